Context: an optimization exercise on an open-source flow, tuned for small area and a short achievable clock period. The choices shown serve that exercise and are no tape-out recipe.
Where RTL was checked, it was by simulation tests only, not by an equivalence proof against the original.
Runs are listed by start time; runs that overlapped did not see each other's results, and the first one shown may already differ from the original design.
Not every run is shown, and edits may drop behaviour that the tests do not exercise.
Function not checked in run 2: the RTL went through the layout flow alone.
Power figures rest on the tool's default switching activity, not on a simulated workload.

`flow/constraint.sdc`:
```
create_clock -name core_clock -period 12.0 [get_ports {clk}]
set_input_delay 2.4000 -clock core_clock [delete_from_list [all_inputs] [get_ports {clk}]]
set_output_delay 2.4000 -clock core_clock [all_outputs]
set_load 0.01 [all_outputs]
```
`flow/run.sh`:
```
#!/bin/bash
# synth_recipe.tcl (not shown) runs the flow's synth.tcl, then flattens the netlist and writes it again
# the make line also repeats each setting of config.mk as NAME=value (left out here)
make -C /OpenROAD-flow-scripts/flow DESIGN_CONFIG=/design/flow/config.mk WORK_HOME=/design/flow/orfs CLKGATE_MAP_FILE= SYNTH_SCRIPT=/design/flow/synth_recipe.tcl finish
```
`flow/design.v`:
```
module CPU(
    clk,
    rst_n,
    data_read,
    instruction,
    data_wen,
    data_addr,
    inst_addr,
    data_write
);
    input clk;
    input rst_n;
    input [31:0] instruction;
    input [31:0] data_read;
    output reg data_wen;
    output reg [31:0] data_addr;
    output reg [31:0] inst_addr;
    output reg [31:0] data_write;
    reg [31:0] pc;
    reg signed [31:0] reg_file [0:31];
    reg [31:0] cnt;
    reg [31:0] IF_ID_pc;
    reg [31:0] IF_ID_instr;
    reg [31:0] ID_EX_instr;
    reg [31:0] EX_MEM_instr;
    reg [31:0] ID_EX_pc;
    reg [31:0] ID_EX_reg_data2;
    wire [31:0] ID_EX_sign_ext_imm= {{16{ID_EX_instr[15]}}, ID_EX_instr[15:0]};
    wire [5:0] ID_EX_opcode=ID_EX_instr[31:26]; 
    wire [4:0] ID_EX_rs=ID_EX_instr[25:21];
    wire [4:0] ID_EX_rt=ID_EX_instr[20:16];
    wire [4:0] ID_EX_rd=ID_EX_instr[15:11];
    wire [5:0] ID_EX_funct=ID_EX_instr[5:0];
    wire[25:0] ID_EX_address=ID_EX_instr[25:0];
    reg [31:0] EX_MEM_alu_result;
    reg [31:0] EX_MEM_pc;
    reg [31:0] EX_MEM_reg_data2;
    wire [31:0] EX_MEM_sign_ext_imm = {{16{EX_MEM_instr[15]}}, EX_MEM_instr[15:0]};;
    wire [5:0] EX_MEM_opcode=EX_MEM_instr[31:26];
    wire [4:0] EX_MEM_rd=EX_MEM_instr[15:11];
    wire [4:0] EX_MEM_rt=EX_MEM_instr[20:16];
    reg EX_MEM_zero;
    reg forwardbeq;
    reg [4:0] forwardrs;
    integer i;
    always @(*) begin
        if(IF_ID_instr[31:26]=='b000100)begin  
            if ((ID_EX_instr[31:26]=='b000000)&&(ID_EX_instr[5:0]=='b101010)) begin  
                forwardbeq = 1; 
                forwardrs=(reg_file[ID_EX_rs] < reg_file[ID_EX_rt]) ? 1 : 0;
            end else begin 
                forwardbeq = 0; 
                forwardrs=0;
            end
        end else begin 
            forwardbeq = 0; 
            forwardrs=0;
        end
    end
    always @(posedge clk or negedge rst_n) begin
        if(!rst_n)
            pc<=0;
        else begin
            if(instruction[31:26]==6'b000010)
                pc <= {2'b00, pc[31:28],instruction[25:0]};
            else if(IF_ID_instr[31:26]==6'b00100)begin 
                if(forwardbeq==1)
                    pc <= (((forwardrs - reg_file[IF_ID_instr[20:16]]) == 0) ? pc + 1 -1 + {{16{IF_ID_instr[15]}},IF_ID_instr[15:0]} : pc + 1);
                else 
                    pc<=pc+1;
            end else begin
                if(cnt>='d1)begin 
                    pc <= pc + 1;
                end else begin
                    pc<=pc;
                end
            end
        end
    end
    always @(posedge clk or negedge rst_n) begin
        if(!rst_n)
            cnt<=0;
        else begin 
            cnt<=cnt+1;
        end
    end
    always @(*) begin
        inst_addr = pc;
    end
    always @(posedge clk or negedge rst_n) begin
        if (!rst_n) begin
            IF_ID_pc <= 0;
            IF_ID_instr<=0;
        end else begin
            IF_ID_instr <= instruction;
            IF_ID_pc <= pc;
        end
    end
    always @(posedge clk or negedge rst_n) begin
        if (!rst_n) begin
            ID_EX_pc <= 0;
            ID_EX_reg_data2 <= 0;
            ID_EX_instr<=0;
        end else begin
            ID_EX_pc <= IF_ID_pc;
            ID_EX_reg_data2 <= reg_file[IF_ID_instr[20:16]]; 
            ID_EX_instr<=IF_ID_instr;
        end
    end
    always@(posedge clk or negedge rst_n)begin
        if (!rst_n) begin
            EX_MEM_instr<=0;
        end else begin
            EX_MEM_instr<=ID_EX_instr;
        end
    end
    always@(*)begin
        EX_MEM_zero = ((reg_file[ID_EX_rs] - reg_file[ID_EX_rt]) == 0);
    end
    always@(posedge clk or negedge rst_n)begin
        if(!rst_n)begin
            EX_MEM_alu_result<=0;
        end else begin
            case(ID_EX_opcode)
                6'b000000: begin  
                    case (ID_EX_funct)
                        6'b100000: EX_MEM_alu_result <= reg_file[ID_EX_rs] + reg_file[ID_EX_rt];  
                        6'b101010: EX_MEM_alu_result <= (reg_file[ID_EX_rs] < reg_file[ID_EX_rt]) ? 1 : 0;  
                        default: EX_MEM_alu_result <= EX_MEM_alu_result;
                    endcase
                end
                6'b001000: EX_MEM_alu_result <= reg_file[ID_EX_rs] + ID_EX_sign_ext_imm;  
                6'b100011: EX_MEM_alu_result <= reg_file[ID_EX_rs] + ID_EX_sign_ext_imm;  
                6'b101011: EX_MEM_alu_result <= reg_file[ID_EX_rs] + ID_EX_sign_ext_imm;  
                6'b000100: EX_MEM_alu_result <= reg_file[ID_EX_rs] - reg_file[ID_EX_rt];  
                6'b000010: EX_MEM_alu_result <= {2'b00, pc[31:28], ID_EX_address};  
                default: EX_MEM_alu_result <= EX_MEM_alu_result;
            endcase
        end
    end
    always@(*)begin
        data_addr = EX_MEM_alu_result;  
        case (EX_MEM_opcode)
            6'b101011: data_wen = 1;  
            default: data_wen = 0;
        endcase
    end
    always @(posedge clk or negedge rst_n)begin
        if(!rst_n)begin
            data_write <= 0;
        end else begin
            data_write <= ID_EX_reg_data2;  
        end
    end
    always @(posedge clk or negedge rst_n) begin
        if (!rst_n) begin
            for (i = 0; i < 32; i = i + 1) begin
                reg_file[i] <= 0;
            end
        end else begin
            if(EX_MEM_instr!='d0)begin
                case (EX_MEM_opcode)
                    6'b000000: reg_file[EX_MEM_rd] <= EX_MEM_alu_result;  
                    6'b001000: reg_file[EX_MEM_rt] <= EX_MEM_alu_result;  
                    6'b100011: reg_file[EX_MEM_rt] <= data_read;  
                    default:begin
                        for (i = 0; i < 32; i = i + 1) begin
                            reg_file[i] <= reg_file[i] ;
                        end
                    end
                endcase
            end else begin
                for (i = 0; i < 32; i = i + 1) begin
                    reg_file[i] <= reg_file[i] ;
                end
            end
        end
    end
endmodule
```
`flow/config.mk`:
```
export PLATFORM = sky130hd
export DESIGN_NAME = CPU
export DESIGN_NICKNAME = CPU
export VERILOG_FILES = /design/flow/design.v
export SDC_FILE = /design/flow/constraint.sdc
export NUM_CORES = 8
export LEC_CHECK = 0
export CAP_MARGIN = 20
export CORE_MARGIN = 2
export CORE_UTILIZATION = 30
export PLACE_DENSITY = 0.5
export SLEW_MARGIN = 20
```
==> flow_summary_export.csv, run 1 <==
group,metric,value,unit
worst_setup_path,reg2reg_slack,910,ps
placement,dpl.hpwl,326800,um
clocking,cts-root-buf,"clkbuf_16",
routing,via_count,83140,
clocking,htreeDepth,4,
die,num_io_pins,163,
clocking,cts_setup_buffers,0,
final_layout,final_nets,8560,
power_and_ir_drop,irDropWorstVdd,206.7,uV
worst_setup_path,required,12800,ps
synthesis,yosysWarnings,2,
clocking,worstSkewPairLatency,900,ps
routing,drtPass1Iterations,14,
timing,finClkSkew,68.05,ps
placement,pre_cts_slack,1492,ps
synthesis,netlist_area,0.07340,mm2
global_route,grt_remaining_overflow,0,
timing,holdWs,348.0,ps
global_route,grt_pass1_vias,75030,
clocking,cts_tree,"built",
clocking,clkSinkCount,1280,
power_and_ir_drop,p_total,16.24,mW
timing,hold_violations,0,
routing,vias_per_cell,7.092,
global_route,grt_max_degree,156,
final_layout,final_common_cell,"dfrtp_1",
final_layout,nFillCells,24950,
timing,finalCritPeriodShare,0.9241,
clocking,numCtsBuffers,156,
timing,setup_ws,910.5,ps
worst_setup_path,crit_top_cell,"nand4_1",
worst_setup_path,cpPeakStageDelay,1040,ps
power_and_ir_drop,leakage,33.01,nW
die,coreArea,0.2432,mm2
worst_setup_path,critical_path.startpoint_type,"flop",
timing,maxSlewViolCount,0,
routing,ant_nets,0,
routing,routed_wl,501600,um
die,fp-row-count,181,
synthesis,avgSynthCellArea,8.681,um2
routing,initialDrtViolationCount,17360,
clocking,hold_buffers,0,
power_and_ir_drop,power.internal,9.689,mW
placement,dp.cells,11370,
timing,finalCriticalPeriod,11090,ps
global_route,grt_pass1_wl,669300,um
synthesis,syn_nets,8685,
synthesis,async_reset_ff_frac,1.000,
timing,tns,0,ps
worst_setup_path,crit_type,"flop to flop",
worst_setup_path,slowest_stage,"and4_2",
clocking,clockBufferDepth,3,
synthesis,synthFlopType,"dfrtp_1",
worst_setup_path,crit_fanout,36,
final_layout,final_cells,11720,
synthesis,syn_inst,8455,
die,die_h,498.6,um
worst_hold_path,hp-class,"flop to flop",
final_layout,drive_gt1_frac,0.09716,
die,initial_core_util,0.3018,
placement,io_buffers,162,
final_layout,final_util,0.3529,
synthesis,synth_cell_types,92,
synthesis,ys_seq_area_frac,0.4364,
timing,setup_viol,0,
power_and_ir_drop,p_per_area,189.2,mW/mm2
power_and_ir_drop,combPwrFrac,0.281,
global_route,antenna_found_initial,64,
timing,max_freq,90.18,MHz
timing,worst_pin_slew,1377,ps
power_and_ir_drop,p_sw,6.550,mW
worst_setup_path,arrival,11890,ps
die,die_w,498.6,um
timing,slew_headroom,0.07840,
power_and_ir_drop,clockPowerShare,0.327,
worst_setup_path,crit_path_end_kind,"flop",
run_status,status,"complete, no violations",
final_layout,final_cell_mix,"dfrtp_1, a21oi_1, nor2_1, nand3_1, a22oi_1",
synthesis,ys_ff_latch,1280,
routing,routedWlPerCell,42.79,um
die,dieArea,0.2486,mm2
clocking,cts_resized,0,
placement,routabilityCongestion,1.095,
flow_run,drv_cap,0,
synthesis,synth_edf_count,0,
power_and_ir_drop,sw_frac_of_total,0.4034,
routing,drc,0,
power_and_ir_drop,p_seq_frac,0.392,
global_route,grt_usage,0.3878,
clocking,clk_pin_slew,60,ps
final_layout,area_delta_synth_final,16.94,%
placement,placed_cell_area,0.07991,mm2
timing,rsz0062_at_grt,"no",
final_layout,fin_area,0.08583,mm2
layer usage:
metal / share of wire / track usage / vias up
met3: 0.15 / 0.1972 / 2610
li1: - / - / 31510
met1: 0.37 / 0.4759 / 40830
met4: 0.086 / 0.2568 / 54
met5: 0.0024 / 0.01814 / -
met2: 0.39 / 0.5244 / 8141
Yosys cell counts (all sizes together), types with 49 or more instances:
cell type / count / area [um2]
o21ai: 355 / 1777
xor2: 49 / 429.2
a2111oi: 82 / 736.9
clkbuf: 650 / 2440
a221oi: 273 / 2391
nand3: 598 / 2998
nor3: 65 / 335.3
nand2: 399 / 1498
a22oi: 498 / 3739
nand4: 254 / 1589
nor4: 72 / 469.2
xnor2: 76 / 665.6
buf: 117 / 653.1
inv: 174 / 653.1
nor2: 1076 / 4041
and3: 296 / 1857
a22o: 264 / 2312
a21oi: 1026 / 5135
ha: 160 / 2002
dfrtp: 1280 / 32030
critical path, delay by kind of cell (launching register included):
| family | cells | cell delay, ps |
|---|---|---|
| buffers and inverters | 2 | 820 |
| and+or+nand+nor | 11 | 3990 |
| DFF | 1 | 590 |
| AOI/OAI and AO/OA | 14 | 4540 |
| adders and majority gates | 3 | 940 |
state kept, by name, summed over array words and instances (netlist names):
| register | cells |
|---|---|
| cnt | 32 |
| EX_MEM_instr | 32 |
| data_write | 32 |
| EX_MEM_alu_result | 32 |
| reg_file | 1024 |
| ID_EX_instr | 32 |
| IF_ID_instr | 32 |
| ID_EX_reg_data2 | 32 |
| pc | 32 |
power by group through the flow:
stage / sequential (mW) / clock (mW) / combinational (mW)
6_report: 6.36 / 5.32 / 4.56
5_1_grt: 6.33 / 5.53 / 4.84
4_1_cts: 6.23 / 5.35 / 4.38
3_5_place_dp: 6.29 / 0 / 4.36
3_3_place_gp: 6.32 / 0 / 4.33
2_1_floorplan: 5.68 / 0 / 2.55
area by class of cell:
cell class                      instances  area (um2)  share of cell area
Clock buffer                          203        4382             0.05105
Timing Repair Buffer                  484        4262             0.04965
Tap cell                             3202        4006             0.04668
Sequential cell                      1280       32040              0.3733
Clock inverter                         85        1304             0.01519
Multi-Input combinational cell       6234       39030              0.4548
Inverter                              174       653.1            0.007609
Antenna cell                           61       152.6            0.001778
final timing paths:
kind,from,end,cells after the start
min,ID_EX_reg_data2[2]$_DFF_PN0_,data_write[2]$_DFF_PN0_,0
max reg2reg,ID_EX_instr[16]$_DFF_PN0_,pc[0]$_DFFE_PN0P_,30
max in group asynchronous,rst_n,IF_ID_instr[18]$_DFF_PN0_,3
min reg2reg,ID_EX_reg_data2[2]$_DFF_PN0_,data_write[2]$_DFF_PN0_,0
max,ID_EX_instr[16]$_DFF_PN0_,pc[0]$_DFFE_PN0P_,30
min in group asynchronous,rst_n,reg_file[6][27]$_DFFE_PN0P_,1
cells by family (layout without fill, tap and decap cells):
family,count (synthesis),after routing,share of synthesized area
simple gates,3005,3005,0.1981
buf+inv,941,946,0.05104
flops,1280,1280,0.4364
mux,56,56,0.007790
fa+ha+maj,164,164,0.02837
other cells,0,61,0
compound gates,2884,2884,0.2634
xor+xnor,125,125,0.01492
==> inputs of run 2 (changes only) <==
==> flow/design.v (replaced) <==
module CPU(
    clk,
    rst_n,
    data_read,
    instruction,
    data_wen,
    data_addr,
    inst_addr,
    data_write
);
    input clk;
    input rst_n;
    input [31:0] instruction;
    input [31:0] data_read;
    output data_wen;
    output [31:0] data_addr;
    output [31:0] inst_addr;
    output reg [31:0] data_write;
    localparam OP_R    = 6'b000000;
    localparam OP_J    = 6'b000010;
    localparam OP_BEQ  = 6'b000100;
    localparam OP_ADDI = 6'b001000;
    localparam OP_LW   = 6'b100011;
    localparam OP_SW   = 6'b101011;
    localparam FN_ADD  = 6'b100000;
    localparam FN_SLT  = 6'b101010;
    reg [31:0] pc;
    reg        started;    
    reg [31:0] d_ins;      
    reg [31:0] e_a;        
    reg [31:0] e_b;        
    reg [25:0] e_addr;     
    reg        e_add, e_slt, e_imm, e_beq, e_j;
    reg [4:0]  e_dst;
    reg        e_wa, e_lw, e_sw;
    reg [31:0] alu;        
    reg [4:0]  m_dst;
    reg        m_wa, m_lw, m_sw;
    reg [31:0] rf [0:31];
    reg [31:0] rf_ok;
    wire        m_we = m_wa | m_lw;
    wire [31:0] wd   = m_lw ? data_read : alu;
    integer k;
    always @(posedge clk) begin
        for (k = 0; k < 32; k = k + 1)
            if (m_we && m_dst == k) rf[k] <= wd;
    end
    always @(posedge clk or negedge rst_n) begin
        if (!rst_n) rf_ok <= 32'd0;
        else if (m_we) rf_ok[m_dst] <= 1'b1;
    end
    wire [5:0]  d_op = d_ins[31:26];
    wire [5:0]  d_fn = d_ins[5:0];
    wire [4:0]  d_rs = d_ins[25:21];
    wire [4:0]  d_rt = d_ins[20:16];
    wire [4:0]  d_rd = d_ins[15:11];
    wire [31:0] rs_v = rf_ok[d_rs] ? rf[d_rs] : 32'd0;
    wire [31:0] rt_v = rf_ok[d_rt] ? rf[d_rt] : 32'd0;
    wire d_isr   = d_op == OP_R;
    wire d_isbeq = d_op == OP_BEQ;
    wire d_issw  = d_op == OP_SW;
    wire d_nz    = |d_ins;
    always @(posedge clk or negedge rst_n) begin
        if (!rst_n) begin
            e_add <= 1'b0; e_slt <= 1'b0; e_imm <= 1'b0; e_beq <= 1'b0; e_j <= 1'b0;
            e_wa <= 1'b0; e_lw <= 1'b0; e_sw <= 1'b0; e_dst <= 5'd0;
        end else begin
            e_add <= d_isr && d_fn == FN_ADD;
            e_slt <= d_isr && d_fn == FN_SLT;
            e_imm <= d_op == OP_ADDI || d_op == OP_LW || d_issw;
            e_beq <= d_isbeq;
            e_j   <= d_op == OP_J;
            e_wa  <= (d_isr && d_nz) || d_op == OP_ADDI;
            e_lw  <= d_op == OP_LW;
            e_sw  <= d_issw;
            e_dst <= d_isr ? d_rd : d_rt;
        end
    end
    always @(posedge clk) begin
        e_a    <= (m_we && m_dst == d_rs) ? wd : rs_v;
        e_b    <= (m_we && m_dst == d_rt && !d_issw) ? wd : rt_v;
        e_addr <= d_ins[25:0];
    end
    wire [31:0] imm32 = {{16{e_addr[15]}}, e_addr[15:0]};
    wire        e_sub = e_beq | e_slt;
    wire [31:0] opb   = e_imm ? imm32 : (e_sub ? ~e_b : e_b);
    wire [31:0] sum   = e_a + opb + {31'd0, e_sub};
    wire        lt    = $signed(e_a) < $signed(e_b);
    always @(posedge clk or negedge rst_n) begin
        if (!rst_n) begin
            alu <= 32'd0;
            m_dst <= 5'd0; m_wa <= 1'b0; m_lw <= 1'b0; m_sw <= 1'b0;
        end else begin
            if (e_add | e_imm | e_beq) alu <= sum;
            else if (e_slt)            alu <= {31'd0, lt};
            else if (e_j)              alu <= {2'b00, pc[31:28], e_addr};
            m_dst <= e_dst; m_wa <= e_wa; m_lw <= e_lw; m_sw <= e_sw;
        end
    end
    always @(posedge clk) data_write <= e_b;
    assign data_addr = alu;
    assign data_wen  = m_sw;
    assign inst_addr = pc;
    wire take = d_isbeq && e_slt && (rt_v == {31'd0, lt});
    always @(posedge clk or negedge rst_n) begin
        if (!rst_n) begin
            pc <= 32'd0;
            started <= 1'b0;
            d_ins <= 32'd0;
        end else begin
            started <= 1'b1;
            d_ins <= instruction;
            if (instruction[31:26] == OP_J)
                pc <= {2'b00, pc[31:28], instruction[25:0]};
            else if (take)
                pc <= pc + {{16{d_ins[15]}}, d_ins[15:0]};
            else if (started)
                pc <= pc + 32'd1;
        end
    end
endmodule
==> run 2 against run 1 <==
  * Still clean
  * Wire length decreased by 38%
  * Die area shrank 20%
  * Sequential share of layout area grew 16 points
  * Via count decreased by 39%
  * First-iteration DRC count is 38% lower
  * Hold slack got worse by 3.5 ps
==> flow_summary_export.csv, run 2 <==
group,metric,value,unit
final_layout,final_common_cell,"edfxtp_1",
routing,initialDrtViolationCount,10740,
timing,slew_headroom,0.1103,
placement,routabilityCongestion,0.9763,
global_route,grt_remaining_overflow,0,
die,initial_core_util,0.3019,
routing,wl_met2,125900,um
timing,finalCriticalPeriod,9202,ps
synthesis,ys_seq_area_frac,0.6283,
worst_setup_path,crit_fanout,43,
synthesis,yosysWarnings,2,
die,dieArea,0.1996,mm2
clocking,clockBufferDepth,3,
clocking,cts_setup_buffers,0,
global_route,grt_pass1_vias,47380,
routing,via_count,50690,
synthesis,synth_edf_count,1024,
die,num_io_pins,163,
final_layout,final_cells,7508,
synthesis,syn_nets,4770,
worst_setup_path,r2r_cells,28,
worst_setup_path,critical_path.startpoint_type,"flop",
worst_hold_path,whs_path_depth,0,
worst_setup_path,crit_top_cell,"buf_4",
placement,dp.cells,7238,
timing,finalCritPeriodShare,0.7668,
synthesis,avgSynthCellArea,12.77,um2
routing,routed_wl,310500,um
die,die_h,446.7,um
synthesis,synth_cell_types,87,
timing,setup_viol,0,
synthesis,synth_common_cells,"edfxtp_1, nand3_1, a221oi_1",
power_and_ir_drop,p_total,11.59,mW
timing,maxSlewViolCount,0,
placement,placed_cell_area,0.06436,mm2
routing,drc,0,
power_and_ir_drop,p_seq_frac,0.466,
worst_setup_path,crit_type,"flop to flop",
timing,hold_violations,0,
routing,routedWlPerCell,41.36,um
global_route,grt_usage,0.3002,
power_and_ir_drop,power.internal,8.376,mW
synthesis,netlist_area,0.05880,mm2
final_layout,drive_gt1_frac,0.1197,
die,coreArea,0.1948,mm2
global_route,grt_pass1_wl,410300,um
final_layout,final_util,0.3554,
worst_setup_path,required,12650,ps
power_and_ir_drop,sw_frac_of_total,0.2771,
synthesis,syn_inst,4603,
die,die_w,446.7,um
routing,ant_nets,0,
power_and_ir_drop,p_per_area,167.4,mW/mm2
routing,wl_met1,109400,um
worst_setup_path,crit_path_end_kind,"flop",
routing,routed.top_layer,"met5",
synthesis,synth_top_area_frac,0.5229,
worst_setup_path,slowest_stage,"dfrtp_4",
timing,tns,0,ps
power_and_ir_drop,leakage,24.11,nW
synthesis,synth_most_common_cell,"edfxtp_1",
final_layout,area_delta_synth_final,17.72,%
synthesis,ys_ff_latch,1296,
worst_hold_path,hp-class,"flop to flop",
clocking,hold_buffers,0,
final_layout,top_register,"rf",
clocking,worstSkewPairLatency,840,ps
synthesis,synthFlopType,"edfxtp_1",
clocking,clk_pin_slew,60,ps
global_route,antenna_found_initial,21,
power_and_ir_drop,p_sw,3.211,mW
power_and_ir_drop,combPwrFrac,0.140,
clocking,numCtsBuffers,143,
placement,dpl.hpwl,182400,um
routing,drtPass1Iterations,13,
global_route,grt_max_degree,79,
routing,vias_per_cell,6.752,
placement,io_buffers,162,
worst_setup_path,cpPeakStageDelay,760,ps
synthesis,yosys.area.top_type,"edfxtp_1",
power_and_ir_drop,clockPowerShare,0.395,
timing,max_freq,108.7,MHz
synthesis,ys_top_cells_by_area,"edfxtp_1, dfrtp_1, dfxtp_1, a221oi_1, a22o_1",
power_and_ir_drop,irDropWorstVdd,130.1,uV
clocking,cts-root-buf,"clkbuf_16",
timing,finClkSkew,57.59,ps
clocking,clkSinkCount,1296,
timing,worst_pin_slew,1335,ps
placement,pre_cts_slack,3177,ps
synthesis,async_reset_ff_frac,0.1157,
final_layout,fin_area,0.06922,mm2
die,fp-row-count,162,
timing,rsz0062_at_grt,"no",
flow_run,drv_cap,0,
clocking,cts_tree,"built",
clocking,htreeDepth,4,
final_layout,final_cell_mix,"edfxtp_1, nand3_1, a221oi_1, a22o_1, a22oi_1",
clocking,cts_resized,0,
routing,met3_wirelength,51730,um
timing,holdWs,344.5,ps
timing,setup_ws,2798,ps
final_layout,largest_register_ffs,1024,
final_layout,final_nets,4928,
run_status,status,"complete, no violations",
worst_setup_path,arrival,9850,ps
run 2: cell count changes after synthesis, sizes merged, moves of 298 or more:
cell	delta
a21oi	-935
clkbuf	-397
dfrtp	-1130
edfxtp	+1024
nand3	-298
nor2	-844
run 2: final cells by class:
class	instances	area, um2
timing repair buffer	340	3058
tap	2624	3283
multi-input combinational	2882	20760
sequential	1296	36960
clock inverter	79	852.1
inverter	98	367.9
fill	18840	125600
clock buffer	182	3923
antenna	7	17.52
run 2: power groups by stage:
stage	Sequential [mW]	Clock (mW)	Combinational, mW
2_1_floorplan	5.44	0	0.763
6_report	5.40	4.57	1.62
4_1_cts	5.40	4.58	1.53
3_5_place_dp	5.49	0	1.53
3_3_place_gp	5.49	0	1.52
5_1_grt	5.41	4.75	1.68
run 2: kinds of logic (layout without fill, tap and decap cells):
| family | after synthesis | after routing | synth area share |
|---|---|---|---|
| simple gates | 1290 | 1290 | 0.1155 |
| mux | 105 | 105 | 0.02092 |
| other cells | 1 | 8 | 0.00006377 |
| compound gates | 1288 | 1288 | 0.1695 |
| flops | 1296 | 1296 | 0.6283 |
| buf+inv | 425 | 699 | 0.02939 |
| xor+xnor | 97 | 97 | 0.01445 |
| fa+ha+maj | 101 | 101 | 0.02187 |
run 2: critical path, delay by kind of cell, from the launching register on:
kind                     cells  cell delay, ps
AO/OA/AOI/OAI               10            2950
AND/OR/NAND/NOR             10            2710
adder cells (fa/ha/maj)      2             420
buffers and inverters        5            1800
flip-flops                   1             760
multiplexers                 1             240
run 2: worst paths after layout:
| check | from | end | slack [ps] |
|---|---|---|---|
| min reg2reg | e_wa$_DFF_PN0_ | m_wa$_DFF_PN0_ | 340 |
| max in group asynchronous | rst_n | d_ins[16]$_DFF_PN0_ | 8760 |
| max reg2reg | d_ins[16]$_DFF_PN0_ | pc[30]$_DFFE_PN0P_ | 2800 |
| min in group asynchronous | rst_n | alu[1]$_DFFE_PN0P_ | 1460 |
| max | d_ins[16]$_DFF_PN0_ | pc[30]$_DFFE_PN0P_ | 2800 |
| min | e_wa$_DFF_PN0_ | m_wa$_DFF_PN0_ | 340 |
run 2: per-layer routing:
metal  vias up  global-route usage
met4        20              0.1844
met1     25020              0.3700
met3      1422              0.1377
li1      18960                   -
met5         -            0.001221
met2      5277              0.4245
==> inputs of run 3 (changes only) <==
==> flow/design.v (replaced) <==
module CPU(
    clk,
    rst_n,
    data_read,
    instruction,
    data_wen,
    data_addr,
    inst_addr,
    data_write
);
    input clk;
    input rst_n;
    input [31:0] instruction;
    input [31:0] data_read;
    output data_wen;
    output [31:0] data_addr;
    output [31:0] inst_addr;
    output reg [31:0] data_write;
    localparam OP_R    = 6'b000000;
    localparam OP_J    = 6'b000010;
    localparam OP_BEQ  = 6'b000100;
    localparam OP_ADDI = 6'b001000;
    localparam OP_LW   = 6'b100011;
    localparam OP_SW   = 6'b101011;
    localparam FN_ADD  = 6'b100000;
    localparam FN_SLT  = 6'b101010;
    reg [31:0] pc;
    reg        started;    
    reg [31:0] d_ins;      
    reg        d_nz;       
    reg        d_is0;      
    reg        d_is1;      
    reg [31:0] e_a;        
    reg [31:0] e_y;        
    reg [31:0] e_sd;       
    reg        e_sum, e_slt, e_sub, e_j;
    reg [4:0]  e_dst;
    reg        e_wa, e_lw, e_sw;
    reg [31:0] alu;        
    reg [4:0]  m_dst;
    reg        m_wa, m_lw, m_sw;
    reg [31:0] rf [0:31];
    reg [31:0] rf_ok;
    reg [31:0] rf_hz;      
    wire        m_we   = m_wa | m_lw;
    wire [31:0] wd     = m_lw ? data_read : alu;
    wire        wd_hz  = wd[31:1] == 31'd0;
    wire [31:0] row_we = {31'd0, m_we} << m_dst;
    integer k;
    always @(posedge clk) begin
        for (k = 0; k < 32; k = k + 1)
            if (row_we[k]) begin
                rf[k]    <= wd;
                rf_hz[k] <= wd_hz;
            end
    end
    always @(posedge clk or negedge rst_n) begin
        if (!rst_n) rf_ok <= 32'd0;
        else rf_ok <= rf_ok | row_we;
    end
    wire [4:0] i_rt  = instruction[20:16];
    wire       i_fwd = m_we && m_dst == i_rt;
    wire       i_ok  = rf_ok[i_rt];
    wire       i_hz  = i_fwd ? wd_hz : (~i_ok | rf_hz[i_rt]);
    wire       i_b0  = i_fwd ? wd[0] : (i_ok & rf[i_rt][0]);
    wire [5:0]  d_op = d_ins[31:26];
    wire [5:0]  d_fn = d_ins[5:0];
    wire [4:0]  d_rs = d_ins[25:21];
    wire [4:0]  d_rt = d_ins[20:16];
    wire [4:0]  d_rd = d_ins[15:11];
    wire [31:0] rs_v = rf_ok[d_rs] ? rf[d_rs] : 32'd0;
    wire [31:0] rt_v = rf_ok[d_rt] ? rf[d_rt] : 32'd0;
    wire [31:0] rs_f = (m_we && m_dst == d_rs) ? wd : rs_v;
    wire [31:0] rt_f = (m_we && m_dst == d_rt) ? wd : rt_v;
    wire d_isr   = d_op == OP_R;
    wire d_isadd = d_isr && d_fn == FN_ADD;
    wire d_isslt = d_isr && d_fn == FN_SLT;
    wire d_isbeq = d_op == OP_BEQ;
    wire d_isimm = d_op == OP_ADDI || d_op == OP_LW || d_op == OP_SW;
    wire d_isj   = d_op == OP_J;
    always @(posedge clk or negedge rst_n) begin
        if (!rst_n) begin
            e_sum <= 1'b0; e_slt <= 1'b0; e_sub <= 1'b0; e_j <= 1'b0;
            e_wa <= 1'b0; e_lw <= 1'b0; e_sw <= 1'b0; e_dst <= 5'd0;
        end else begin
            e_sum <= d_isadd | d_isimm | d_isbeq;
            e_slt <= d_isslt;
            e_sub <= d_isslt | d_isbeq;
            e_j   <= d_isj;
            e_wa  <= (d_isr && d_nz) || d_op == OP_ADDI;
            e_lw  <= d_op == OP_LW;
            e_sw  <= d_op == OP_SW;
            e_dst <= d_isr ? d_rd : d_rt;
        end
    end
    always @(posedge clk) begin
        e_a    <= rs_f;
        e_y    <= d_isimm ? {{16{d_ins[15]}}, d_ins[15:0]}
                : d_isj   ? {6'd0, d_ins[25:0]}
                          : ((d_isslt | d_isbeq) ? ~rt_f : rt_f);
        e_sd   <= rt_v;
    end
    wire [32:0] sum33 = {e_a[31], e_a} + {e_y[31], e_y} + {32'd0, e_sub};
    wire        lt    = sum33[32];
    always @(posedge clk or negedge rst_n) begin
        if (!rst_n) begin
            alu <= 32'd0;
            m_dst <= 5'd0; m_wa <= 1'b0; m_lw <= 1'b0; m_sw <= 1'b0;
        end else begin
            if (e_sum)      alu <= sum33[31:0];
            else if (e_slt) alu <= {31'd0, lt};
            else if (e_j)   alu <= {2'b00, pc[31:28], e_y[25:0]};
            m_dst <= e_dst; m_wa <= e_wa; m_lw <= e_lw; m_sw <= e_sw;
        end
    end
    always @(posedge clk) data_write <= e_sd;
    assign data_addr = alu;
    assign data_wen  = m_sw;
    assign inst_addr = pc;
    wire take = d_isbeq & e_slt & (lt ? d_is1 : d_is0);
    reg  [31:0] pc_c;
    integer b, s;
    always @(*) begin
        pc_c = pc;
        for (s = 1; s < 32; s = s * 2)
            for (b = 31; b >= s; b = b - 1)
                pc_c[b] = pc_c[b] & pc_c[b-s];
    end
    wire [31:0] pc_inc = pc ^ {pc_c[30:0], 1'b1};
    wire [31:0] pc_br  = pc + {{16{d_ins[15]}}, d_ins[15:0]};
    always @(posedge clk or negedge rst_n) begin
        if (!rst_n) begin
            pc <= 32'd0;
            started <= 1'b0;
            d_ins <= 32'd0;
            d_nz  <= 1'b0;
            d_is0 <= 1'b0;
            d_is1 <= 1'b0;
        end else begin
            started <= 1'b1;
            d_ins <= instruction;
            d_nz  <= |instruction;
            d_is0 <= i_hz & ~i_b0;
            d_is1 <= i_hz & i_b0;
            if (instruction[31:26] == OP_J)
                pc <= {2'b00, pc[31:28], instruction[25:0]};
            else if (take)
                pc <= pc_br;
            else if (started)
                pc <= pc_inc;
        end
    end
endmodule
==> flow/flow/run.sh (new file) <==
#!/bin/bash
set -euo pipefail
bash standard.sh SETUP_SLACK_MARGIN=8.3 finish > standard_flow.log 2>&1
==> flow/standard.sh (new file) <==
#!/bin/bash
# synth_recipe.tcl (not shown) runs the flow's synth.tcl, then flattens the netlist and writes it again
# the make line also repeats each setting of config.mk as NAME=value (left out here)
make -C /OpenROAD-flow-scripts/flow DESIGN_CONFIG=/design/flow/config.mk WORK_HOME=/design/flow/orfs CLKGATE_MAP_FILE= SYNTH_SCRIPT=/design/flow/synth_recipe.tcl "${@:-finish}"
--- a/flow/config.mk
+++ b/flow/config.mk
@@ -9,4 +9,6 @@
 export CORE_MARGIN = 2
-export CORE_UTILIZATION = 30
-export PLACE_DENSITY = 0.5
+export CORE_UTILIZATION = 55
+export CTS_CLUSTER_DIAMETER = 80
+export CTS_CLUSTER_SIZE = 30
+export PLACE_DENSITY = 0.65
 export SLEW_MARGIN = 20
removed: flow/run.sh
==> run 3 against run 2 <==
  * Wire length decreased by 12%
  * Combinational power decreased by 6%
  * Area after synthesis increased by 0.19%
  * Hold slack got worse by 9.2 ps
  * Die area decreased by 45%
  * Final cell count decreased by 20%
  * Synthesized cell count decreased by 6.3%
  * Clock skew decreased by 6.4 ps
==> flow_summary_export.csv, run 3 <==
group,metric,value,unit
routing,vias_per_cell,8.336,
final_layout,fin_area,0.06683,mm2
global_route,antenna_found_initial,19,
synthesis,ys_seq_area_frac,0.6463,
timing,finClkSkew,51.19,ps
worst_setup_path,crit_chain,"nand2b_2, nor2_4, buf_4, a22o_1, a221oi_1, nand4_1, o221ai_4, o21ai_0",
routing,routed_wl,273700,um
timing,maxSlewViolCount,0,
routing,ant_nets,0,
global_route,grt_remaining_overflow,0,
placement,dpl.hpwl,144700,um
clocking,clkSinkCount,1336,
worst_setup_path,cpPeakStageDelay,790,ps
final_layout,drive_gt1_frac,0.1877,
global_route,grt_usage,0.4830,
timing,tns,0,ps
synthesis,avgSynthCellArea,13.67,um2
die,num_io_pins,163,
routing,wl_met1,88080,um
clocking,cts_tree,"built",
final_layout,final_nets,4654,
final_layout,final_cell_mix,"edfxtp_1, a221oi_1, a22o_1, buf_4, nand2_1",
synthesis,synthFlopType,"edfxtp_1",
worst_setup_path,required,12620,ps
routing,wl_met2,106400,um
worst_setup_path,crit_path_end_kind,"flop",
flow_run,drv_cap,0,
die,die_h,331.3,um
synthesis,yosys.area.top_type,"edfxtp_1",
die,dieArea,0.1097,mm2
clocking,hold_buffers,0,
clocking,htreeDepth,2,
global_route,grt_pass1_wl,366900,um
final_layout,final_util,0.6269,
die,die_w,331.3,um
routing,met3_wirelength,54880,um
placement,placed_cell_area,0.06292,mm2
synthesis,netlist_area,0.05891,mm2
clocking,numCtsBuffers,56,
synthesis,syn_nets,4443,
final_layout,area_delta_synth_final,13.43,%
worst_setup_path,arrival,4580,ps
final_layout,top_register,"rf",
clocking,clk_pin_slew,110,ps
placement,io_buffers,162,
synthesis,yosysWarnings,2,
synthesis,synth_most_common_cell,"edfxtp_1",
timing,slew_headroom,0.1172,
worst_setup_path,slowest_stage,"nor2_4",
timing,max_freq,252.9,MHz
die,initial_core_util,0.5526,
routing,drtPass1Iterations,13,
worst_setup_path,crit_type,"flop to flop",
worst_setup_path,crit_family,"simple AND/OR/NAND/NOR gates",
clocking,worstSkewPairLatency,770,ps
placement,routabilityCongestion,0.9747,
clocking,clockBufferDepth,3,
synthesis,synth_common_cells,"edfxtp_1, a221oi_1, a22o_1",
routing,routed.top_layer,"met5",
die,fp-row-count,120,
routing,drc,0,
clocking,cts-root-buf,"clkbuf_16",
final_layout,final_common_cell,"edfxtp_1",
power_and_ir_drop,leakage,22.65,nW
routing,via_count,49820,
final_layout,largest_register_ffs,1024,
synthesis,synth_top_area_frac,0.5383,
global_route,grt_pass1_vias,45370,
timing,setup_viol,0,
run_status,status,"complete, no violations",
power_and_ir_drop,irDropWorstVdd,122.7,uV
synthesis,syn_inst,4311,
timing,finalCriticalPeriod,3955,ps
synthesis,synth_edf_count,1056,
worst_setup_path,crit_buf_inv,1,
routing,initialDrtViolationCount,12810,
timing,finalCritPeriodShare,0.3296,
synthesis,ys_top_cells_by_area,"edfxtp_1, dfrtp_1, a221oi_1, a22o_1, dfxtp_1",
worst_setup_path,crit_fanout,23,
timing,hold_violations,0,
global_route,grt_max_degree,66,
synthesis,synth_cell_types,73,
worst_hold_path,hp-class,"flop to flop",
final_layout,nFillCells,8006,
synthesis,async_reset_ff_frac,0.1138,
timing,worst_pin_slew,1321,ps
timing,holdWs,335.3,ps
synthesis,ys_ff_latch,1336,
timing,rsz0062_at_grt,"yes",
worst_setup_path,critical_path.startpoint_type,"flop",
die,coreArea,0.1066,mm2
power_and_ir_drop,p_per_area,139.9,mW/mm2
routing,routedWlPerCell,45.79,um
run 3: where the power goes:
part	switching (mW)	internal (mW)	leakage [nW]
clock network	1.53	0.972	0.891
logic	0.980	0.548	9.11
registers	0.0891	5.23	12.6
run 3: cell families (layout without fill, tap and decap cells):
family,Yosys count,count (layout),share of synthesized area
simple gates,825,829,0.06866
flops,1336,1336,0.6463
fa+ha+maj,66,66,0.01440
xor+xnor,129,129,0.01918
mux,147,147,0.03415
other cells,1,20,0.00006365
compound gates,1444,1445,0.1915
buf+inv,363,602,0.02576
run 3: worst reg2reg max path, delay by kind of cell, from the launching register on:
family | cells | cell delay, ps
buf+inv | 1 | 730
simple gates | 3 | 1460
flops | 1 | 780
compound gates | 4 | 890
run 3: what timing repair did:
action                     4_1_cts  5_1_grt
pin swaps                       20       14
cloned                           7        1
resized for setup              548      130
buffers inserted               106       33
setup endpoints to repair      392      334
run 3: worst paths after layout:
| path | startpoint | slack, ps | depth (start not counted) | to |
|---|---|---|---|---|
| worst max-delay path | d_ins[25]$_DFF_PN0_ | 8050 | 8 | e_a[4]$_DFF_P_ |
| worst min-delay path | e_sd[22]$_DFF_P_ | 340 | 0 | data_write[22]$_DFF_P_ |
| worst max register to register | d_ins[25]$_DFF_PN0_ | 8050 | 8 | e_a[4]$_DFF_P_ |
| worst min register to register | e_sd[22]$_DFF_P_ | 340 | 0 | data_write[22]$_DFF_P_ |
| max in group asynchronous | rst_n | 8760 | 3 | pc[12]$_DFFE_PN0P_ |
| min in group asynchronous | rst_n | 1640 | 1 | alu[19]$_DFFE_PN0P_ |
run 3: layout make-up:
type	instances	area (um2)	area share
antenna	19	47.55	0.0007115
clock buffer	62	1445	0.02163
clock inverter	29	346.6	0.005186
inverter	62	275.3	0.004119
multi-input combinational	2617	20980	0.3139
sequential	1336	38140	0.5708
tap	1403	1755	0.02627
timing repair buffer	448	3830	0.05731
timing repair inverter	1	5.005	0.00007489
run 3: stage by stage:
step	power [mW]	setup WS [ps]	cells
after detailed placement	6.653	6818	5718
after CTS	9.180	8068	5922
after global routing	9.523	8055	5968
after floorplan	6.088	7598	4311
final	9.350	8045	5977
after global placement	6.641	6818	5716
run 3: routing by layer:
layer	global-route usage	vias to the layer above
met1	0.5993	23920
met3	0.2764	1741
met5	0.03778	-
li1	-	18150
met4	0.2826	34
met2	0.6497	5977
==> inputs of run 4 (changes only) <==
--- a/flow/design.v
+++ b/flow/design.v
@@ -28,6 +28,9 @@
     reg        started;    
-    reg [31:0] d_ins;      
+    reg [5:0]  d_opf;      
+    reg [5:0]  d_fnf;      
+    reg [25:6] d_mid;      
+    wire [31:0] d_ins = {d_opf, d_mid, d_fnf};
     reg        d_nz;       
-    reg        d_is0;      
-    reg        d_is1;      
+    reg [3:0]  d_rs_lo, d_rt_lo;
+    reg [7:0]  d_rs_hi, d_rt_hi;
     reg [31:0] e_a;        
@@ -60,7 +63,2 @@
     end
-    wire [4:0] i_rt  = instruction[20:16];
-    wire       i_fwd = m_we && m_dst == i_rt;
-    wire       i_ok  = rf_ok[i_rt];
-    wire       i_hz  = i_fwd ? wd_hz : (~i_ok | rf_hz[i_rt]);
-    wire       i_b0  = i_fwd ? wd[0] : (i_ok & rf[i_rt][0]);
     wire [5:0]  d_op = d_ins[31:26];
@@ -70,4 +68,15 @@
     wire [4:0]  d_rd = d_ins[15:11];
-    wire [31:0] rs_v = rf_ok[d_rs] ? rf[d_rs] : 32'd0;
-    wire [31:0] rt_v = rf_ok[d_rt] ? rf[d_rt] : 32'd0;
+    reg  [31:0] rs_v, rt_v;
+    reg         rt_nhz;    
+    integer r;
+    always @(*) begin
+        rs_v = 32'd0;
+        rt_v = 32'd0;
+        rt_nhz = 1'b0;
+        for (r = 0; r < 32; r = r + 1) begin
+            rs_v = rs_v | (rf[r] & {32{d_rs_lo[r % 4] & d_rs_hi[r / 4] & rf_ok[r]}});
+            rt_v = rt_v | (rf[r] & {32{d_rt_lo[r % 4] & d_rt_hi[r / 4] & rf_ok[r]}});
+            rt_nhz = rt_nhz | (~rf_hz[r] & d_rt_lo[r % 4] & d_rt_hi[r / 4] & rf_ok[r]);
+        end
+    end
     wire [31:0] rs_f = (m_we && m_dst == d_rs) ? wd : rs_v;
@@ -119,3 +128,10 @@
     assign inst_addr = pc;
-    wire take = d_isbeq & e_slt & (lt ? d_is1 : d_is0);
+    wire take = d_isbeq & e_slt & ~rt_nhz & (rt_v[0] == lt);
+    always @(posedge clk) begin
+        d_mid <= instruction[25:6];
+        d_rs_lo <= 4'd1 << instruction[22:21];
+        d_rs_hi <= 8'd1 << instruction[25:23];
+        d_rt_lo <= 4'd1 << instruction[17:16];
+        d_rt_hi <= 8'd1 << instruction[20:18];
+    end
     reg  [31:0] pc_c;
@@ -134,12 +150,10 @@
             started <= 1'b0;
-            d_ins <= 32'd0;
+            d_opf <= 6'd0;
+            d_fnf <= 6'd0;
             d_nz  <= 1'b0;
-            d_is0 <= 1'b0;
-            d_is1 <= 1'b0;
         end else begin
             started <= 1'b1;
-            d_ins <= instruction;
+            d_opf <= instruction[31:26];
+            d_fnf <= instruction[5:0];
             d_nz  <= |instruction;
-            d_is0 <= i_hz & ~i_b0;
-            d_is1 <= i_hz & i_b0;
             if (instruction[31:26] == OP_J)
==> flow/flow/run.sh (replaced) <==
#!/bin/bash
set -euo pipefail
bash standard.sh SETUP_SLACK_MARGIN=8.3 \
  "CTS_ARGS=-sink_clustering_enable -repair_clock_nets -sink_clustering_size 25 -sink_clustering_max_diameter 60 -dont_use_dummy_load" \
  finish > standard_flow.log 2>&1
--- a/flow/config.mk
+++ b/flow/config.mk
@@ -9,6 +9,6 @@
 export CORE_MARGIN = 2
-export CORE_UTILIZATION = 55
-export CTS_CLUSTER_DIAMETER = 80
-export CTS_CLUSTER_SIZE = 30
-export PLACE_DENSITY = 0.65
+export CORE_UTILIZATION = 65
+export CTS_CLUSTER_DIAMETER = 60
+export CTS_CLUSTER_SIZE = 25
+export PLACE_DENSITY = 0.75
 export SLEW_MARGIN = 20
==> run 4 against run 3 <==
  * Register-to-register slack improved by 40 ps
  * Power up 2.3%
  * Combinational power down 14%
  * Die area fell by 16%
  * Sequential power is 2% higher
  * Hold slack worse by 14 ps
  * Sequential cell count is 22 higher
  * Maximum frequency rose by 1.1%
  * Still clean on timing, DRC and antenna
  * Critical path type unchanged
  * Final cell count shrank 5.3%
==> flow_summary_export.csv, run 4 <==
group,metric,value,unit
run_status,status,"complete, no violations",
placement,dp.cells,5448,
synthesis,synth_cell_types,78,
placement,placed_cell_area,0.06135,mm2
worst_setup_path,arrival,4420,ps
clocking,cts_tree,"built",
timing,maxSlewViolCount,0,
final_layout,final_cell_mix,"edfxtp_1, a22oi_1, nand4_1, a22o_1, a221oi_1",
clocking,cts-root-buf,"clkbuf_16",
routing,via_count,50470,
worst_setup_path,required,12510,ps
die,num_io_pins,163,
worst_setup_path,crit_fanout,17,
die,dieArea,0.09206,mm2
synthesis,ys_seq_area_frac,0.6591,
synthesis,synth_common_cells,"edfxtp_1, a22oi_1, nand4_1",
synthesis,synth_most_common_cell,"edfxtp_1",
synthesis,synth_top_family_by_area,"compound AO/OA/AOI/OAI gates",
worst_setup_path,cpPeakStageDelay,1070,ps
worst_hold_path,whs_path_depth,0,
final_layout,fin_area,0.06442,mm2
clocking,numCtsBuffers,87,
power_and_ir_drop,clockPowerShare,0.292,
flow_run,drv_cap,0,
worst_hold_path,hp-class,"flop to flop",
worst_setup_path,crit_path_end_kind,"flop",
power_and_ir_drop,p_per_area,148.4,mW/mm2
synthesis,synth_xor_area_frac,0.01698,
timing,tns,0,ps
clocking,clockBufferDepth,3,
die,fp-row-count,109,
routing,drtPass1Iterations,14,
power_and_ir_drop,power.internal,7.078,mW
synthesis,netlist_area,0.05827,mm2
routing,routed_wl,265100,um
clocking,htreeDepth,3,
die,initial_core_util,0.6573,
final_layout,final_nets,4607,
final_layout,top_register,"rf",
timing,hold_violations,0,
worst_setup_path,critical_path.startpoint_type,"flop",
final_layout,largest_register_ffs,1024,
synthesis,synth_compound_area_frac,0.1762,
timing,holdWs,321.0,ps
synthesis,yosysWarnings,2,
worst_hold_path,min_from,"e_dst[1]$_DFF_PN0_",
final_layout,drive_gt1_frac,0.1368,
synthesis,syn_nets,4464,
timing,finalCritPeriodShare,0.3260,
power_and_ir_drop,p_sw,2.485,mW
synthesis,ys_top_cells_by_area,"edfxtp_1, a22oi_1, dfxtp_1, dfrtp_1, a22o_1",
global_route,grt_pass1_vias,45220,
final_layout,final_cells,5661,
power_and_ir_drop,sw_frac_of_total,0.2598,
final_layout,area_delta_synth_final,10.56,%
worst_setup_path,crit_chain,"and3_2, buf_4, a22o_1, a221oi_1, nand4_1, nor3_1, a21oi_1",
die,die_h,303.4,um
routing,drc,0,
die,die_w,303.4,um
clocking,clkSinkCount,1358,
worst_setup_path,slowest_stage,"nor3_1",
routing,ant_nets,0,
timing,finalCriticalPeriod,3912,ps
synthesis,syn_inst,4332,
synthesis,avgSynthCellArea,13.45,um2
final_layout,final_common_cell,"edfxtp_1",
power_and_ir_drop,p_seq_frac,0.570,
worst_setup_path,worstReg2RegStart,"rf_ok[29]$_DFF_PN0_",
global_route,grt_max_degree,69,
power_and_ir_drop,leakage,22.60,nW
clocking,worstSkewPairLatency,730,ps
synthesis,synth_top_area_frac,0.5442,
placement,routabilityCongestion,1.029,
synthesis,synth_edf_count,1056,
timing,max_freq,255.6,MHz
global_route,grt_usage,0.5611,
synthesis,synthMuxAreaShare,0.01963,
placement,io_buffers,162,
synthesis,synth_simple_gate_area_frac,0.08644,
timing,finClkSkew,74.97,ps
placement,dpl.hpwl,140800,um
timing,setup_viol,0,
synthesis,synth_fa_ha_area_frac,0.01456,
synthesis,async_reset_ff_frac,0.09573,
timing,rsz0062_at_grt,"yes",
clocking,clk_pin_slew,90,ps
routing,routedWlPerCell,46.84,um
timing,slew_headroom,0.04866,
power_and_ir_drop,combPwrFrac,0.138,
worst_setup_path,startpoint,"rf_ok[29]$_DFF_PN0_",
synthesis,yosys.area.top_type,"edfxtp_1",
worst_setup_path,crit_type,"flop to flop",
timing,worst_pin_slew,1416,ps
die,coreArea,0.08865,mm2
synthesis,ys_ff_latch,1358,
global_route,antenna_found_initial,23,
synthesis,synthFlopType,"edfxtp_1",
power_and_ir_drop,irDropWorstVdd,155.3,uV
global_route,grt_remaining_overflow,0,
routing,vias_per_cell,8.916,
routing,initialDrtViolationCount,14110,
global_route,grt_pass1_wl,350200,um
worst_setup_path,r2r_cells,7,
## run 4: changes by cell type after synthesis, moves of 29 or more
cell      change
a22o_1      -181
a22oi_1     +406
nand2_1      -95
and3_1       +67
a221oi_1    -220
nand4_1     +120
mux4_2       -41
nor2_1       -64
o221ai_1     -32
dfxtp_1      +44
buf_1        +30
clkbuf_1     +36
o21ai_0      -29
## run 4: logic make-up (layout without fill, tap and decap cells)
| group | after synthesis | in the layout |
|---|---|---|
| flops | 1358 | 1358 |
| compound gates | 1357 | 1357 |
| simple gates | 924 | 928 |
| buf+inv | 404 | 536 |
| xor+xnor | 113 | 113 |
| mux | 109 | 114 |
| fa+ha+maj | 66 | 66 |
| other cells | 1 | 24 |
## run 4: worst paths after layout
kind                                       end  slack (ps)
max                            e_a[11]$_DFF_P_        8090
min                         m_dst[1]$_DFF_PN0_         320
max reg2reg                    e_a[11]$_DFF_P_        8090
min reg2reg                 m_dst[1]$_DFF_PN0_         320
max in group asynchronous   pc[17]$_DFFE_PN0P_        8710
min in group asynchronous  alu[27]$_DFFE_PN0P_        1670
## run 4: repair_timing
action,in CTS,in global routing
setup endpoints to repair,161,104
hold buffers,0,0
buffers inserted,70,23
cloned,2,7
resized for setup,332,76
pin swaps,10,7
## run 4: power groups by stage
stage | sequential [mW] | combinational [mW] | clock [mW]
after detailed placement | 5.59 | 1.08 | 0
after global routing | 5.45 | 1.37 | 2.91
after floorplan | 5.54 | 0.618 | 0
final | 5.45 | 1.32 | 2.79
after CTS | 5.44 | 1.20 | 2.73
after global placement | 5.58 | 1.06 | 0
## run 4: layer usage
| layer | GRT usage | vias up | wire (um) |
|---|---|---|---|
| met4 | 0.4205 | 40 | 30140 |
| met3 | 0.3601 | 2400 | 57320 |
| met1 | 0.6532 | 23390 | 77860 |
| met5 | 0.06263 | - | 1256 |
| li1 | - | 17910 | - |
| met2 | 0.7316 | 6739 | 98570 |
## run 4: final cells by class
type | instances | area (um2)
Sequential cell | 1358 | 38440
Fill cell | 5871 | 24220
Multi-Input combinational cell | 2579 | 19030
Timing Repair Buffer | 371 | 2972
Clock buffer | 87 | 2177
Tap cell | 1165 | 1458
Inverter | 78 | 292.8
Antenna cell | 23 | 57.56
## run 4: per-stage QoR
stage / power [mW] / utilization / setup WS (ps)
detailed placement: 6.662 / 0.6921 / 7000
finish: 9.563 / 0.7267 / 8088
CTS: 9.370 / 0.7221 / 8300
global route: 9.724 / 0.7262 / 8208
floorplan: 6.157 / - / 8208
global placement: 6.640 / 0.6921 / 7073
## run 4: critical path, delay by kind of cell, from the launching register on
family          cells  cell delay [ps]
flops               1              660
buf+inv             1              390
compound gates      3              820
simple gates        3             1800
==> inputs of run 5 (changes only) <==
==> flow/flow/run.sh (replaced) <==
#!/bin/bash
set -euo pipefail
bash standard.sh SETUP_SLACK_MARGIN=8.7 \
  "CTS_ARGS=-sink_clustering_enable -repair_clock_nets -sink_clustering_size 25 -sink_clustering_max_diameter 60 -dont_use_dummy_load" \
  finish > standard_flow.log 2>&1
--- a/flow/config.mk
+++ b/flow/config.mk
@@ -9,6 +9,6 @@
 export CORE_MARGIN = 2
-export CORE_UTILIZATION = 65
+export CORE_UTILIZATION = 50
 export CTS_CLUSTER_DIAMETER = 60
 export CTS_CLUSTER_SIZE = 25
-export PLACE_DENSITY = 0.75
+export PLACE_DENSITY = 0.6
 export SLEW_MARGIN = 20
==> run 5 against run 4 <==
  * Hold slack worse by 12 ps
  * Synthesized cell count unchanged
  * Critical path depth fell by 6
  * Non-clock buffer count grew 98
  * Setup slack gained 170 ps
  * Clock skew increased by 8.6 ps
  * Largest cell class unchanged
  * Largest power group unchanged
==> flow_summary_export.csv, run 5 <==
group,metric,value,unit
worst_setup_path,arrival,1340,ps
routing,drtPass1Iterations,19,
timing,finalCriticalPeriod,3745,ps
power_and_ir_drop,p_total,10.18,mW
timing,tns,0,ps
synthesis,synth_top_area_frac,0.5442,
synthesis,netlist_area,0.05827,mm2
global_route,antenna_found_initial,29,
timing,setup_viol,0,
worst_hold_path,whs_path_depth,0,
synthesis,synth_common_cells,"edfxtp_1, a22oi_1, nand4_1",
worst_setup_path,crit_fanout,2,
final_layout,final_nets,4752,
final_layout,top_register,"rf",
die,fp-row-count,125,
worst_setup_path,crit_family,"flip-flops",
final_layout,drive_gt1_frac,0.2051,
synthesis,syn_inst,4332,
final_layout,fin_area,0.06773,mm2
clocking,clockBufferDepth,3,
synthesis,ys_seq_area_frac,0.6591,
final_layout,final_cell_mix,"edfxtp_1, a22oi_1, nand4_1, buf_4, a22o_1",
global_route,grt_usage,0.4685,
final_layout,final_util,0.5844,
die,die_h,345.4,um
worst_setup_path,critical_path_depth,1,
routing,ant_nets,0,
final_layout,area_delta_synth_final,16.23,%
power_and_ir_drop,leakage,23.82,nW
clocking,numCtsBuffers,105,
synthesis,yosysWarnings,2,
global_route,grt_pass1_vias,45640,
synthesis,synthFlopType,"edfxtp_1",
die,coreArea,0.1159,mm2
global_route,grt_pass1_wl,382600,um
routing,vias_per_cell,8.309,
die,num_io_pins,163,
global_route,use_met1,0.5730,
clocking,cts_tree,"built",
routing,routedWlPerCell,48.41,um
synthesis,yosys.area.top_type,"edfxtp_1",
timing,max_freq,267.0,MHz
global_route,grt_remaining_overflow,0,
routing,drc,0,
clocking,cts-root-buf,"clkbuf_16",
run_status,status,"complete, no violations",
die,dieArea,0.1193,mm2
power_and_ir_drop,p_per_area,150.3,mW/mm2
clocking,hold_buffers,0,
placement,io_buffers,162,
worst_setup_path,critical_path.startpoint_type,"flop",
worst_hold_path,hp-class,"flop to flop",
routing,via_count,51370,
synthesis,ys_ff_latch,1358,
worst_setup_path,crit_buf_inv,1,
synthesis,ys_top_cells_by_area,"edfxtp_1, a22oi_1, dfxtp_1, dfrtp_1, a22o_1",
global_route,grt_util_met2,0.6430,
synthesis,synth_most_common_cell,"edfxtp_1",
clocking,worstSkewPairLatency,770,ps
clocking,clk_pin_slew,80,ps
routing,initialDrtViolationCount,12230,
synthesis,synth_edf_count,1056,
worst_setup_path,crit_chain,"buf_6",
timing,hold_violations,0,
global_route,grt_max_degree,65,
placement,dpl.hpwl,150800,um
timing,rsz0062_at_grt,"yes",
worst_setup_path,cpPeakStageDelay,490,ps
worst_setup_path,required,9600,ps
routing,routed_wl,299300,um
timing,finalCritPeriodShare,0.3121,
placement,routabilityCongestion,0.9868,
synthesis,synth_cell_types,78,
worst_setup_path,r2r_cells,11,
global_route,gr-usage-met3,0.2331,
timing,holdWs,309.4,ps
worst_setup_path,crit_path_end_kind,"primary output",
synthesis,avgSynthCellArea,13.45,um2
final_layout,final_common_cell,"edfxtp_1",
worst_setup_path,crit_type,"flop to primary output",
flow_run,drv_cap,0,
final_layout,largest_register_ffs,1024,
die,initial_core_util,0.5028,
synthesis,async_reset_ff_frac,0.09573,
global_route,busiest_layer,"met2",
synthesis,syn_nets,4464,
timing,worst_pin_slew,1286,ps
power_and_ir_drop,irDropWorstVdd,118.4,uV
clocking,clkSinkCount,1358,
timing,finClkSkew,83.59,ps
timing,slew_headroom,0.1426,
timing,maxSlewViolCount,0,
die,die_w,345.4,um
clocking,htreeDepth,3,
worst_setup_path,slowest_stage,"dfrtp_2",
placement,placed_cell_area,0.06201,mm2
-- run 5: metrics by stage --
| step | cells | setup WS [ps] |
|---|---|---|
| 6_report | 6183 | 8255 |
| 3_3_place_gp | 5817 | 6732 |
| 3_5_place_dp | 5820 | 6734 |
| 4_1_cts | 6066 | 8220 |
| 5_1_grt | 6151 | 8262 |
| 2_1_floorplan | 4332 | 8208 |
-- run 5: path summary, 6_finish.rpt --
kind | slack, ps | endpoint | from
worst max-delay path | 8260 | inst_addr[31] | pc[31]$_DFFE_PN0P_
worst max register to register | 8350 | pc[11]$_DFFE_PN0P_ | rf_ok[30]$_DFF_PN0_
min in group asynchronous | 1600 | alu[31]$_DFFE_PN0P_ | rst_n
worst min-delay path | 310 | data_write[25]$_DFF_P_ | e_sd[25]$_DFF_P_
max in group asynchronous | 8970 | rf_ok[26]$_DFF_PN0_ | rst_n
worst min register to register | 310 | data_write[25]$_DFF_P_ | e_sd[25]$_DFF_P_
-- run 5: area by class of cell --
class | count | area [um2]
Tap cell | 1524 | 1907
Clock buffer | 105 | 2628
Timing Repair Buffer | 469 | 4185
Multi-Input combinational cell | 2608 | 20120
Antenna cell | 41 | 102.6
Inverter | 78 | 292.8
Sequential cell | 1358 | 38490
Fill cell | 9127 | 48160
-- run 5: what timing repair did --
item | CTS | global route
buffers inserted | 122 | 56
gates cloned | 19 | 20
pin swaps | 50 | 48
endpoints found under the setup margin | 486 | 543
resized for setup | 662 | 195
-- run 5: kinds of logic after synthesis --
kind of cell,after synthesis,share of synthesized area
flip-flops,1358,0.6591
AO/OA/AOI/OAI,1357,0.1762
AND/OR/NAND/NOR,924,0.08644
buffers and inverters,404,0.02703
XOR/XNOR,113,0.01698
multiplexers,109,0.01962
adder cells (fa/ha/maj),66,0.01456
other,1,0.00006435
-- run 5: metal layers --
layer | part of all wire | wire length (um) | vias to the layer above
met2 | 0.39 | 115400 | 6270
met1 | 0.32 | 96520 | 24840
met4 | 0.093 | 27790 | 33
li1 | - | - | 18270
met5 | 0.0041 | 1231 | -
met3 | 0.20 | 58400 | 1956
-- run 5: power breakdown --
part	switching, mW	internal (mW)	total [mW]
registers	0.119	5.34	5.46
clock network	1.62	1.53	3.15
logic	1.00	0.571	1.57
total	2.74	7.44	10.2
==> inputs of run 6 (changes only) <==
--- a/flow/design.v
+++ b/flow/design.v
@@ -33,4 +33,3 @@
     reg        d_nz;       
-    reg [3:0]  d_rs_lo, d_rt_lo;
-    reg [7:0]  d_rs_hi, d_rt_hi;
+    reg [31:0] d_rs_sel, d_rt_sel;
     reg [31:0] e_a;        
@@ -42,2 +41,3 @@
     reg [31:0] alu;        
+    reg        alu_hz;     
     reg [4:0]  m_dst;
@@ -49,3 +49,3 @@
     wire [31:0] wd     = m_lw ? data_read : alu;
-    wire        wd_hz  = wd[31:1] == 31'd0;
+    wire        wd_hz  = m_lw ? (data_read[31:1] == 31'd0) : alu_hz;
     wire [31:0] row_we = {31'd0, m_we} << m_dst;
@@ -76,5 +76,5 @@
         for (r = 0; r < 32; r = r + 1) begin
-            rs_v = rs_v | (rf[r] & {32{d_rs_lo[r % 4] & d_rs_hi[r / 4] & rf_ok[r]}});
-            rt_v = rt_v | (rf[r] & {32{d_rt_lo[r % 4] & d_rt_hi[r / 4] & rf_ok[r]}});
-            rt_nhz = rt_nhz | (~rf_hz[r] & d_rt_lo[r % 4] & d_rt_hi[r / 4] & rf_ok[r]);
+            rs_v = rs_v | (rf[r] & {32{d_rs_sel[r]}});
+            rt_v = rt_v | (rf[r] & {32{d_rt_sel[r]}});
+            rt_nhz = rt_nhz | (~rf_hz[r] & d_rt_sel[r]);
         end
@@ -111,4 +111,5 @@
     end
-    wire [32:0] sum33 = {e_a[31], e_a} + {e_y[31], e_y} + {32'd0, e_sub};
-    wire        lt    = sum33[32];
+    wire [31:0] sum = e_a + e_y + {31'd0, e_sub};
+    wire [31:0] e_b = ~e_y;
+    wire        lt  = (e_a[31] ^ e_b[31]) ? e_a[31] : (e_a[30:0] < e_b[30:0]);
     always @(posedge clk or negedge rst_n) begin
@@ -116,7 +117,15 @@
             alu <= 32'd0;
+            alu_hz <= 1'b1;
             m_dst <= 5'd0; m_wa <= 1'b0; m_lw <= 1'b0; m_sw <= 1'b0;
         end else begin
-            if (e_sum)      alu <= sum33[31:0];
-            else if (e_slt) alu <= {31'd0, lt};
-            else if (e_j)   alu <= {2'b00, pc[31:28], e_y[25:0]};
+            if (e_sum) begin
+                alu    <= sum;
+                alu_hz <= sum[31:1] == 31'd0;
+            end else if (e_slt) begin
+                alu    <= {31'd0, lt};
+                alu_hz <= 1'b1;
+            end else if (e_j) begin
+                alu    <= {2'b00, pc[31:28], e_y[25:0]};
+                alu_hz <= {pc[31:28], e_y[25:1]} == 29'd0;
+            end
             m_dst <= e_dst; m_wa <= e_wa; m_lw <= e_lw; m_sw <= e_sw;
@@ -131,6 +140,4 @@
         d_mid <= instruction[25:6];
-        d_rs_lo <= 4'd1 << instruction[22:21];
-        d_rs_hi <= 8'd1 << instruction[25:23];
-        d_rt_lo <= 4'd1 << instruction[17:16];
-        d_rt_hi <= 8'd1 << instruction[20:18];
+        d_rs_sel <= (32'd1 << instruction[25:21]) & (rf_ok | row_we);
+        d_rt_sel <= (32'd1 << instruction[20:16]) & (rf_ok | row_we);
     end
==> flow/flow/run.sh (replaced) <==
#!/bin/bash
set -euo pipefail
bash standard.sh SETUP_SLACK_MARGIN=8.5 \
  "CTS_ARGS=-sink_clustering_enable -repair_clock_nets -sink_clustering_size 25 -sink_clustering_max_diameter 60 -dont_use_dummy_load" \
  finish > standard_flow.log 2>&1
==> run 6 against run 5 <==
  * Still clean on timing, DRC and antenna
  * Via count fell by 3.4%
  * Die area rose by 1.6%
  * Final cell count rose by 1.0%
  * Wire length fell by 6.6%
  * Largest cell class unchanged
==> flow_summary_export.csv, run 6 <==
group,metric,value,unit
final_layout,final_common_cell,"edfxtp_1",
worst_setup_path,crit_family,"flip-flops",
synthesis,synth_cell_types,84,
die,initial_core_util,0.5028,
clocking,numCtsBuffers,111,
final_layout,regArea,0.03938,mm2
timing,rsz0062_at_grt,"yes",
placement,dp.cells,6000,
synthesis,netlist_area,0.05921,mm2
clocking,hold_buffers,0,
routing,drtPass1Iterations,9,
synthesis,async_reset_ff_frac,0.09364,
global_route,antenna_found_initial,16,
synthesis,synthFlopType,"edfxtp_1",
timing,maxSlewViolCount,0,
placement,dpl.hpwl,151900,um
timing,hold_violations,0,
final_layout,final_cell_mix,"edfxtp_1, a22oi_1, buf_4, nand3_1, nor2_1",
routing,routedWlPerCell,44.78,um
synthesis,synth_edf_count,1056,
clocking,htreeDepth,3,
timing,setup_viol,0,
timing,tns,0,ps
synthesis,avgSynthCellArea,13.28,um2
routing,drc,0,
global_route,grt_max_degree,81,
worst_setup_path,arrival,1310,ps
synthesis,ys_top_cells_by_area,"edfxtp_1, a22oi_1, dfxtp_1, dfrtp_1, a221oi_1",
routing,vias_per_cell,7.950,
die,coreArea,0.1178,mm2
worst_setup_path,crit_fanout,3,
clocking,cts_tree,"built",
final_layout,fin_area,0.06730,mm2
synthesis,ys_seq_area_frac,0.6627,
worst_setup_path,critical_path.startpoint_type,"flop",
global_route,grt_pass1_vias,45520,
worst_setup_path,crit_path_end_kind,"primary output",
clocking,clk_pin_slew,80,ps
power_and_ir_drop,irDropWorstVdd,137.9,uV
placement,placed_cell_area,0.06307,mm2
routing,ant_nets,0,
synthesis,syn_nets,4591,
placement,io_buffers,162,
final_layout,multi_input_area,0.01947,mm2
timing,finalCritPeriodShare,0.3091,
clocking,clkSinkCount,1399,
die,num_io_pins,163,
run_status,status,"complete, no violations",
power_and_ir_drop,p_per_area,150.1,mW/mm2
routing,routed_wl,279700,um
worst_setup_path,crit_chain,"buf_2",
final_layout,final_nets,4826,
worst_setup_path,crit_type,"flop to primary output",
die,dieArea,0.1212,mm2
worst_setup_path,cpPeakStageDelay,420,ps
worst_setup_path,crit_buf_inv,1,
synthesis,yosysWarnings,2,
routing,via_count,49650,
worst_setup_path,required,9600,ps
clocking,cts-root-buf,"clkbuf_16",
timing,finClkSkew,85.02,ps
synthesis,syn_inst,4459,
synthesis,synth_common_cells,"edfxtp_1, a22oi_1, clkbuf_1",
power_and_ir_drop,leakage,22.68,nW
timing,worst_pin_slew,1254,ps
final_layout,drive_gt1_frac,0.1522,
worst_setup_path,slowest_stage,"dfrtp_1",
die,fp-row-count,126,
timing,finalCriticalPeriod,3709,ps
clocking,worstSkewPairLatency,750,ps
die,die_h,348.1,um
flow_run,drv_cap,0,
global_route,grt_pass1_wl,373400,um
global_route,grt_remaining_overflow,0,
final_layout,largest_register_ffs,1024,
final_layout,top_register,"rf",
routing,initialDrtViolationCount,11670,
global_route,grt_usage,0.4493,
final_layout,final_cells,6245,
synthesis,synth_most_common_cell,"edfxtp_1",
synthesis,synth_top_area_frac,0.5356,
timing,max_freq,269.6,MHz
final_layout,nFillCells,9435,
timing,slew_headroom,0.1566,
clocking,clockBufferDepth,3,
placement,routabilityCongestion,0.9857,
final_layout,area_delta_synth_final,13.66,%
power_and_ir_drop,p_total,10.10,mW
synthesis,yosys.area.top_type,"edfxtp_1",
worst_hold_path,hp-class,"flop to flop",
synthesis,ys_ff_latch,1399,
die,die_w,348.1,um
[run 6: changes by cell type after synthesis, sizes merged, moves of 50 or more]
cell,previous run,this run
a221oi,198,132
a22o,204,130
a22oi,573,769
and3,78,13
nand3,101,184
nand4,274,162
nor2,147,197
[run 6: final timing paths]
| check | startpoint | depth (start not counted) | end | slack, ps |
|---|---|---|---|---|
| setup / recovery | pc[22]$_DFFE_PN0P_ | 1 | inst_addr[22] | 8290 |
| hold / removal | e_sd[9]$_DFF_P_ | 0 | data_write[9]$_DFF_P_ | 300 |
| setup reg to reg | d_rt_sel[17]$_DFF_P_ | 12 | pc[31]$_DFFE_PN0P_ | 8330 |
| hold reg to reg | e_sd[9]$_DFF_P_ | 0 | data_write[9]$_DFF_P_ | 300 |
| max in group asynchronous | rst_n | 2 | pc[19]$_DFFE_PN0P_ | 8840 |
| min in group asynchronous | rst_n | 1 | alu[9]$_DFFE_PN0P_ | 1720 |
[run 6: cell type report]
class | instances | area share
Timing Repair Buffer | 400 | 0.05072
Inverter | 76 | 0.004295
Timing Repair inverter | 1 | 0.0001116
Clock buffer | 111 | 0.04128
Multi-Input combinational cell | 2705 | 0.2893
Sequential cell | 1399 | 0.5851
Antenna cell | 17 | 0.0006321
Tap cell | 1536 | 0.02856
[run 6: metal layers]
layer | share of wire | track usage
met1 | 0.33 | 0.5531
met3 | 0.18 | 0.2112
met2 | 0.40 | 0.6320
met5 | 0.0010 | 0
met4 | 0.088 | 0.2915
[run 6: cells by family after synthesis]
logic type,Yosys count,share of synthesized area
compound gates,1424,0.1767
xor+xnor,105,0.01553
fa+ha+maj,66,0.01433
buf+inv,358,0.02306
flops,1399,0.6627
mux,112,0.01972
other cells,1,0.00006334
simple gates,994,0.08791
[run 6: report_power, final]
part / leakage (nW) / switching (mW) / internal (mW) / total, mW
clock: 1.37 / 1.65 / 1.62 / 3.27
sequential: 12.3 / 0.0940 / 5.43 / 5.52
combinational: 9.00 / 0.820 / 0.496 / 1.32
total: 22.7 / 2.56 / 7.54 / 10.1
[run 6: through the flow]
stage	utilization	hold slack [ps]	setup WS [ps]
3_5_place_dp	0.5356	312.1	6935
2_1_floorplan	-	309.6	8248
5_1_grt	0.5711	306.2	8234
6_report	0.5714	299.6	8291
4_1_cts	0.5662	302.6	8251
3_3_place_gp	0.5355	311.5	6931
[run 6: what timing repair did]
item | 4_1_cts | 5_1_grt
pin swaps | 20 | 14
setup endpoints to repair | 320 | 250
resized for setup | 542 | 71
cloned | 5 | 0
setup buffers | 86 | 26
==> inputs of run 7 (changes only) <==
==> flow/flow/run.sh (replaced) <==
#!/bin/bash
set -euo pipefail
bash standard.sh SETUP_SLACK_MARGIN=8.7 \
  "CTS_ARGS=-sink_clustering_enable -repair_clock_nets -sink_clustering_size 25 -sink_clustering_max_diameter 60 -dont_use_dummy_load" \
  finish > standard_flow.log 2>&1
==> run 7 against run 6 <==
  * Largest cell class unchanged
  * Highest routed layer unchanged
  * Via count rose by 0.52%
  * Count of clock-buffer cells in the layout grew 1
  * Clock skew fell by 6.9 ps
  * Setup slack lost 39 ps
  * Non-clock buffer count rose by 24
  * Die area is the same
  * Register-to-register slack worse by 20 ps
  * Still clean
  * First-iteration DRC count is 2.7% lower
  * Critical path type unchanged
  * Final area grew 1.1%
  * Maximum frequency is 1.0% lower
==> flow_summary_export.csv, run 7 <==
group,metric,value,unit
run_status,status,"complete, no violations",
synthesis,yosys.area.top_type,"edfxtp_1",
die,fp-row-count,126,
clocking,clockBufferDepth,3,
die,coreArea,0.1178,mm2
die,die_w,348.1,um
routing,drc,0,
worst_hold_path,hp-class,"flop to flop",
power_and_ir_drop,irDropWorstVdd,145.2,uV
synthesis,synth_edf_count,1056,
clocking,clk_pin_slew,90,ps
power_and_ir_drop,p_per_area,149.6,mW/mm2
worst_setup_path,crit_type,"flop to primary output",
worst_setup_path,critical_path.startpoint_type,"flop",
placement,io_buffers,162,
timing,rsz0062_at_grt,"yes",
routing,initialDrtViolationCount,11360,
synthesis,syn_inst,4459,
synthesis,synth_most_common_cell,"edfxtp_1",
timing,worst_pin_slew,1328,ps
final_layout,largest_register_ffs,1024,
timing,max_freq,266.8,MHz
final_layout,top_register,"rf",
timing,maxSlewViolCount,0,
worst_setup_path,required,9600,ps
synthesis,async_reset_ff_frac,0.09364,
timing,finClkSkew,78.16,ps
worst_setup_path,crit_fanout,2,
global_route,grt_remaining_overflow,0,
synthesis,netlist_area,0.05921,mm2
clocking,worstSkewPairLatency,750,ps
routing,vias_per_cell,7.945,
synthesis,syn_nets,4591,
final_layout,nFillCells,9472,
synthesis,synth_simple_gate_area_frac,0.08791,
synthesis,ys_seq_area_frac,0.6627,
routing,via_count,49910,
final_layout,final_nets,4862,
routing,routed_wl,288200,um
global_route,grt_pass1_wl,381600,um
timing,finalCritPeriodShare,0.3124,
synthesis,synth_xor_area_frac,0.01553,
placement,routabilityCongestion,0.9892,
timing,slew_headroom,0.1074,
global_route,grt_usage,0.4607,
synthesis,synth_cell_types,84,
routing,drtPass1Iterations,8,
die,die_h,348.1,um
synthesis,avgSynthCellArea,13.28,um2
synthesis,synth_common_cells,"edfxtp_1, a22oi_1, clkbuf_1",
routing,routedWlPerCell,45.88,um
synthesis,synth_fa_ha_area_frac,0.01433,
die,num_io_pins,163,
placement,dpl.hpwl,155400,um
routing,ant_nets,0,
global_route,grt_max_degree,76,
timing,setup_viol,0,
flow_run,drv_cap,0,
clocking,cts_tree,"built",
final_layout,drive_gt1_frac,0.1686,
synthesis,synthFlopType,"edfxtp_1",
global_route,grt_pass1_vias,46120,
synthesis,synthMuxAreaShare,0.01972,
synthesis,yosysWarnings,2,
clocking,numCtsBuffers,112,
clocking,cts-root-buf,"clkbuf_16",
synthesis,synth_compound_area_frac,0.1767,
timing,tns,0,ps
die,initial_core_util,0.5028,
synthesis,ys_top_cells_by_area,"edfxtp_1, a22oi_1, dfxtp_1, dfrtp_1, a221oi_1",
worst_setup_path,crit_path_end_kind,"primary output",
final_layout,area_delta_synth_final,14.92,%
timing,finalCriticalPeriod,3748,ps
global_route,antenna_found_initial,30,
synthesis,ys_ff_latch,1399,
worst_setup_path,arrival,1350,ps
final_layout,final_cell_mix,"edfxtp_1, a22oi_1, buf_4, nand3_1, nand4_1",
clocking,clkSinkCount,1399,
die,dieArea,0.1212,mm2
final_layout,final_common_cell,"edfxtp_1",
synthesis,synth_top_family_by_area,"compound AO/OA/AOI/OAI gates",
synthesis,synth_top_area_frac,0.5356,
clocking,hold_buffers,0,
power_and_ir_drop,leakage,22.95,nW
clocking,htreeDepth,3,
timing,hold_violations,0,
final_layout,final_util,0.5777,
run 7: power breakdown:
group	internal, mW	switching (mW)
combinational	0.509	0.862
clock	1.63	1.66
sequential	5.43	0.0938
total	7.56	2.61
run 7: worst max-delay path, cell delays in order, from the launching register on:
cell and delay (ps):
dfrtp_2 420, buf_8 120, buf_6 110
run 7: final timing paths:
path,slack [ps],cells after the start,end,startpoint
min in group asynchronous,1700,1,alu[2]$_DFFE_PN0P_,rst_n
setup / recovery,8250,2,inst_addr[28],pc[28]$_DFFE_PN0P_
hold reg to reg,320,0,data_write[5]$_DFF_P_,e_sd[5]$_DFF_P_
hold / removal,320,0,data_write[5]$_DFF_P_,e_sd[5]$_DFF_P_
max in group asynchronous,9050,2,pc[17]$_DFFE_PN0P_,rst_n
setup reg to reg,8310,12,pc[31]$_DFFE_PN0P_,d_rt_sel[25]$_DFF_P_
run 7: cell families (layout without fill, tap and decap cells):
group                      Yosys count  count (layout)
xor gates and xnor gates           105             105
other                                1              19
and+or+nand+nor                    994            1000
muxes                              112             120
buffers and inverters              358             612
adders and majority gates           66              66
DFF                               1399            1399
AOI/OAI and AO/OA                 1424            1425
run 7: repair_timing:
item | in CTS | in global routing
setup endpoints to repair | 535 | 348
setup buffers | 105 | 25
cloned | 14 | 3
gates resized for setup | 656 | 106
pin swaps | 40 | 26
run 7: cell type report:
class	count	area (um2)	area share
flip-flops and latches	1399	39390	0.5789
inverters	76	287.8	0.004230
clock buffers	112	2803	0.04119
multi-input cells	2717	19830	0.2914
well taps	1536	1922	0.02825
diodes	18	45.04	0.0006620
repair buffers	424	3766	0.05535
run 7: stage by stage:
step	hold WS (ps)	worst slack [ps]	power (mW)	area (um2)	std cells
floorplan	309.6	8248	6.237	59450	4459
global placement	309.9	6951	6.740	63260	6004
detailed placement	312.8	6965	6.744	63270	6004
CTS	306.1	8219	10.07	67340	6235
global route	304.2	8218	10.39	68000	6265
finish	318.1	8252	10.18	68040	6282
run 7: metal layers:
metal  part of all wire  GRT usage  vias to the layer above
li1                   -          -                    18550
met1               0.33     0.5583                    24080
met2               0.40     0.6522                     5638
met3               0.18     0.2313                     1616
met4              0.085     0.2842                       30
met5             0.0017    0.01120                        -
==> inputs of run 8 (changes only) <==
--- a/flow/design.v
+++ b/flow/design.v
@@ -33,3 +33,4 @@
     reg        d_nz;       
-    reg [31:0] d_rs_sel, d_rt_sel;
+    reg [3:0]  d_rs_lo, d_rt_lo;
+    reg [7:0]  d_rs_hi, d_rt_hi;
     reg [31:0] e_a;        
@@ -41,3 +42,2 @@
     reg [31:0] alu;        
-    reg        alu_hz;     
     reg [4:0]  m_dst;
@@ -49,3 +49,3 @@
     wire [31:0] wd     = m_lw ? data_read : alu;
-    wire        wd_hz  = m_lw ? (data_read[31:1] == 31'd0) : alu_hz;
+    wire        wd_hz  = m_lw ? (data_read[31:1] == 31'd0) : (alu[31:1] == 31'd0);
     wire [31:0] row_we = {31'd0, m_we} << m_dst;
@@ -76,5 +76,5 @@
         for (r = 0; r < 32; r = r + 1) begin
-            rs_v = rs_v | (rf[r] & {32{d_rs_sel[r]}});
-            rt_v = rt_v | (rf[r] & {32{d_rt_sel[r]}});
-            rt_nhz = rt_nhz | (~rf_hz[r] & d_rt_sel[r]);
+            rs_v = rs_v | (rf[r] & {32{d_rs_lo[r % 4] & d_rs_hi[r / 4] & rf_ok[r]}});
+            rt_v = rt_v | (rf[r] & {32{d_rt_lo[r % 4] & d_rt_hi[r / 4] & rf_ok[r]}});
+            rt_nhz = rt_nhz | (~rf_hz[r] & d_rt_lo[r % 4] & d_rt_hi[r / 4] & rf_ok[r]);
         end
@@ -117,15 +117,7 @@
             alu <= 32'd0;
-            alu_hz <= 1'b1;
             m_dst <= 5'd0; m_wa <= 1'b0; m_lw <= 1'b0; m_sw <= 1'b0;
         end else begin
-            if (e_sum) begin
-                alu    <= sum;
-                alu_hz <= sum[31:1] == 31'd0;
-            end else if (e_slt) begin
-                alu    <= {31'd0, lt};
-                alu_hz <= 1'b1;
-            end else if (e_j) begin
-                alu    <= {2'b00, pc[31:28], e_y[25:0]};
-                alu_hz <= {pc[31:28], e_y[25:1]} == 29'd0;
-            end
+            if (e_sum)      alu <= sum;
+            else if (e_slt) alu <= {31'd0, lt};
+            else if (e_j)   alu <= {2'b00, pc[31:28], e_y[25:0]};
             m_dst <= e_dst; m_wa <= e_wa; m_lw <= e_lw; m_sw <= e_sw;
@@ -140,4 +132,6 @@
         d_mid <= instruction[25:6];
-        d_rs_sel <= (32'd1 << instruction[25:21]) & (rf_ok | row_we);
-        d_rt_sel <= (32'd1 << instruction[20:16]) & (rf_ok | row_we);
+        d_rs_lo <= 4'd1 << instruction[22:21];
+        d_rs_hi <= 8'd1 << instruction[25:23];
+        d_rt_lo <= 4'd1 << instruction[17:16];
+        d_rt_hi <= 8'd1 << instruction[20:18];
     end
==> flow/flow/run.sh (replaced) <==
#!/bin/bash
set -euo pipefail
bash standard.sh SETUP_SLACK_MARGIN=8.5 \
  "CTS_ARGS=-sink_clustering_enable -repair_clock_nets -sink_clustering_size 25 -sink_clustering_max_diameter 60 -dont_use_dummy_load" \
  finish > standard_flow.log 2>&1
==> run 8 against run 7 <==
  * The layout now fails its checks (max-capacitance violations, max-slew violations)
  * First-iteration DRC count rose by 4.9%
  * Core utilization fell by 0.97 points
  * Maximum frequency rose by 0.26%
  * Register-to-register slack got worse by 50 ps
  * Area after synthesis fell by 1.3%
  * Final area fell by 3.1%
  * Wire length fell by 2.5%
  * Sequential share of layout area rose by 0.49 points
==> flow_summary_export.csv, run 8 <==
group,metric,value,unit
final_layout,area_delta_synth_final,12.76,%
global_route,grt_pass1_wl,374100,um
final_layout,nFillCells,9403,
power_and_ir_drop,p_per_area,153.5,mW/mm2
worst_setup_path,critical_path.startpoint_type,"flop",
global_route,busiest_layer,"met2",
die,dieArea,0.1197,mm2
worst_setup_path,crit_type,"flop to flop",
synthesis,yosysWarnings,2,
timing,rsz0062_at_grt,"yes",
global_route,grt_pass1_vias,45710,
final_layout,top_register,"rf",
routing,drtPass1Iterations,13,
worst_setup_path,slowest_stage,"or4_1",
synthesis,ys_ff_latch,1358,
worst_setup_path,crit_path_end_kind,"flop",
worst_setup_path,required,12600,ps
clocking,worstSkewPairLatency,780,ps
die,initial_core_util,0.5038,
timing,holdWs,304.6,ps
clocking,clockBufferDepth,3,
final_layout,final_nets,4631,
routing,via_count,49270,
synthesis,synth_common_cells,"edfxtp_1, a22oi_1, nand4_1",
routing,drc,0,
placement,io_buffers,162,
final_layout,largest_register_ffs,1024,
flow_run,drv_cap,1,
final_layout,regArea,0.03849,mm2
die,die_w,345.9,um
placement,dpl.hpwl,150200,um
synthesis,synth_top_area_frac,0.5424,
synthesis,synthFlopType,"edfxtp_1",
timing,finalCritPeriodShare,0.3116,
synthesis,avgSynthCellArea,13.49,um2
global_route,antenna_found_initial,23,
run_status,failed_checks,"max-capacitance violations, max-slew violations",
clocking,htreeDepth,3,
timing,hold_violations,0,
timing,maxSlewViolCount,3,
routing,routedWlPerCell,46.54,um
run_status,status,"complete, but fails checks",
final_layout,final_cell_mix,"edfxtp_1, a22oi_1, nand4_1, a22o_1, a221oi_1",
clocking,cts-root-buf,"clkbuf_16",
timing,tns,0,ps
global_route,gr-usage-met3,0.2259,
clocking,clkSinkCount,1358,
die,fp-row-count,125,
clocking,cts_tree,"built",
worst_setup_path,crit_fanout,26,
worst_setup_path,cpPeakStageDelay,910,ps
routing,ant_nets,0,
global_route,grt_util_met2,0.6284,
synthesis,netlist_area,0.05846,mm2
synthesis,syn_nets,4466,
synthesis,ys_seq_area_frac,0.6569,
worst_hold_path,hp-class,"flop to flop",
timing,max_freq,267.5,MHz
final_layout,final_cells,6040,
clocking,clk_pin_slew,70,ps
worst_setup_path,arrival,4330,ps
timing,slew_headroom,-0.05849,
final_layout,drive_gt1_frac,0.1568,
worst_setup_path,worstReg2RegStart,"rf_ok[6]$_DFF_PN0_",
global_route,use_met1,0.5619,
die,die_h,345.9,um
placement,routabilityCongestion,0.9678,
die,coreArea,0.1160,mm2
power_and_ir_drop,p_total,10.12,mW
global_route,grt_usage,0.4547,
worst_hold_path,min_from,"e_sd[13]$_DFF_P_",
placement,dp.cells,5809,
routing,initialDrtViolationCount,11920,
synthesis,synth_edf_count,1056,
final_layout,multi_input_area,0.01927,mm2
routing,routed_wl,281100,um
worst_setup_path,crit_chain,"and3_2, buf_4, a22oi_1, nand4_1, or4_1, mux2i_1, xnor2_1, nand2_1, o21ai_0, a21oi_1",
synthesis,synth_most_common_cell,"edfxtp_1",
synthesis,async_reset_ff_frac,0.09573,
worst_setup_path,startpoint,"rf_ok[6]$_DFF_PN0_",
global_route,grt_max_degree,69,
power_and_ir_drop,leakage,22.77,nW
timing,setup_viol,0,
timing,worst_pin_slew,1576,ps
clocking,numCtsBuffers,113,
synthesis,syn_inst,4334,
timing,finClkSkew,104.5,ps
routing,vias_per_cell,8.157,
timing,finalCriticalPeriod,3739,ps
power_and_ir_drop,irDropWorstVdd,134.6,uV
synthesis,synth_cell_types,78,
synthesis,yosys.area.top_type,"edfxtp_1",
die,num_io_pins,163,
final_layout,final_common_cell,"edfxtp_1",
global_route,grt_remaining_overflow,0,
synthesis,ys_top_cells_by_area,"edfxtp_1, a22oi_1, dfxtp_1, dfrtp_1, a22o_1",
run 8: area by class of cell:
cell class,instances,area share
inverters,52,0.002961
repair buffers,367,0.04828
diodes,19,0.0007212
well taps,1524,0.02892
flip-flops and latches,1358,0.5839
clock buffers,113,0.04289
multi-input cells,2607,0.2924
run 8: layer usage:
| metal | share of wire | wire length (um) | up-vias |
|---|---|---|---|
| met5 | 0.0014 | 402 | - |
| met3 | 0.19 | 53250 | 1664 |
| met4 | 0.089 | 24990 | 22 |
| met2 | 0.39 | 110600 | 5849 |
| li1 | - | - | 18020 |
| met1 | 0.33 | 91900 | 23720 |
run 8: logic make-up (layout without fill, tap and decap cells):
kind of cell	Yosys count	count (layout)	share of synthesized area
fa+ha+maj	66	66	0.01451
xor+xnor	121	121	0.01813
simple gates	949	955	0.08922
flops	1358	1358	0.6569
buf+inv	376	532	0.02602
other cells	1	20	0.00006414
compound gates	1345	1346	0.1741
mux	118	118	0.02099
run 8: timing repair:
action / CTS / global route
endpoints found under the setup margin: 221 / 465
cloned: 6 / 1
pin swaps: 12 / 7
resized for setup: 545 / 56
hold buffers: 0 / 0
buffers inserted: 80 / 11
run 8: power by group:
group | total (mW) | leakage [nW] | switching, mW | internal, mW
registers | 5.46 | 12.7 | 0.119 | 5.34
clock network | 3.29 | 1.39 | 1.65 | 1.64
logic | 1.38 | 8.66 | 0.857 | 0.518
total | 10.1 | 22.8 | 2.62 | 7.50
run 8: per-stage QoR:
step                area [um2]  utilization  setup slack (ps)
floorplan                58530            -              8346
global placement         61890       0.5333              7109
detailed placement       61900       0.5334              7091
CTS                      65510       0.5645              8252
global route             65880       0.5677              8252
finish                   65920       0.5681              8261
run 8: path summary, 6_finish.rpt:
kind                                                to  slack (ps)  depth (start not counted)
worst max-delay path                   e_y[19]$_DFF_P_        8260                         10
worst min-delay path            data_write[13]$_DFF_P_         300                          0
worst max register to register         e_y[19]$_DFF_P_        8260                         10
worst min register to register  data_write[13]$_DFF_P_         300                          0
max in group asynchronous           alu[2]$_DFFE_PN0P_        8820                          2
min in group asynchronous           pc[21]$_DFFE_PN0P_        1730                          1
run 8: critical path, delay by kind of cell (launching register included):
family	cells	cell delay (ps)
compound gates	3	510
xor+xnor	1	140
buf+inv	1	380
flops	1	700
mux	1	330
simple gates	4	1510
==> inputs of run 9 (changes only) <==
--- a/flow/config.mk
+++ b/flow/config.mk
@@ -7,3 +7,3 @@
 export LEC_CHECK = 0
-export CAP_MARGIN = 20
+export CAP_MARGIN = 30
 export CORE_MARGIN = 2
@@ -13,2 +13,2 @@
 export PLACE_DENSITY = 0.6
-export SLEW_MARGIN = 20
+export SLEW_MARGIN = 30
==> run 9 against run 8 <==
  * The run now finishes clean
  * Clock power decreased by 3%
  * Critical endpoint is now data_addr[11]
  * Clock skew rose by 12 ps
  * Hold slack better by 3.1 ps
  * Sequential cell count stayed put
  * Final area up 0.14%
  * Sequential share of layout area is 0.077 points lower
  * Count of clock-buffer cells in the layout fell by 5
  * Via count increased by 0.65%
  * Combinational power barely moved
==> flow_summary_export.csv, run 9 <==
group,metric,value,unit
worst_setup_path,crit_type,"flop to primary output",
timing,setup_viol,0,
final_layout,final_cell_mix,"edfxtp_1, a22oi_1, nand4_1, a22o_1, a221oi_1",
global_route,grt_pass1_vias,45460,
synthesis,synth_most_common_cell,"edfxtp_1",
power_and_ir_drop,p_per_area,152.0,mW/mm2
final_layout,final_common_cell,"edfxtp_1",
routing,vias_per_cell,8.204,
timing,hold_violations,0,
placement,dpl.hpwl,151200,um
synthesis,synthFlopType,"edfxtp_1",
final_layout,final_nets,4634,
synthesis,synth_edf_count,1056,
final_layout,largest_register_ffs,1024,
timing,slew_headroom,0.2056,
worst_setup_path,r2r_end,"e_a[18]$_DFF_P_",
final_layout,final_cells,6045,
die,fp-row-count,125,
worst_setup_path,crit_path_end_kind,"primary output",
final_layout,area_delta_synth_final,12.92,%
synthesis,ys_seq_area_frac,0.6569,
timing,finalCritPeriodShare,0.3103,
synthesis,synth_cell_types,78,
worst_setup_path,reg2reg_slack,8310,ps
synthesis,syn_nets,4466,
worst_setup_path,crit_fanout,2,
die,die_w,345.9,um
synthesis,netlist_area,0.05846,mm2
placement,dp.cells,5813,
global_route,antenna_found_initial,31,
synthesis,avgSynthCellArea,13.49,um2
placement,io_buffers,162,
worst_setup_path,crit_end,"data_addr[11]",
clocking,htreeDepth,3,
placement,routabilityCongestion,0.9678,
clocking,clockBufferDepth,3,
clocking,cts-root-buf,"clkbuf_16",
worst_setup_path,r2r_cells,7,
worst_setup_path,critical_path_depth,1,
routing,routed_wl,282500,um
power_and_ir_drop,leakage,22.82,nW
clocking,cts_tree,"built",
synthesis,syn_inst,4334,
worst_setup_path,critical_path.startpoint_type,"flop",
clocking,worstSkewPairLatency,770,ps
worst_setup_path,cpPeakStageDelay,430,ps
routing,drc,0,
die,num_io_pins,163,
worst_setup_path,required,9600,ps
clocking,numCtsBuffers,108,
synthesis,synth_common_cells,"edfxtp_1, a22oi_1, nand4_1",
worst_setup_path,arrival,1320,ps
synthesis,synth_top_area_frac,0.5424,
run_status,status,"complete, no violations",
synthesis,yosysWarnings,2,
clocking,clk_pin_slew,80,ps
final_layout,top_register,"rf",
synthesis,yosys.area.top_type,"edfxtp_1",
worst_setup_path,slowest_stage,"dfrtp_2",
worst_hold_path,hp-class,"flop to flop",
routing,routedWlPerCell,46.74,um
routing,via_count,49590,
global_route,grt_usage,0.4548,
worst_setup_path,startpoint,"alu[11]$_DFFE_PN0P_",
timing,max_freq,268.5,MHz
worst_setup_path,crit_chain,"buf_6",
timing,rsz0062_at_grt,"yes",
die,die_h,345.9,um
routing,ant_nets,0,
worst_setup_path,crit_buf_inv,1,
die,coreArea,0.1160,mm2
final_layout,final_util,0.5689,
global_route,grt_max_degree,69,
timing,worst_pin_slew,1182,ps
timing,tns,0,ps
die,initial_core_util,0.5038,
global_route,grt_remaining_overflow,0,
timing,finalCriticalPeriod,3724,ps
global_route,grt_pass1_wl,374000,um
die,dieArea,0.1197,mm2
flow_run,drv_cap,0,
final_layout,nFillCells,9294,
synthesis,ys_top_cells_by_area,"edfxtp_1, a22oi_1, dfxtp_1, dfrtp_1, a22o_1",
power_and_ir_drop,irDropWorstVdd,124.7,uV
final_layout,drive_gt1_frac,0.1593,
routing,drtPass1Iterations,12,
synthesis,ys_ff_latch,1358,
timing,finClkSkew,116.2,ps
final_layout,regArea,0.03849,mm2
final_layout,multi_input_area,0.01929,mm2
timing,maxSlewViolCount,0,
timing,holdWs,307.7,ps
clocking,clkSinkCount,1358,
routing,initialDrtViolationCount,12300,
worst_setup_path,worstReg2RegStart,"rf_ok[13]$_DFF_PN0_",
synthesis,async_reset_ff_frac,0.09573,
clocking,hold_buffers,0,
worst_setup_path,crit_family,"flip-flops",
-- run 9: cell counts after synthesis --
No cell type changed its count.
-- run 9: timing repair --
| item | 4_1_cts | 5_1_grt |
|---|---|---|
| pin swaps | 13 | 7 |
| buffers inserted | 78 | 16 |
| gates cloned | 6 | 1 |
| gates resized for setup | 551 | 54 |
| endpoints found under the setup margin | 199 | 371 |
-- run 9: logic make-up after synthesis --
group / Yosys count / share of synthesized area
XOR/XNOR: 121 / 0.01813
adder cells (fa/ha/maj): 66 / 0.01451
multiplexers: 118 / 0.02099
AND/OR/NAND/NOR: 949 / 0.08922
flip-flops: 1358 / 0.6569
buffers and inverters: 376 / 0.02602
other: 1 / 0.00006414
AO/OA/AOI/OAI: 1345 / 0.1741
-- run 9: worst min-delay path by stage --
stage,slack [ps],endpoint,startpoint,depth (start not counted)
global route,300,data_write[15]$_DFF_P_,e_sd[15]$_DFF_P_,0
CTS,310,data_write[15]$_DFF_P_,e_sd[15]$_DFF_P_,0
detailed placement,310,data_write[11]$_DFF_P_,e_sd[11]$_DFF_P_,0
floorplan,310,data_write[0]$_DFF_P_,e_sd[0]$_DFF_P_,0
finish,310,data_write[6]$_DFF_P_,e_sd[6]$_DFF_P_,0
global placement,310,data_write[0]$_DFF_P_,e_sd[0]$_DFF_P_,0
-- run 9: per-layer routing --
layer	track usage	routed length, um
met1	0.5545	92000
met2	0.6279	111400
met3	0.2344	53460
met4	0.2985	25100
met5	0.01160	571
-- run 9: area by class of cell --
cell class	count	share of cell area
Timing Repair Buffer	375	0.05117
Antenna cell	21	0.0007960
Clock buffer	108	0.04094
Tap cell	1524	0.02888
Multi-Input combinational cell	2607	0.2922
Inverter	52	0.002957
Sequential cell	1358	0.5831
-- run 9: through the flow --
| stage | worst slack, ps | total power, mW | area [um2] |
|---|---|---|---|
| global placement | 7109 | 6.712 | 61890 |
| finish | 8276 | 10.03 | 66020 |
| floorplan | 8346 | 6.183 | 58530 |
| detailed placement | 7081 | 6.720 | 62030 |
| CTS | 8266 | 9.905 | 65520 |
| global route | 8262 | 10.25 | 65970 |
-- run 9: power breakdown --
group	switching (mW)	internal [mW]
logic	0.863	0.519
registers	0.119	5.34
clock network	1.62	1.57
==> inputs of run 10 (changes only) <==
--- a/flow/config.mk
+++ b/flow/config.mk
@@ -9,6 +9,6 @@
 export CORE_MARGIN = 2
-export CORE_UTILIZATION = 50
+export CORE_UTILIZATION = 55
 export CTS_CLUSTER_DIAMETER = 60
 export CTS_CLUSTER_SIZE = 25
-export PLACE_DENSITY = 0.6
+export PLACE_DENSITY = 0.65
 export SLEW_MARGIN = 30
==> run 10 against run 9 <==
  * Still clean on timing, DRC and antenna
  * Maximum frequency grew 0.28%
  * Global-route usage grew 4.5 points
  * Wire length shrank 0.44%
  * Sequential share of layout area grew 0.35 points
  * Power shrank 1.0%
  * Setup slack gained 10 ps
  * Sequential power is essentially flat
  * Non-clock buffer count shrank 10
  * Synthesized cell count is the same
  * Area after synthesis is the same
  * Combinational power is essentially flat
  * Critical endpoint is now data_addr[13]
  * Largest power group unchanged
==> flow_summary_export.csv, run 10 <==
group,metric,value,unit
placement,io_buffers,162,
worst_setup_path,critical_path_depth,1,
power_and_ir_drop,p_total,9.927,mW
flow_run,drv_cap,0,
timing,max_freq,269.3,MHz
timing,finalCritPeriodShare,0.3095,
synthesis,synth_common_cells,"edfxtp_1, a22oi_1, nand4_1",
timing,worst_pin_slew,1223,ps
final_layout,final_cell_mix,"edfxtp_1, a22oi_1, nand4_1, a22o_1, a221oi_1",
routing,drtPass1Iterations,27,
worst_setup_path,crit_path_end_kind,"primary output",
synthesis,ys_seq_area_frac,0.6569,
synthesis,avgSynthCellArea,13.49,um2
final_layout,final_nets,4625,
synthesis,synth_cell_types,78,
synthesis,yosysWarnings,2,
clocking,htreeDepth,3,
worst_setup_path,crit_family,"flip-flops",
routing,via_count,49490,
final_layout,drive_gt1_frac,0.1579,
worst_setup_path,required,9600,ps
final_layout,final_cells,5895,
worst_setup_path,crit_fanout,2,
timing,tns,0,ps
global_route,antenna_found_initial,22,
power_and_ir_drop,power.internal,7.329,mW
global_route,grt_usage,0.5000,
clocking,clk_pin_slew,60,ps
final_layout,largest_register_ffs,1024,
global_route,grt_pass1_vias,44980,
worst_setup_path,crit_chain,"buf_6",
timing,maxSlewViolCount,0,
clocking,cts-root-buf,"clkbuf_16",
global_route,grt_max_degree,69,
final_layout,top_register,"rf",
clocking,clockBufferDepth,3,
worst_setup_path,startpoint,"alu[13]$_DFFE_PN0P_",
worst_setup_path,r2r_cells,10,
final_layout,regArea,0.03848,mm2
run_status,status,"complete, no violations",
synthesis,netlist_area,0.05846,mm2
worst_setup_path,cpPeakStageDelay,460,ps
placement,routabilityCongestion,0.9718,
timing,finClkSkew,79.00,ps
worst_setup_path,arrival,1310,ps
worst_setup_path,crit_buf_inv,1,
placement,dp.cells,5674,
clocking,cts_tree,"built",
synthesis,syn_inst,4334,
synthesis,synth_top_area_frac,0.5424,
routing,ant_nets,0,
power_and_ir_drop,irDropWorstVdd,149.4,uV
worst_setup_path,reg2reg_slack,8430,ps
synthesis,synth_edf_count,1056,
worst_setup_path,crit_type,"flop to primary output",
die,dieArea,0.1089,mm2
synthesis,yosys.area.top_type,"edfxtp_1",
power_and_ir_drop,leakage,22.70,nW
routing,vias_per_cell,8.395,
timing,holdWs,322.7,ps
final_layout,nFillCells,8015,
die,coreArea,0.1054,mm2
synthesis,ys_top_cells_by_area,"edfxtp_1, a22oi_1, dfxtp_1, dfrtp_1, a22o_1",
clocking,clkSinkCount,1358,
routing,routedWlPerCell,47.72,um
final_layout,area_delta_synth_final,12.22,%
power_and_ir_drop,p_sw,2.598,mW
synthesis,syn_nets,4466,
worst_setup_path,crit_end,"data_addr[13]",
timing,hold_violations,0,
die,die_w,330.0,um
clocking,numCtsBuffers,101,
die,fp-row-count,119,
die,initial_core_util,0.5546,
timing,setup_viol,0,
die,num_io_pins,163,
global_route,grt_pass1_wl,369200,um
routing,drc,0,
synthesis,synth_most_common_cell,"edfxtp_1",
global_route,grt_remaining_overflow,0,
timing,slew_headroom,0.1785,
synthesis,ys_ff_latch,1358,
power_and_ir_drop,sw_frac_of_total,0.2617,
final_layout,multi_input_area,0.01940,mm2
worst_setup_path,critical_path.startpoint_type,"flop",
worst_setup_path,worstReg2RegStart,"rf_ok[0]$_DFF_PN0_",
timing,rsz0062_at_grt,"yes",
power_and_ir_drop,p_seq_frac,0.551,
worst_setup_path,slowest_stage,"dfrtp_2",
worst_hold_path,hp-class,"flop to flop",
clocking,worstSkewPairLatency,740,ps
worst_setup_path,r2r_end,"e_y[23]$_DFF_P_",
power_and_ir_drop,combPwrFrac,0.140,
power_and_ir_drop,clockPowerShare,0.309,
final_layout,final_common_cell,"edfxtp_1",
power_and_ir_drop,p_per_area,151.3,mW/mm2
routing,initialDrtViolationCount,11760,
routing,routed_wl,281300,um
placement,dpl.hpwl,144400,um
worst_hold_path,whs_path_depth,0,
synthesis,synthFlopType,"edfxtp_1",
synthesis,async_reset_ff_frac,0.09573,
die,die_h,330.0,um
timing,finalCriticalPeriod,3714,ps
run 10: area by class of cell:
cell class	instances	area share
clock buffers	101	0.03852
diodes	13	0.0004959
repair buffers	365	0.04918
flip-flops and latches	1358	0.5866
multi-input cells	2615	0.2957
well taps	1391	0.02653
inverters	52	0.002975
run 10: kinds of logic after synthesis:
family,Yosys count,synth area share
adders and majority gates,66,0.01451
and+or+nand+nor,949,0.08922
other,1,0.00006414
xor gates and xnor gates,121,0.01813
buffers and inverters,376,0.02602
DFF,1358,0.6569
AOI/OAI and AO/OA,1345,0.1741
muxes,118,0.02099
run 10: power groups by stage:
stage / sequential, mW / combinational, mW / clock (mW)
5_1_grt: 5.47 / 1.45 / 3.20
6_report: 5.47 / 1.39 / 3.07
4_1_cts: 5.46 / 1.28 / 3.03
3_5_place_dp: 5.61 / 1.11 / 0
2_1_floorplan: 5.55 / 0.636 / 0
3_3_place_gp: 5.61 / 1.09 / 0
run 10: metal layers:
metal | track usage | up-vias | part of all wire
met4 | 0.3387 | 20 | 0.10
met5 | 0 | - | 0.00061
met3 | 0.2416 | 1768 | 0.19
li1 | - | 18010 | -
met2 | 0.6665 | 6013 | 0.39
met1 | 0.6413 | 23670 | 0.32
run 10: timing repair:
item / 4_1_cts / 5_1_grt
gates resized for setup: 550 / 81
gates cloned: 8 / 7
setup buffers: 72 / 17
pin swaps: 15 / 7
endpoints found under the setup margin: 178 / 179
hold buffers: 0 / 0
run 10: worst min path at each step:
stage | startpoint | end
6_report | e_sd[2]$_DFF_P_ | data_write[2]$_DFF_P_
5_1_grt | e_sd[2]$_DFF_P_ | data_write[2]$_DFF_P_
4_1_cts | e_sd[2]$_DFF_P_ | data_write[2]$_DFF_P_
3_5_place_dp | e_sd[16]$_DFF_P_ | data_write[16]$_DFF_P_
3_3_place_gp | e_sd[29]$_DFF_P_ | data_write[29]$_DFF_P_
2_1_floorplan | e_sd[0]$_DFF_P_ | data_write[0]$_DFF_P_
run 10: through the flow:
stage            util  cell area, um2  worst slack, ps
2_1_floorplan       -           58530             8346
3_3_place_gp   0.5852           61690             7167
3_5_place_dp   0.5858           61750             7103
4_1_cts        0.6165           64990             8281
5_1_grt        0.6221           65580             8280
6_report       0.6224           65610             8286
==> inputs of run 11 (changes only) <==
--- a/flow/flow/run.sh
+++ b/flow/flow/run.sh
@@ -4,2 +4,3 @@
   "CTS_ARGS=-sink_clustering_enable -repair_clock_nets -sink_clustering_size 25 -sink_clustering_max_diameter 60 -dont_use_dummy_load" \
+  "BUFFER_PORTS_ARGS=-buffer_cell sky130_fd_sc_hd__buf_2" \
   finish > standard_flow.log 2>&1
==> run 11 against run 10 <==
  * First-iteration DRC count increased by 0.17%
  * Maximum frequency down 0.39%
  * Hold slack gained 2.9 ps
  * Final area decreased by 1.4%
  * Sequential share of layout area grew 0.86 points
  * Synthesized cell count stayed put
  * Sequential cell count did not move
  * Power fell by 1.6%
  * Register-to-register slack lost 30 ps
  * Critical path type is now input port to flop
==> flow_summary_export.csv, run 11 <==
group,metric,value,unit
flow_run,drv_cap,0,
final_layout,drive_gt1_frac,0.1608,
final_layout,area_delta_synth_final,10.61,%
power_and_ir_drop,p_total,9.765,mW
routing,initialDrtViolationCount,11780,
synthesis,synthMuxAreaShare,0.02099,
power_and_ir_drop,leakage,22.44,nW
timing,worst_pin_slew,1147,ps
worst_setup_path,crit_chain,"buf_2, nor4_1, nand4_1, o22ai_4",
power_and_ir_drop,p_seq_frac,0.560,
synthesis,synth_xor_area_frac,0.01813,
routing,vias_per_cell,8.297,
synthesis,synth_most_common_cell,"edfxtp_1",
synthesis,netlist_area,0.05846,mm2
final_layout,regArea,0.03848,mm2
routing,routedWlPerCell,46.63,um
final_layout,final_cell_mix,"edfxtp_1, a22oi_1, nand4_1, a22o_1, a221oi_1",
timing,tns,0,ps
die,num_io_pins,163,
clocking,clkSinkCount,1358,
clocking,clockBufferDepth,3,
clocking,cts-root-buf,"clkbuf_16",
synthesis,ys_ff_latch,1358,
clocking,cts_tree,"built",
worst_setup_path,slowest_stage,"o22ai_4",
placement,dp.cells,5674,
global_route,grt_pass1_vias,44200,
synthesis,synth_common_cells,"edfxtp_1, a22oi_1, nand4_1",
final_layout,final_cells,5866,
clocking,clk_pin_slew,60,ps
final_layout,final_util,0.6135,
synthesis,async_reset_ff_frac,0.09573,
clocking,htreeDepth,3,
placement,placed_cell_area,0.06093,mm2
die,die_w,330.0,um
synthesis,synth_fa_ha_area_frac,0.01451,
worst_setup_path,cpPeakStageDelay,840,ps
timing,slew_headroom,0.2292,
clocking,worstSkewPairLatency,760,ps
synthesis,ys_top_cells_by_area,"edfxtp_1, a22oi_1, dfxtp_1, dfrtp_1, a22o_1",
power_and_ir_drop,sw_frac_of_total,0.2560,
synthesis,yosysWarnings,2,
worst_setup_path,crit_family,"compound AO/OA/AOI/OAI gates",
synthesis,synth_compound_area_frac,0.1741,
synthesis,synth_edf_count,1056,
final_layout,final_common_cell,"edfxtp_1",
final_layout,multi_input_area,0.01907,mm2
synthesis,syn_nets,4466,
timing,finalCritPeriodShare,0.3107,
die,coreArea,0.1054,mm2
final_layout,nFillCells,8088,
global_route,antenna_found_initial,14,
timing,finalCriticalPeriod,3728,ps
worst_setup_path,crit_fanout,32,
die,initial_core_util,0.5546,
power_and_ir_drop,clockPowerShare,0.307,
synthesis,synth_top_family_by_area,"compound AO/OA/AOI/OAI gates",
synthesis,ys_seq_area_frac,0.6569,
timing,maxSlewViolCount,0,
synthesis,syn_inst,4334,
timing,rsz0062_at_grt,"yes",
run_status,status,"complete, no violations",
placement,dpl.hpwl,151300,um
worst_setup_path,required,12330,ps
synthesis,yosys.area.top_type,"edfxtp_1",
die,dieArea,0.1089,mm2
timing,finClkSkew,81.68,ps
routing,drtPass1Iterations,29,
worst_setup_path,crit_type,"input port to flop",
routing,ant_nets,0,
power_and_ir_drop,p_sw,2.500,mW
die,die_h,330.0,um
worst_setup_path,crit_path_end_kind,"flop",
global_route,grt_max_degree,86,
final_layout,top_register,"rf",
clocking,numCtsBuffers,99,
worst_hold_path,hp-class,"flop to flop",
routing,via_count,48670,
placement,routabilityCongestion,0.9971,
worst_setup_path,critical_path.startpoint_type,"input port",
global_route,grt_pass1_wl,364400,um
synthesis,avgSynthCellArea,13.49,um2
worst_setup_path,arrival,4060,ps
global_route,grt_usage,0.4928,
timing,max_freq,268.2,MHz
synthesis,synth_simple_gate_area_frac,0.08922,
synthesis,synth_cell_types,78,
global_route,grt_remaining_overflow,0,
synthesis,synth_top_area_frac,0.5424,
final_layout,final_nets,4592,
die,fp-row-count,119,
worst_setup_path,crit_buf_inv,1,
placement,io_buffers,162,
timing,hold_violations,0,
final_layout,fin_area,0.06467,mm2
routing,drc,0,
timing,setup_viol,0,
power_and_ir_drop,irDropWorstVdd,131.6,uV
power_and_ir_drop,p_per_area,151.0,mW/mm2
power_and_ir_drop,power.internal,7.265,mW
routing,routed_wl,273600,um
power_and_ir_drop,combPwrFrac,0.133,
synthesis,synthFlopType,"edfxtp_1",
final_layout,largest_register_ffs,1024,
-- run 11: per-stage QoR --
step                      hold slack [ps]  setup WS, ps
after detailed placement            312.1          7498
final                               325.6          8272
after CTS                           326.0          8265
after global placement              309.6          7487
after global routing                332.5          8275
after floorplan                     309.6          8346
-- run 11: cell type report --
cell class / instances / share of cell area
Sequential cell: 1358 / 0.5951
Multi-Input combinational cell: 2603 / 0.2950
Timing Repair Buffer: 346 / 0.04104
Clock buffer: 99 / 0.03831
Tap cell: 1391 / 0.02691
Inverter: 52 / 0.003018
Antenna cell: 17 / 0.0006578
-- run 11: metal layers --
metal  up-vias  wire (um)  global-route usage
li1      17920          -                   -
met1     23550      91220              0.6307
met2      5612     108100              0.6658
met3      1572      48230              0.2206
met4        20      25770              0.3449
met5         -        192            0.006522
-- run 11: timing repair --
action                                 4_1_cts  5_1_grt
resized for setup                          118       44
hold buffers                                 0        0
setup buffers                               62        9
pin swaps                                    2        3
cloned                                       2        1
setup endpoints to repair                  142      172
endpoints found under the hold margin        0        0
-- run 11: path summary, 6_finish.rpt --
kind / from / end / slack (ps) / depth (start not counted)
setup / recovery: data_read[14] / rf_hz[14]$_DFFE_PP_ / 8270 / 4
hold / removal: e_sd[16]$_DFF_P_ / data_write[16]$_DFF_P_ / 330 / 0
setup reg to reg: rf_ok[16]$_DFF_PN0_ / e_y[16]$_DFF_P_ / 8400 / 10
hold reg to reg: e_sd[16]$_DFF_P_ / data_write[16]$_DFF_P_ / 330 / 0
max in group asynchronous: rst_n / alu[13]$_DFFE_PN0P_ / 8860 / 2
min in group asynchronous: rst_n / rf_ok[5]$_DFF_PN0_ / 1740 / 1
-- run 11: power by group through the flow --
stage / Combinational (mW) / Sequential (mW) / Clock (mW)
final: 1.29 / 5.47 / 3.00
after global routing: 1.36 / 5.47 / 3.15
after CTS: 1.23 / 5.46 / 2.98
after detailed placement: 1.04 / 5.60 / 0
after global placement: 1.03 / 5.60 / 0
after floorplan: 0.636 / 5.55 / 0
-- run 11: kinds of logic after synthesis --
family          Yosys count
compound gates         1345
xor+xnor                121
fa+ha+maj                66
buf+inv                 376
flops                  1358
mux                     118
other cells               1
simple gates            949
==> inputs of run 12 (changes only) <==
--- a/flow/config.mk
+++ b/flow/config.mk
@@ -9,6 +9,6 @@
 export CORE_MARGIN = 2
-export CORE_UTILIZATION = 55
+export CORE_UTILIZATION = 60
 export CTS_CLUSTER_DIAMETER = 60
 export CTS_CLUSTER_SIZE = 25
-export PLACE_DENSITY = 0.65
+export PLACE_DENSITY = 0.7
 export SLEW_MARGIN = 30
==> run 12 against run 11 <==
  * Still clean
  * First-iteration DRC count grew 14%
  * Hold slack lost 18 ps
  * Combinational power is essentially flat
  * Non-clock buffer count grew 16
  * Sequential power is essentially flat
  * Clock power shrank 2%
  * Wire length shrank 1.7%
  * Largest cell class unchanged
  * Register-to-register slack is essentially flat
  * Final area shrank 0.28%
  * Area after synthesis is the same
  * Maximum frequency grew 1.3%
==> flow_summary_export.csv, run 12 <==
group,metric,value,unit
final_layout,final_cells,5760,
die,die_h,316.2,um
synthesis,ys_seq_area_frac,0.6569,
die,initial_core_util,0.6054,
worst_hold_path,hp-class,"flop to flop",
timing,max_freq,271.7,MHz
timing,hold_violations,0,
routing,ant_nets,0,
synthesis,synthFlopType,"edfxtp_1",
clocking,hold_buffers,0,
clocking,clkSinkCount,1358,
timing,setup_viol,0,
clocking,worstSkewPairLatency,740,ps
worst_setup_path,crit_family,"flip-flops",
worst_setup_path,worstReg2RegStart,"d_rt_lo[2]$_SDFF_PN0_",
routing,via_count,49430,
die,die_w,316.2,um
clocking,htreeDepth,3,
worst_setup_path,slowest_stage,"dfrtp_1",
routing,routed_wl,268900,um
timing,finalCritPeriodShare,0.3067,
final_layout,final_nets,4607,
final_layout,area_delta_synth_final,10.30,%
final_layout,final_common_cell,"edfxtp_1",
worst_hold_path,hold_path_end,"data_write[20]$_DFF_P_",
final_layout,top_register,"rf",
die,fp-row-count,114,
synthesis,netlist_area,0.05846,mm2
final_layout,regArea,0.03847,mm2
placement,dp.cells,5557,
timing,maxSlewViolCount,0,
routing,initialDrtViolationCount,13420,
worst_setup_path,crit_fanout,2,
placement,io_buffers,162,
synthesis,async_reset_ff_frac,0.09573,
final_layout,drive_gt1_frac,0.1630,
final_layout,nFillCells,6919,
final_layout,multi_input_area,0.01918,mm2
routing,drc,0,
synthesis,syn_nets,4466,
synthesis,synth_most_common_cell,"edfxtp_1",
synthesis,ys_top_cells_by_area,"edfxtp_1, a22oi_1, dfxtp_1, dfrtp_1, a22o_1",
synthesis,ys_ff_latch,1358,
worst_setup_path,cpPeakStageDelay,420,ps
timing,slew_headroom,0.1838,
global_route,grt_pass1_vias,44430,
global_route,grt_usage,0.5267,
routing,drtPass1Iterations,9,
final_layout,final_cell_mix,"edfxtp_1, a22oi_1, nand4_1, a22o_1, a221oi_1",
worst_setup_path,crit_path_end_kind,"primary output",
synthesis,synth_edf_count,1056,
final_layout,largest_register_ffs,1024,
power_and_ir_drop,p_per_area,150.8,mW/mm2
die,dieArea,0.09995,mm2
run_status,status,"complete, no violations",
timing,worst_pin_slew,1215,ps
worst_setup_path,r2r_cells,11,
clocking,clockBufferDepth,3,
clocking,clk_pin_slew,90,ps
placement,dpl.hpwl,142600,um
worst_hold_path,whs_path_depth,0,
worst_setup_path,arrival,1280,ps
placement,placed_cell_area,0.06076,mm2
synthesis,syn_inst,4334,
timing,rsz0062_at_grt,"yes",
die,num_io_pins,163,
timing,finClkSkew,76.56,ps
synthesis,synth_cell_types,78,
timing,tns,0,ps
synthesis,synth_common_cells,"edfxtp_1, a22oi_1, nand4_1",
synthesis,yosysWarnings,2,
clocking,cts-root-buf,"clkbuf_16",
clocking,numCtsBuffers,94,
clocking,cts_tree,"built",
worst_setup_path,critical_path.startpoint_type,"flop",
routing,vias_per_cell,8.581,
power_and_ir_drop,leakage,22.47,nW
synthesis,synth_top_area_frac,0.5424,
global_route,grt_remaining_overflow,0,
die,coreArea,0.09657,mm2
synthesis,avgSynthCellArea,13.49,um2
routing,routedWlPerCell,46.68,um
worst_hold_path,min_from,"e_sd[20]$_DFF_P_",
final_layout,fin_area,0.06449,mm2
power_and_ir_drop,irDropWorstVdd,150.1,uV
timing,finalCriticalPeriod,3680,ps
worst_setup_path,reg2reg_slack,8400,ps
worst_setup_path,crit_buf_inv,1,
worst_setup_path,required,9600,ps
flow_run,drv_cap,0,
global_route,grt_pass1_wl,356800,um
placement,routabilityCongestion,0.9900,
worst_setup_path,r2r_end,"e_y[20]$_DFF_P_",
worst_setup_path,crit_chain,"buf_2",
global_route,grt_max_degree,71,
global_route,antenna_found_initial,17,
worst_setup_path,crit_type,"flop to primary output",
synthesis,yosys.area.top_type,"edfxtp_1",
==> run 12: cell count changes in the layout (fill, tap and decap cells not counted), moves of 6 or more <==
cell and delta:
buf_2 +15, buf_6 -15, buf_4 +17, diode_2 -6, dfxtp_2 -6, dfrtp_1 +10, dfrtp_2 -9
==> run 12: worst max path at each step <==
| stage | start | endpoint | slack [ps] | depth (start not counted) |
|---|---|---|---|---|
| floorplan | instruction[30] | pc[26]$_DFFE_PN0P_ | 8350 | 6 |
| global placement | instruction[30] | pc[1]$_DFFE_PN0P_ | 7520 | 6 |
| detailed placement | instruction[30] | pc[1]$_DFFE_PN0P_ | 7450 | 6 |
| CTS | pc[13]$_DFFE_PN0P_ | inst_addr[13] | 8300 | 1 |
| global route | alu[17]$_DFFE_PN0P_ | data_addr[17] | 8300 | 1 |
| finish | alu[2]$_DFFE_PN0P_ | data_addr[2] | 8320 | 1 |
==> run 12: cells by family (layout without fill, tap and decap cells) <==
family | count (synthesis) | count (layout) | synth area share
compound gates | 1345 | 1347 | 0.1741
xor+xnor | 121 | 121 | 0.01813
fa+ha+maj | 66 | 66 | 0.01451
buf+inv | 376 | 508 | 0.02602
flops | 1358 | 1358 | 0.6569
mux | 118 | 118 | 0.02099
other cells | 1 | 12 | 0.00006414
simple gates | 949 | 954 | 0.08922
==> run 12: report_power, final <==
part	switching [mW]	total, mW	internal (mW)
clock	1.56	2.94	1.38
sequential	0.121	5.46	5.34
combinational	0.839	1.32	0.479
total	2.52	9.72	7.20
==> run 12: area by class of cell <==
cell class / count / share of cell area
tap: 1276 / 0.02476
multi-input combinational: 2607 / 0.2974
inverter: 52 / 0.003027
antenna: 11 / 0.0004269
sequential: 1358 / 0.5965
timing repair buffer: 362 / 0.04137
clock buffer: 94 / 0.03648
==> run 12: through the flow <==
stage	power, mW	worst slack, ps	util	hold WS (ps)
detailed placement	6.620	7452	0.6292	312.8
global route	9.915	8301	0.6675	321.3
global placement	6.605	7517	0.6289	310.3
CTS	9.575	8303	0.6623	313.6
finish	9.722	8320	0.6678	308.0
floorplan	6.183	8346	-	309.6
==> run 12: timing repair <==
| action | 4_1_cts | 5_1_grt |
|---|---|---|
| endpoints found under the setup margin | 171 | 146 |
| gates resized for setup | 85 | 53 |
| buffers inserted | 68 | 18 |
| pin swaps | 6 | 7 |
| cloned | 3 | 4 |
| endpoints found under the hold margin | 0 | 0 |
==> run 12: layer usage <==
layer  part of all wire  GRT usage
met5            0.00038          0
met4               0.10     0.3783
met3               0.20     0.2699
met2               0.38     0.6959
met1               0.32     0.6633
==> inputs of run 13 (changes only) <==
--- a/flow/config.mk
+++ b/flow/config.mk
@@ -9,6 +9,6 @@
 export CORE_MARGIN = 2
-export CORE_UTILIZATION = 60
+export CORE_UTILIZATION = 65
 export CTS_CLUSTER_DIAMETER = 60
 export CTS_CLUSTER_SIZE = 25
-export PLACE_DENSITY = 0.7
+export PLACE_DENSITY = 0.75
 export SLEW_MARGIN = 30
==> run 13 against run 12 <==
  * Maximum frequency down 0.38%
  * Wire length down 1.2%
  * Still clean on timing, DRC and antenna
  * Critical endpoint is now data_addr[19]
  * Non-clock buffer count down 4
  * Sequential cell count unchanged
==> flow_summary_export.csv, run 13 <==
group,metric,value,unit
run_status,status,"complete, no violations",
timing,setup_viol,0,
power_and_ir_drop,leakage,22.46,nW
final_layout,nFillCells,5794,
die,die_w,303.9,um
timing,worst_pin_slew,1193,ps
worst_setup_path,critical_path_depth,1,
routing,initialDrtViolationCount,13890,
synthesis,ys_seq_area_frac,0.6569,
final_layout,drive_gt1_frac,0.1617,
worst_hold_path,hp-class,"flop to flop",
power_and_ir_drop,p_per_area,150.6,mW/mm2
global_route,grt_remaining_overflow,0,
placement,dpl.hpwl,141800,um
routing,drc,0,
global_route,grt_pass1_wl,356900,um
die,num_io_pins,163,
final_layout,final_common_cell,"edfxtp_1",
worst_setup_path,r2r_end,"e_y[17]$_DFF_P_",
worst_setup_path,reg2reg_slack,8310,ps
timing,hold_violations,0,
worst_setup_path,arrival,1290,ps
worst_setup_path,cpPeakStageDelay,430,ps
synthesis,async_reset_ff_frac,0.09573,
timing,tns,0,ps
timing,maxSlewViolCount,0,
synthesis,avgSynthCellArea,13.49,um2
routing,via_count,50130,
timing,rsz0062_at_grt,"yes",
clocking,cts-root-buf,"clkbuf_16",
synthesis,synth_edf_count,1056,
global_route,grt_max_degree,74,
power_and_ir_drop,irDropWorstVdd,160.0,uV
placement,pre_cts_slack,7438,ps
clocking,clk_pin_slew,90,ps
clocking,clkSinkCount,1358,
synthesis,ys_ff_latch,1358,
final_layout,regArea,0.03848,mm2
worst_setup_path,crit_family,"flip-flops",
global_route,grt_pass1_vias,45050,
synthesis,synthFlopType,"edfxtp_1",
final_layout,final_nets,4599,
clocking,worstSkewPairLatency,750,ps
synthesis,netlist_area,0.05846,mm2
routing,routedWlPerCell,47.01,um
synthesis,syn_nets,4466,
global_route,antenna_found_initial,16,
worst_setup_path,crit_buf_inv,1,
synthesis,synth_most_common_cell,"edfxtp_1",
timing,setup_ws,8306,ps
global_route,grt_usage,0.5615,
routing,drtPass1Iterations,16,
placement,placed_cell_area,0.06062,mm2
worst_setup_path,slowest_stage,"dfrtp_1",
routing,vias_per_cell,8.870,
clocking,cts_tree,"built",
die,initial_core_util,0.6585,
synthesis,synth_top_area_frac,0.5424,
synthesis,yosysWarnings,2,
timing,finClkSkew,68.25,ps
synthesis,synth_common_cells,"edfxtp_1, a22oi_1, nand4_1",
final_layout,largest_register_ffs,1024,
clocking,hold_buffers,0,
worst_setup_path,r2r_cells,10,
timing,slew_headroom,0.2050,
die,fp-row-count,109,
placement,io_buffers,162,
timing,max_freq,270.7,MHz
die,coreArea,0.08878,mm2
die,die_h,303.9,um
placement,routabilityCongestion,1.072,
worst_setup_path,required,9600,ps
routing,ant_nets,0,
worst_setup_path,worstReg2RegStart,"d_rt_hi[4]$_SDFF_PN0_",
synthesis,syn_inst,4334,
worst_setup_path,crit_end,"data_addr[19]",
synthesis,ys_top_cells_by_area,"edfxtp_1, a22oi_1, dfxtp_1, dfrtp_1, a22o_1",
final_layout,fin_area,0.06437,mm2
worst_setup_path,startpoint,"alu[19]$_DFFE_PN0P_",
flow_run,drv_cap,0,
die,dieArea,0.09236,mm2
synthesis,synth_cell_types,78,
routing,routed_wl,265700,um
timing,finalCriticalPeriod,3694,ps
final_layout,top_register,"rf",
timing,finalCritPeriodShare,0.3079,
synthesis,yosys.area.top_type,"edfxtp_1",
worst_setup_path,crit_fanout,4,
worst_setup_path,crit_type,"flop to primary output",
final_layout,area_delta_synth_final,10.10,%
clocking,htreeDepth,3,
final_layout,multi_input_area,0.01909,mm2
final_layout,final_cell_mix,"edfxtp_1, a22oi_1, nand4_1, a22o_1, a221oi_1",
clocking,numCtsBuffers,94,
timing,holdWs,326.4,ps
clocking,clockBufferDepth,3,
worst_setup_path,critical_path.startpoint_type,"flop",
worst_setup_path,crit_chain,"buf_2",
worst_setup_path,crit_path_end_kind,"primary output",
[run 13: cells by family (layout without fill, tap and decap cells)]
family          after synthesis  in the layout  synth area share
xor+xnor                    121            121           0.01813
simple gates                949            951           0.08922
mux                         118            118           0.02099
compound gates             1345           1346            0.1741
buf+inv                     376            504           0.02602
other cells                   1             23        0.00006414
fa+ha+maj                    66             66           0.01451
flops                      1358           1358            0.6569
[run 13: metal layers]
metal / global-route usage / vias up / wire length [um]
met2: 0.7324 / 6626 / 100400
li1: - / 17940 / -
met1: 0.6845 / 23420 / 80430
met5: 0.01240 / - / 388
met3: 0.3243 / 2115 / 54640
met4: 0.4152 / 25 / 29810
[run 13: worst min-delay path by stage]
stage	slack (ps)	depth (start not counted)	from	to
4_1_cts	320	0	e_dst[4]$_DFF_PN0_	m_dst[4]$_DFF_PN0_
3_3_place_gp	310	0	e_sd[7]$_DFF_P_	data_write[7]$_DFF_P_
6_report	330	0	e_dst[4]$_DFF_PN0_	m_dst[4]$_DFF_PN0_
5_1_grt	330	0	e_sd[12]$_DFF_P_	data_write[12]$_DFF_P_
2_1_floorplan	310	0	e_sd[0]$_DFF_P_	data_write[0]$_DFF_P_
3_5_place_dp	310	0	e_sd[7]$_DFF_P_	data_write[7]$_DFF_P_
[run 13: final cells by class]
class                      count  share of cell area
inverter                      52            0.003032
tap                         1165             0.02265
timing repair buffer         358             0.04249
multi-input combinational   2603              0.2966
sequential                  1358              0.5978
clock buffer                  94             0.03654
antenna                       22           0.0008553
[run 13: power breakdown]
| part | internal (mW) | switching (mW) |
|---|---|---|
| Combinational | 0.473 | 0.836 |
| Sequential | 5.34 | 0.124 |
| Clock | 1.38 | 1.54 |
| Total | 7.19 | 2.50 |
[run 13: per-stage QoR]
stage	cells	total power, mW	utilization
after detailed placement	5446	6.616	0.6828
after global placement	5446	6.598	0.6825
after global routing	5632	9.859	0.7244
after floorplan	4334	6.183	-
after CTS	5611	9.540	0.7192
final	5652	9.694	0.7250
[run 13: what timing repair did]
action,CTS,global route
cloned,3,0
endpoints found under the setup margin,175,157
gates resized for setup,91,55
pin swaps,5,2
buffers inserted,68,15
==> inputs of run 14 (changes only) <==
==> flow/flow/run.sh (replaced) <==
#!/bin/bash
set -euo pipefail
bash standard.sh SETUP_SLACK_MARGIN=8.6 \
  "CTS_ARGS=-sink_clustering_enable -repair_clock_nets -sink_clustering_size 25 -sink_clustering_max_diameter 60 -dont_use_dummy_load" \
  "BUFFER_PORTS_ARGS=-buffer_cell sky130_fd_sc_hd__buf_2" \
  finish > standard_flow.log 2>&1
--- a/flow/config.mk
+++ b/flow/config.mk
@@ -9,6 +9,6 @@
 export CORE_MARGIN = 2
-export CORE_UTILIZATION = 65
+export CORE_UTILIZATION = 60
 export CTS_CLUSTER_DIAMETER = 60
 export CTS_CLUSTER_SIZE = 25
-export PLACE_DENSITY = 0.75
+export PLACE_DENSITY = 0.7
 export SLEW_MARGIN = 30
==> run 14 against run 13 <==
  * Still clean on timing, DRC and antenna
  * Hold slack lost 17 ps
  * Sequential cell count is the same
  * Sequential power is essentially flat
  * Synthesized cell count is the same
  * Final area grew 0.88%
  * Count of clock-buffer cells in the layout grew 7
  * Final cell count grew 2.2%
  * Power grew 1.6%
  * Wire length grew 2.6%
  * Register-to-register slack gained 140 ps
  * Critical path depth is the same
  * Sequential share of layout area shrank 0.52 points
  * Largest cell class unchanged
==> flow_summary_export.csv, run 14 <==
group,metric,value,unit
run_status,status,"complete, no violations",
timing,hold_violations,0,
placement,io_buffers,162,
synthesis,ys_ff_latch,1358,
power_and_ir_drop,p_per_area,151.7,mW/mm2
power_and_ir_drop,leakage,22.61,nW
worst_setup_path,worstReg2RegStart,"rf_ok[13]$_DFF_PN0_",
timing,worst_pin_slew,1162,ps
timing,maxSlewViolCount,0,
clocking,htreeDepth,3,
timing,slew_headroom,0.2253,
final_layout,area_delta_synth_final,11.07,%
synthesis,synth_xor_area_frac,0.01813,
final_layout,top_register,"rf",
final_layout,multi_input_area,0.01931,mm2
die,fp-row-count,114,
synthesis,synth_cell_types,78,
worst_setup_path,crit_family,"flip-flops",
timing,finClkSkew,94.89,ps
timing,max_freq,268.6,MHz
timing,setup_viol,0,
worst_hold_path,hp-class,"flop to flop",
worst_setup_path,crit_fanout,2,
final_layout,final_cell_mix,"edfxtp_1, a22oi_1, nand4_1, a22o_1, a221oi_1",
worst_hold_path,whs_path_depth,0,
placement,dpl.hpwl,144400,um
power_and_ir_drop,sw_frac_of_total,0.2592,
placement,routabilityCongestion,1.035,
die,initial_core_util,0.6054,
final_layout,final_nets,4617,
synthesis,synthFlopType,"edfxtp_1",
worst_hold_path,hold_path_end,"data_write[9]$_DFF_P_",
synthesis,synth_compound_area_frac,0.1741,
routing,initialDrtViolationCount,12870,
clocking,clockBufferDepth,3,
routing,ant_nets,0,
clocking,numCtsBuffers,101,
final_layout,final_common_cell,"edfxtp_1",
timing,tns,0,ps
synthesis,synth_edf_count,1056,
final_layout,fin_area,0.06493,mm2
timing,rsz0062_at_grt,"yes",
synthesis,async_reset_ff_frac,0.09573,
worst_setup_path,r2r_cells,9,
die,die_h,316.2,um
clocking,worstSkewPairLatency,750,ps
global_route,grt_pass1_vias,44700,
worst_setup_path,cpPeakStageDelay,430,ps
die,die_w,316.2,um
die,dieArea,0.09995,mm2
worst_setup_path,slowest_stage,"dfrtp_1",
die,num_io_pins,163,
routing,drc,0,
timing,setup_ws,8277,ps
synthesis,yosys.area.top_type,"edfxtp_1",
worst_hold_path,min_from,"e_sd[9]$_DFF_P_",
synthesis,syn_inst,4334,
final_layout,drive_gt1_frac,0.1689,
global_route,grt_max_degree,68,
routing,routedWlPerCell,47.22,um
power_and_ir_drop,power.internal,7.298,mW
worst_setup_path,crit_buf_inv,1,
routing,via_count,49890,
synthesis,ys_top_cells_by_area,"edfxtp_1, a22oi_1, dfxtp_1, dfrtp_1, a22o_1",
worst_setup_path,crit_chain,"buf_2",
power_and_ir_drop,clockPowerShare,0.310,
global_route,grt_remaining_overflow,0,
final_layout,largest_register_ffs,1024,
placement,pre_cts_slack,7465,ps
synthesis,avgSynthCellArea,13.49,um2
synthesis,synth_fa_ha_area_frac,0.01451,
clocking,clkSinkCount,1358,
power_and_ir_drop,combPwrFrac,0.136,
routing,vias_per_cell,8.640,
global_route,antenna_found_initial,12,
synthesis,synth_simple_gate_area_frac,0.08922,
power_and_ir_drop,p_sw,2.554,mW
clocking,cts-root-buf,"clkbuf_16",
power_and_ir_drop,irDropWorstVdd,159.8,uV
synthesis,ys_seq_area_frac,0.6569,
power_and_ir_drop,p_seq_frac,0.555,
synthesis,syn_nets,4466,
worst_setup_path,required,9600,ps
synthesis,synthMuxAreaShare,0.02099,
final_layout,nFillCells,6904,
clocking,cts_tree,"built",
clocking,clk_pin_slew,100,ps
synthesis,synth_most_common_cell,"edfxtp_1",
routing,drtPass1Iterations,13,
worst_setup_path,crit_path_end_kind,"primary output",
synthesis,synth_top_family_by_area,"compound AO/OA/AOI/OAI gates",
flow_run,drv_cap,0,
synthesis,synth_common_cells,"edfxtp_1, a22oi_1, nand4_1",
worst_setup_path,crit_type,"flop to primary output",
timing,finalCriticalPeriod,3723,ps
synthesis,yosysWarnings,2,
worst_setup_path,r2r_end,"e_y[8]$_DFF_P_",
die,coreArea,0.09657,mm2
final_layout,regArea,0.03848,mm2
worst_setup_path,critical_path.startpoint_type,"flop",
synthesis,netlist_area,0.05846,mm2
worst_setup_path,critical_path_depth,1,
worst_setup_path,arrival,1320,ps
timing,finalCritPeriodShare,0.3102,
worst_setup_path,reg2reg_slack,8450,ps
placement,placed_cell_area,0.06087,mm2
global_route,grt_pass1_wl,360100,um
synthesis,synth_top_area_frac,0.5424,
global_route,grt_usage,0.5306,
routing,routed_wl,272700,um
[run 14: cell counts after synthesis]
No cell type changed its count.
[run 14: layout make-up]
cell class,count,area share
sequential,1358,0.5927
multi-input combinational,2608,0.2974
timing repair buffer,364,0.04280
clock buffer,101,0.03892
tap,1276,0.02459
inverter,52,0.003006
antenna,16,0.0006166
[run 14: layer usage]
layer,share of wire,vias to the layer above,global-route usage
met5,0.0015,-,0.005208
li1,-,17990,-
met2,0.38,6263,0.6894
met1,0.32,23690,0.6651
met3,0.20,1935,0.2778
met4,0.11,21,0.4032
[run 14: cell families after synthesis]
family,Yosys count
AO/OA/AOI/OAI,1345
XOR/XNOR,121
adder cells (fa/ha/maj),66
buffers and inverters,376
flip-flops,1358
multiplexers,118
other,1
AND/OR/NAND/NOR,949
[run 14: worst reg2reg max path, stage by stage, from the launching register on]
cell and delay (ps):
dfrtp_1 570, and3_4 370, buf_4 370, a22o_1 350, a221oi_1 320, nand3_1 130
or4_1 720, mux2i_1 250, xnor2_1 100, o21ai_2 260
[run 14: how the worst max path moves through the flow]
stage / start / to
floorplan: instruction[30] / pc[26]$_DFFE_PN0P_
global placement: instruction[30] / pc[1]$_DFFE_PN0P_
detailed placement: instruction[30] / pc[1]$_DFFE_PN0P_
CTS: alu[1]$_DFFE_PN0P_ / data_addr[1]
global route: alu[1]$_DFFE_PN0P_ / data_addr[1]
finish: alu[1]$_DFFE_PN0P_ / data_addr[1]
[run 14: metrics by stage]
| step | total power, mW | instances | hold slack (ps) | util |
|---|---|---|---|---|
| 2_1_floorplan | 6.188 | 4334 | 309.6 | - |
| 3_3_place_gp | 6.612 | 5557 | 311.1 | 0.6299 |
| 3_5_place_dp | 6.627 | 5559 | 312.1 | 0.6304 |
| 4_1_cts | 9.707 | 5733 | 303.4 | 0.6663 |
| 5_1_grt | 10.03 | 5761 | 320.1 | 0.6721 |
| 6_report | 9.851 | 5775 | 309.1 | 0.6724 |
[run 14: repair_timing]
action | CTS | global route
pin swaps | 7 | 8
setup endpoints to repair | 227 | 194
buffers inserted | 69 | 18
hold buffers | 0 | 0
resized for setup | 107 | 73
cloned | 4 | 4
[run 14: power by group through the flow]
stage | Combinational, mW | Clock, mW | Sequential, mW
floorplan | 0.641 | 0 | 5.55
global placement | 1.02 | 0 | 5.59
detailed placement | 1.04 | 0 | 5.59
CTS | 1.24 | 3.01 | 5.45
global route | 1.40 | 3.17 | 5.46
finish | 1.34 | 3.05 | 5.46

## afterwards: timing with drivers on the ports
The flow's constraints put no driver on any port. The routed layouts listed below were extracted and timed again, unchanged, in two steps. Step 1, drivers: a clkbuf_16 drives clk and a buf_2 each remaining input, both assumed. Step 2 adds t to the input delays and takes it off the output delays; t is the mean of the earliest and latest rising clock arrival at the registers after step 1. Input paths then give back, and output paths get back, about the clock's delay inside the block. Three values: ideal, step 1, step 2; two values: the first two.
| run | shift t [ns] | slack for setup (ns) | slew at the worst register clock pin (ns) | worst slew at a driven data input, ns |
|---|---|---|---|---|
| run 1 | 0.972 | 0.911 / 0.911 / 0.911 | 0.07 / 0.07 | 0.12 |
| run 2 | 0.907 | 2.798 / 2.798 / 2.798 | 0.07 / 0.07 | 0.06 |
| run 3 | 0.817 | 8.045 / 8.045 / 7.463 | 0.12 / 0.12 | 0.06 |
| run 4 | 0.764 | 8.088 / 8.088 / 7.535 | 0.10 / 0.10 | 0.12 |
| run 5 | 0.799 | 8.255 / 8.180 / 7.521 | 0.10 / 0.10 | 0.05 |
| run 6 | 0.782 | 8.291 / 8.216 / 7.691 | 0.09 / 0.09 | 0.07 |
| run 7 | 0.790 | 8.252 / 8.176 / 7.746 | 0.10 / 0.10 | 0.08 |
| run 8 | 0.800 | 8.261 / 8.191 / 7.750 | 0.10 / 0.10 | 0.05 |
| run 9 | 0.791 | 8.276 / 8.202 / 7.753 | 0.10 / 0.10 | 0.04 |
| run 10 | 0.770 | 8.286 / 8.216 / 7.764 | 0.10 / 0.10 | 0.05 |
| run 11 | 0.784 | 8.272 / 8.219 / 7.534 | 0.10 / 0.10 | 0.08 |
| run 12 | 0.773 | 8.320 / 8.243 / 7.889 | 0.10 / 0.10 | 0.05 |
| run 13 | 0.780 | 8.306 / 8.231 / 7.766 | 0.10 / 0.10 | 0.04 |
| run 14 | 0.771 | 8.277 / 8.206 / 7.868 | 0.11 / 0.11 | 0.05 |
The setup slack of run 11, which loses most, moves by -0.053 ns with the drivers and by -0.738 ns with both steps.
